Source: an optimization exercise on an open RTL-to-GDS flow (aim: small area and a short achievable clock period). Production flows keep margins and buffers that such runs may drop. The RTL was checked by simulation tests, not by an equivalence proof against the original design. Order is by start time. A run may have started before the one above it ended, and the first run may already hold edits. Some runs may be left out. An edit can pass the tests and still lose a function that they never use.

$ cat flow/design.v
module weighted_mean #(
         parameter  N_INPUT =4,
         parameter SIZE =32  
			)  
		  (
		input  clk, reset,enable,reset_s,
		input  [N_INPUT*SIZE-1 :0] in,
		input  [N_INPUT*SIZE-1 :0] weight,
		output  reg [31:0]  mean
			);
integer i;			
reg [31:0]sum[0:3];
reg [31:0]weighted_sum[0:3]; 
reg [31:0] sum_all;
reg [31:0] weighted_sum_all;
reg [31:0]weight_in_prod[0:3];
reg [31:0] weight_sum;
reg [31:0] sum_weight_in_prod;
 always @(posedge clk)  begin
 if(reset)
 begin 
  sum_weight_in_prod <=0;
  weighted_sum_all <= 0;
 end else begin
 sum_weight_in_prod <= weight_in_prod[0]+weight_in_prod[1]+weight_in_prod[2]+weight_in_prod[3];
 weighted_sum_all<=weighted_sum[0]+weighted_sum[1]+weighted_sum[2]+weighted_sum[3];
 end 
 end
 always @(*)
 begin
 			if(reset) begin
	   weight_in_prod[0]=0;
		weight_in_prod[1]=0;
	   weight_in_prod[2]=0;
		weight_in_prod[3]=0;
		weighted_sum[0]=0;
		weighted_sum[1]=0;
		weighted_sum[2]=0;
		weighted_sum[3]=0;
		sum[0]=0;
		sum[1]=0;
		sum[2]=0;
		sum[3]=0;
		     sum_all = 0;
			  mean    = 0;
			  weight_sum = 0;
		 			end
         else 
			begin  
			 for( i=0; i < N_INPUT; i=i+1) 
				begin
				weight_in_prod[i] = (in[i*SIZE +: SIZE]*weight[i*SIZE +: SIZE]);
				sum_all = sum_weight_in_prod; 
				weighted_sum[i] =	weight[i*SIZE +: SIZE];
				end
				mean = (weighted_sum_all == 32'd0) ? 32'hFFFFFFFF : sum_all/weighted_sum_all;
			end
	end
endmodule 
$ cat flow/run.sh
#!/bin/bash
# synth_recipe.tcl (not shown) runs the flow's synth.tcl, then flattens the netlist and writes it again
# the make line also repeats each setting of config.mk as NAME=value (left out here)
make -C /OpenROAD-flow-scripts/flow DESIGN_CONFIG=/design/flow/config.mk WORK_HOME=/design/flow/orfs CLKGATE_MAP_FILE= SYNTH_SCRIPT=/design/flow/synth_recipe.tcl finish
$ cat flow/config.mk
export PLATFORM = sky130hd
export DESIGN_NAME = weighted_mean
export DESIGN_NICKNAME = weighted_mean
export VERILOG_FILES = /design/flow/design.v
export SDC_FILE = /design/flow/constraint.sdc
export NUM_CORES = 4
export LEC_CHECK = 0
export CAP_MARGIN = 20
export CORE_MARGIN = 2
export CORE_UTILIZATION = 40
export SLEW_MARGIN = 20
$ cat flow/constraint.sdc
create_clock -name core_clock -period 92.0 [get_ports {clk}]
set_input_delay 18.4000 -clock core_clock [delete_from_list [all_inputs] [get_ports {clk}]]
set_output_delay 18.4000 -clock core_clock [all_outputs]
set_load 0.01 [all_outputs]
==> implementation parameters, run 1 <==
Parameter                              Value

Outcome
  Outcome    complete, no violations

Yosys
  Share of the synthesized netlist area taken by xor and xnor gates    6.11%
  Share of cell area taken by muxes after synthesis    1.06%
  Part of the Yosys area used for sequential elements    1.29%
  Cell with the most instances after synthesis    sky130_fd_sc_hd__inv_1
  Post-synthesis async set-or-reset flop share    0%
  Fraction of synthesized cell area taken by the top area cell type    35.4%
  Post-synthesis share of cell area spent on full adders, half adders and majority gates    49.1%
  Simple logic cell fraction of the synthesized area    20.1%
  Cell variety after synth    roughly 110
  Mean instance size in the synthesized netlist    7.90 sq um
  Seq cells post-synth    64
  EDFF count, synth    0
  Synth Instances    about 13000
  Cells taking the most area after synthesis    sky130_fd_sc_hd__fa_1 (35%), sky130_fd_sc_hd__ha_1 (14%), sky130_fd_sc_hd__inv_1 (8.4%)
  Synth Area in Compound Gates    11.8%
  Leading register cell type out of synthesis    sky130_fd_sc_hd__dfxtp_1
  Main combinational cell family by area after synthesis    adder cells
  Largest area contributor in the synthesized netlist    sky130_fd_sc_hd__fa_1
  Post-Syn Area    99200 sq um
  Net Count, Synth    15655
  Yosys synthesis warning count    4
  Top cell types by occurrence after synthesis    sky130_fd_sc_hd__inv_1 (2223), sky130_fd_sc_hd__nand2_1 (2157), sky130_fd_sc_hd__fa_1 (1756), sky130_fd_sc_hd__ha_1 (1083), sky130_fd_sc_hd__nor2_1 (598)

Floorplan
  Placeable core region    approximately 250000 sq um
  Starting Density    40.3%
  Die Width    502 um
  Number of standard-cell rows in the floorplan    182
  Die Y-Extent    502 um
  Die ar.    252000 sq um
  Top-Level Pins    292

Setup path
  Critical path launch point type    flip-flop
  Data arrival time of the critical path    approximately 70 ns
  WP data required    ~74 ns
  Dominant cell type by count on the critical path    sky130_fd_sc_hd__buf_4
  Master of the slowest instance on the critical path    sky130_fd_sc_hd__or4_4
  Worst Setup Path Type    flip-flop to output port
  Type of destination of the critical path    output port
  Slowest stage delay, CP    0.58 ns
  Largest driver fanout on the critical path    16

Detailed routing
  Routed wire length    approximately 350000 um
  Vias per Instance    approximately 5.3
  DRT antenna net count    0
  Total via count in the routed design    91430
  Drt first pass iters    6
  Remaining routing DRC violations    0
  WL/cell    20.0 um
  Violation count after the first detailed-route iteration    6067

Job
  Maximum capacitance violations    0

Placement
  DP HPWL    276000 um
  Final Wtd Congestion    0.945
  IO buf count    289

Final layout
  Total of fill cells in the finished design    24416
  Growth of design area from synthesis to finish    19.0%
  Net count of the finished layout    17101
  Multi-input gate area    slightly below 90000 sq um
  Sequential cell area    1280 sq um
  Layout cell share with drive strength beyond 1    14.8%

Global route
  Maximum number of pins on one net before global-route repair    121
  Global route overflow    0
  Via count of the first global-routing pass    93144
  GRT Util Overall    roughly 28%
  Antenna violations before repair    19
  Global-route wire length before repair    about 540000 um

Timing
  Final number of hold-violating endpoints    0
  Final-report max-slew violation count    0
  Min Hold Slack    18.61 ns
  Final period util    between 90% and 100%
  Worst slew margin    between 10% and 20%
  Slew at the pin closest to its max-slew limit    about 1.2 ns
  Fmax    11.3 MHz
  Setup TNS    0 ns
  Minimum clock period after layout    between 80 and 90 ns
  Final setup vio count    0

Clock tree
  CTS buffer count    9
  Clock net sink count    64
  Clock-pin transition on the worst setup and hold timing paths    ~0.06 ns
  Level count of the clock H-tree    3
  Hold_buf cts    0
  Maximum count of clock buffers along a single path    2
  Clock tree from TritonCTS    built
  Clock root buffer    sky130_fd_sc_hd__clkbuf_16

Worst hold path
  Worst min path class    input pin to flip-flop
## kinds of logic (layout without fill, tap and decap cells)
group	after synthesis	after routing
xor+xnor	689	689
compound gates	1759	1759
buf+inv	2793	4244
fa+ha+maj	2839	2839
simple gates	4315	4315
flops	64	64
other cells	0	7
mux	97	97
## repair_timing
item                       CTS  global route
resized for setup            3           143
setup endpoints to repair    1             2
pin swaps                    1            30
buffers inserted             4            16
## layout make-up
type	instances	area share [%]
multi-input cells	9699	74.6
clock buffers	10	0.203
flip-flops and latches	64	1.09
diodes	7	0.0148
repair buffers	2004	13.4
clock inverters	6	0.0361
inverters	2224	7.08
well taps	3312	3.51
## metrics by stage
stage,utilization [%],setup slack [ns],instance area [sq um],instances
after floorplan,-,3.33,99200,12556
after global placement,47.5,0.508,117000,17283
after detailed placement,47.5,0.151,117000,17283
after CTS,47.6,0.0974,117000,17303
after global routing,47.9,-0.212,118000,17325
final,47.9,3.51,118000,17326
## per-layer routing
metal	up-vias	part of all wire [%]	global-route usage (%)
met5	-	0.039	0.251
met4	8	4.7	10.9
met3	682	7.1	3.59
met2	3193	46	45.2
met1	45134	42	36.7
li1	42413	-	-
## state kept, by name, summed over array words and instances (netlist names)
register / flops
sum_weight_in_prod: 32
weighted_sum_all: 32
## cell usage in the layout, fill, tap and decap left out, drive strengths merged, types with 277 or more instances in the layout
cell type      Yosys  final
buf               50   1727
xnor2            460    460
a21oi            490    490
fa              1756   1756
o21ai            326    326
ha              1083   1083
clkdlybuf4s50      0    277
and2             486    486
nor2             599    599
inv             2224   2224
nand2           2159   2159
## worst max-delay path: cells and delay by family, from the launching register on
kind / cells / cell delay, ns
compound gates: 166 / 33.98
simple gates: 80 / 15.82
fa+ha+maj: 31 / 8.82
buf+inv: 50 / 8.53
mux: 6 / 2.08
flops: 1 / 0.40
## worst paths after layout
| path | start | endpoint | slack, ns | depth (start not counted) |
|---|---|---|---|---|
| max | weighted_sum_all[29] | mean[0] | 3.51 | 333 |
| min | reset | weighted_sum_all[1] | 18.61 | 2 |
Power of run 1 is not shown: default switching activity piles up to over one toggle a cycle in this logic, so the estimate is an artifact.
## Run 2: large edit since run 1, in outline
flow/design.v: 59 -> 9421 lines; modules unchanged: 0
  weighted_mean: edited, 59 -> 9421 lines, shown in part
==> module weighted_mean, changes in run 2, first 69 of 9480 lines <==
@@ -1,59 +1,9421 @@
 module weighted_mean #(
-         parameter  N_INPUT =4,
-         parameter SIZE =32  
-			)  
-		  (
-		input  clk, reset,enable,reset_s,
-		input  [N_INPUT*SIZE-1 :0] in,
-		input  [N_INPUT*SIZE-1 :0] weight,
-		output  reg [31:0]  mean
-			);
-integer i;			
-reg [31:0]sum[0:3];
-reg [31:0]weighted_sum[0:3]; 
-reg [31:0] sum_all;
-reg [31:0] weighted_sum_all;
-reg [31:0]weight_in_prod[0:3];
-reg [31:0] weight_sum;
-reg [31:0] sum_weight_in_prod;
- always @(posedge clk)  begin
- if(reset)
- begin 
-  sum_weight_in_prod <=0;
-  weighted_sum_all <= 0;
- end else begin
- sum_weight_in_prod <= weight_in_prod[0]+weight_in_prod[1]+weight_in_prod[2]+weight_in_prod[3];
- weighted_sum_all<=weighted_sum[0]+weighted_sum[1]+weighted_sum[2]+weighted_sum[3];
- end 
- end
- always @(*)
- begin
- 			if(reset) begin
-	   weight_in_prod[0]=0;
-		weight_in_prod[1]=0;
-	   weight_in_prod[2]=0;
-		weight_in_prod[3]=0;
-		weighted_sum[0]=0;
-		weighted_sum[1]=0;
-		weighted_sum[2]=0;
-		weighted_sum[3]=0;
-		sum[0]=0;
-		sum[1]=0;
-		sum[2]=0;
-		sum[3]=0;
-		     sum_all = 0;
-			  mean    = 0;
-			  weight_sum = 0;
-		 			end
-         else 
-			begin  
-			 for( i=0; i < N_INPUT; i=i+1) 
-				begin
-				weight_in_prod[i] = (in[i*SIZE +: SIZE]*weight[i*SIZE +: SIZE]);
-				sum_all = sum_weight_in_prod; 
-				weighted_sum[i] =	weight[i*SIZE +: SIZE];
-				end
-				mean = (weighted_sum_all == 32'd0) ? 32'hFFFFFFFF : sum_all/weighted_sum_all;
-			end
-	end
-endmodule 
+    parameter N_INPUT = 4,
+    parameter SIZE = 32
+) (
+    input clk, reset, enable, reset_s,
+    input [N_INPUT*SIZE-1:0] in,
+    input [N_INPUT*SIZE-1:0] weight,
+    output [31:0] mean
+);
+  wire one1, two2, neg3, pp4, pp5, pp6, pp7, pp8, pp9, pp10, pp11, pp12, pp13, pp14, pp15, pp16;
==> run 2 against run 1 <==
Design area is 18% lower. Critical endpoint unchanged. Cell count is 22% lower. Global-route usage is 9.8 points higher. Maximum frequency is 60% higher. Worst setup slack better by 33 ns. Sequential cell count is 49 higher. Count of clock-buffer cells in the layout is 7 higher. Critical path type unchanged. Die area is 10% lower. Still clean on timing, DRC and antenna. Non-clock buffer count is 1405 lower. Synthesized area is 10% lower.
==> implementation parameters, run 2 <==
Parameter                              Value

Yosys
  Largest area contributor in the synthesized netlist    sky130_fd_sc_hd__fa_1
  Part of the Yosys area used for sequential elements    2.54% (+1.2 points)
  Net Count, Synth    12966 (-17%)
  Synth Instances    10573 (-16%)
  Seq cells post-synth    113 (+77%)
  Cells taking the most area after synthesis    sky130_fd_sc_hd__fa_1 (27%), sky130_fd_sc_hd__ha_1 (13%), sky130_fd_sc_hd__xor2_1 (9.5%)
  Top cell types by occurrence after synthesis    sky130_fd_sc_hd__inv_1 (1316), sky130_fd_sc_hd__fa_1 (1191), sky130_fd_sc_hd__xor2_1 (968), sky130_fd_sc_hd__ha_1 (942), sky130_fd_sc_hd__a22oi_1 (941)
  Leading register cell type out of synthesis    sky130_fd_sc_hd__dfxtp_1
  Post-synthesis async set-or-reset flop share    0% (unchanged)
  Mean instance size in the synthesized netlist    8.43 sq um (+6.8%)
  Cell variety after synth    121 (+6.1%)
  Fraction of synthesized cell area taken by the top area cell type    26.7% (-8.7 points)
  Cell with the most instances after synthesis    sky130_fd_sc_hd__inv_1
  Yosys synthesis warning count    1 (-3)
  Post-Syn Area    89200 sq um (-10%)
  EDFF count, synth    0 (unchanged)

Detailed routing
  Remaining routing DRC violations    0 (unchanged)
  Vias per Instance    6.24 (+18%)
  Total via count in the routed design    84673 (-7.4%)
  DRT antenna net count    0 (unchanged)
  Drt first pass iters    7 (+1)
  Violation count after the first detailed-route iteration    9822 (+62%)
  WL/cell    32.1 um (+61%)
  Routed wire length    436000 um (+26%)

Outcome
  Outcome    complete, no violations

Floorplan
  Die Y-Extent    476 um (-5.1%)
  Placeable core region    222000 sq um (-9.9%)
  Die ar.    227000 sq um (-10%)
  Top-Level Pins    292 (unchanged)
  Die Width    476 um (-5.1%)
  Number of standard-cell rows in the floorplan    173 (-4.9%)
  Starting Density    40.2% (-0.10 points)

Clock tree
  Clock-pin transition on the worst setup and hold timing paths    0.06 ns (about the same)
  Clock root buffer    sky130_fd_sc_hd__clkbuf_16
  Clock tree from TritonCTS    built
  Level count of the clock H-tree    4 (+1)
  Clock net sink count    113 (+77%)
  Maximum count of clock buffers along a single path    2 (unchanged)
  CTS-repair resized insts    0 (-3)
  CTS buffer count    17 (+8)
  Hold_buf cts    0 (unchanged)
  Post-CTS Setup Repair Bufs    0 (-4)

Final layout
  Layout cell share with drive strength beyond 1    5.08% (-9.7 points)
  Total of fill cells in the finished design    22106 (-9.5%)
  Net count of the finished layout    12960 (-24%)
  Commonest non-fill, non-tap cells in the layout    sky130_fd_sc_hd__inv_1 (1316), sky130_fd_sc_hd__fa_1 (1191), sky130_fd_sc_hd__xor2_1 (966)
  Largest registers    mq3: 34 flops, r_q: 32 flops, w_q: 31 flops
  Flip-flop count of the largest register, all copies and words added    34
  Growth of design area from synthesis to finish    8.41%
  Leading cell type in the layout, fill and taps excluded    sky130_fd_sc_hd__inv_1
  Post-layout utilization of the core    43.6% (-4.4 points)
  Top reg by flops    mq3

Timing
  Worst slew margin    11.5% (-8.3 points)
  Setup TNS    0 ns (unchanged)
  Final-report max-slew violation count    0 (unchanged)
  Final number of hold-violating endpoints    0 (unchanged)
  Slew at the pin closest to its max-slew limit    1.32 ns (+0.119 ns)
  Final setup vio count    0 (unchanged)
  Minimum clock period after layout    55.38 ns (-33.11 ns)
  Final period util    60.2% (-36 points)
  Unrepaired setup endpoints after global routing    no
  Fmax    18.1 MHz (+60%)

Worst hold path
  Worst min path class    input pin to flip-flop
  Hold Path Depth    2 (unchanged)
  Worst Hold Launch    reset
  Worst-case hold path end point    r_q[6]

Global route
  Global route overflow    0 (unchanged)
  Global-route wire length before repair    616000 um (+15%)
  GRT Util Overall    37.4% (+9.8 points)
  Maximum number of pins on one net before global-route repair    83 (-31%)
  Via count of the first global-routing pass    85325 (-8.4%)
  Antenna violations before repair    16 (-3)

Setup path
  Type of destination of the critical path    output port
  Master of the slowest instance on the critical path    sky130_fd_sc_hd__nor4b_2
  Critical path launch point type    flip-flop
  Worst Setup Path Type    flip-flop to output port
  Largest driver fanout on the critical path    24 (+8)
  Dominant cell type by count on the critical path    sky130_fd_sc_hd__a21o_1
  WP data required    73.60 ns (about the same)
  Data arrival time of the critical path    36.98 ns (-33.11 ns)
  Slowest stage delay, CP    0.76 ns (+0.18 ns)

Job
  Maximum capacitance violations    0 (unchanged)

Placement
  Final Wtd Congestion    1.10 (+17%)
  IO buf count    289 (unchanged)
  DP HPWL    338000 um (+23%)
run 2: critical path: cells and delay by family, from the launching register on:
kind            cells  cell delay [ns]
compound gates     82            21.33
simple gates       38             9.48
buf+inv            10             2.76
flops               1             0.37
fa+ha+maj           7             2.46
run 2: worst max-delay path by stage:
stage / start / to / slack [ns] / cells after the start
2_1_floorplan: weight[45] / r_q[24] / 45.49 / 139
3_3_place_gp: w_q[31] / mean[0] / 38.16 / 136
3_5_place_dp: w_q[31] / mean[0] / 37.79 / 136
4_1_cts: w_q[31] / mean[0] / 37.20 / 136
5_1_grt: w_q[31] / mean[0] / 34.90 / 136
6_report: w_q[31] / mean[0] / 36.62 / 137
run 2: per-stage QoR:
stage	setup slack (ns)	cells	hold slack (ns)	area [sq um]
2_1_floorplan	45.49	10573	18.72	89200
3_3_place_gp	38.16	13522	18.91	96000
3_5_place_dp	37.79	13522	18.91	96100
4_1_cts	37.20	13554	18.45	96600
5_1_grt	34.90	13562	18.48	96600
6_report	36.62	13569	18.47	96700
run 2: logic make-up after synthesis:
logic type	Yosys count	synth area share, %
adder cells (fa/ha/maj)	2134	40.0
AO/OA/AOI/OAI	2782	21.8
XOR/XNOR	1671	16.5
buffers and inverters	1948	8.25
multiplexers	52	0.591
AND/OR/NAND/NOR	1873	10.4
flip-flops	113	2.54
run 2: cell type report:
type                       count  area [sq um]  share of cell area, %
timing repair buffer         599          5170                   5.35
multi-input combinational   8512         79900                   82.7
tap                         2975          3720                   3.85
sequential                   113          2260                   2.34
clock inverter                15           128                  0.132
inverter                    1324          4980                   5.15
antenna                       14          35.0                 0.0362
clock buffer                  17           425                  0.440
run 2: per-layer routing:
metal  GRT usage (%)  wire length (um)  part of all wire (%)  up-vias
met3            9.84             43600                    10     1640
met4            38.7             55800                    13       12
li1                -                 -                     -    36223
met1            41.4            149000                    34    41588
met5           0.399               161                 0.037        -
met2            56.7            187000                    43     5210
Power of run 2 is left out for the same reason.
==> inputs of run 3 (changes only) <==
==> flow/flow/run.sh (new file) <==
#!/bin/bash
# Standard ORFS layout with two changes:
#  1. after the standard synthesis, inverters between full-adder cells are pushed
#     through the (self-dual) adders and mostly removed (flow/fapol.py);
#  2. repair_timing is asked to leave extra setup slack (SETUP_SLACK_MARGIN), so the
#     resizer keeps working on the paths that set the achieved period.
set -euo pipefail
R=orfs/results/sky130hd/weighted_mean/base
bash standard.sh synth > make_synth.log 2>&1
cp $R/1_2_yosys.v $R/1_2_yosys_std.v
python3 flow/fapol.py $R/1_2_yosys_std.v $R/1_2_yosys.v > fapol.log 2>&1 || cp $R/1_2_yosys_std.v $R/1_2_yosys.v
touch $R/1_2_yosys.v
bash standard.sh finish SETUP_SLACK_MARGIN=50 > make.log 2>&1
==> flow/flow/fapol.py (new file) <==
#!/usr/bin/env python3
"""Push inverters through full-adder cells in a Yosys gate netlist.

A full adder is self-dual: FA(~a,~b,~c) = (~sum, ~cout). Each fa cell may be
'flipped' (fed with inverted inputs, producing inverted outputs). This picks
flips that reduce the number of inverters, removes the inverters and inserts one
inverter per signal that some pin still needs inverted.
usage: fapol.py in.v out.v
"""
import re, sys, collections

src = open(sys.argv[1]).read()
m = re.search(r'\bmodule\b.*?\bendmodule\b', src, re.S)
body = m.group(0)
inst_re = re.compile(r'^(\s*)(sky130_fd_sc_hd__\w+)\s+(\S+)\s*\((.*?)\);\s*$', re.S | re.M)
pin_re = re.compile(r'\.(\w+)\(\s*([^()]*?)\s*\)')
OUTP = {'X', 'Y', 'Q', 'Q_N', 'SUM', 'COUT', 'HI', 'LO'}

cells = []
for mm in inst_re.finditer(body):
    typ, name, pins = mm.group(2), mm.group(3), mm.group(4)
    cells.append({'type': typ, 'name': name, 'pins': dict(pin_re.findall(pins)), 'span': mm.span()})

def is_inv(c):
    return re.match(r'sky130_fd_sc_hd__(inv|clkinv)_\d+$', c['type']) is not None
def is_fa(c):
    return re.match(r'sky130_fd_sc_hd__fa_\d+$', c['type']) is not None

inv_of = {}        # inverter output net -> input net
for c in cells:
    if is_inv(c):
        inv_of[c['pins']['Y']] = c['pins']['A']

def root(n):
    """strip inverter chain: returns (root net, parity)"""
    par = 0
    seen = 0
    while n in inv_of and seen < 100:
        n = inv_of[n]; par ^= 1; seen += 1
    return n, par

# consumers: every input pin of a non-inverter cell, plus output ports
ports_out = set()
for mm in re.finditer(r'^\s*output\s+(\[[^\]]*\]\s*)?([^;]+);', body, re.M):
    rng, names = mm.group(1), mm.group(2)
    for nm in names.split(','):
        nm = nm.strip()
        if rng:
            hi, lo = [int(x) for x in rng.strip()[1:-1].split(':')]
            for i in range(min(hi, lo), max(hi, lo) + 1):
                ports_out.add(f'{nm}[{i}]')
        else:
            ports_out.add(nm)
# assigns that read nets (e.g. assign out = net;)
assign_reads = []
for mm in re.finditer(r'^\s*assign\s+(.+?)\s*=\s*(.+?)\s*;', body, re.M):
    assign_reads.append((mm.group(1), mm.group(2)))

fas = [c for c in cells if is_fa(c)]
fa_idx = {c['name']: i for i, c in enumerate(fas)}
drv_fa = {}
for i, c in enumerate(fas):
    drv_fa[c['pins']['SUM']] = i
    drv_fa[c['pins']['COUT']] = i

# consumers per root: list of (cell name or None, parity needed)
uses = collections.defaultdict(list)   # root -> list of (fa index or -1, parity)
for c in cells:
    if is_inv(c):
        continue
    for p, n in c['pins'].items():
        if p in OUTP or n == '':
            continue
        r, par = root(n)
        uses[r].append((fa_idx.get(c['name'], -1) if is_fa(c) else -1, par))
# nets read by assigns or output ports keep their polarity; inverter outputs feeding
# ports/assigns: treat as consumers
for lhs, rhs in assign_reads:
    for tok in re.findall(r'[\\\w$\.\[\]]+', rhs):
        if tok in inv_of or tok in drv_fa:
            r, par = root(tok)
            uses[r].append((-1, par))
for n in ports_out:
    if n in inv_of or n in drv_fa:
        r, par = root(n)
        uses[r].append((-1, par))

flip = [0] * len(fas)
def src_flip(r):
    i = drv_fa.get(r)
    return flip[i] if i is not None else 0
def needs_inv(r):
    sf = src_flip(r)
    return any((par ^ (flip[ci] if ci >= 0 else 0) ^ sf) for ci, par in uses[r])
# roots touched by fa i
touch = collections.defaultdict(set)
for r, lst in uses.items():
    for ci, _ in lst:
        if ci >= 0:
            touch[ci].add(r)
for i, c in enumerate(fas):
    touch[i].add(c['pins']['SUM']); touch[i].add(c['pins']['COUT'])
def count(rs):
    return sum(1 for r in rs if needs_inv(r))
before = sum(1 for r in list(uses) if needs_inv(r))
for it in range(6):
    changed = 0
    for i in range(len(fas)):
        rs = touch[i]
        a = count(rs)
        flip[i] ^= 1
        b = count(rs)
        if b < a:
            changed += 1
        else:
            flip[i] ^= 1
    if not changed:
        break
after = sum(1 for r in list(uses) if needs_inv(r))
ninv = sum(1 for c in cells if is_inv(c))
print(f'inverters {ninv}; needed before {before}, after {after}; flipped {sum(flip)} of {len(fas)} fa', file=sys.stderr)

# rebuild: physical net for (root, parity): parity 0 -> root if source not flipped
# For a flipped fa, its outputs drive new nets root+'_n' (=~root). Signals:
#   phys(root, want) : net carrying root ^ want
newinv = []
cnt = [0]
phys_cache = {}
def fresh(base):
    cnt[0] += 1
    return f'_fapol{cnt[0]}_'
flip_out = {}
for i, c in enumerate(fas):
    if flip[i]:
        for p in ('SUM', 'COUT'):
            flip_out[c['pins'][p]] = fresh('o')
def phys(r, want):
    key = (r, want)
    if key in phys_cache:
        return phys_cache[key]
    sf = src_flip(r)
    if want == sf:
        net = flip_out[r] if sf else r
    else:
        # need an inverter from the available polarity
        srcn = flip_out[r] if sf else r
        if not sf:
            # root net carries the true value; produce its complement
            net = fresh('i')
        else:
            # flipped source carries ~r on flip_out; the true value goes on r itself
            net = r
        newinv.append((srcn, net))
    phys_cache[key] = net
    return net

out_cells = []
for c in cells:
    if is_inv(c):
        continue
    pins = dict(c['pins'])
    ci = fa_idx.get(c['name']) if is_fa(c) else None
    cf = flip[ci] if ci is not None else 0
    for p, n in list(pins.items()):
        if p in OUTP:
            if ci is not None and cf:
                pins[p] = flip_out[n]
            continue
        if n == '':
            continue
        r, par = root(n)
        pins[p] = phys(r, par ^ cf)
    out_cells.append((c['type'], c['name'], pins))
# ports / assigns: the original net name must carry its original value
fix = []
def keep_name(n):
    r, par = root(n)
    p = phys(r, par)
    if p != n:
        fix.append((n, p))
for n in ports_out:
    if n in inv_of or n in drv_fa:
        keep_name(n)
for lhs, rhs in assign_reads:
    for tok in re.findall(r'[\\\w$\.\[\]]+', rhs):
        if tok in inv_of or tok in drv_fa:
            keep_name(tok)
print(f'new inverters {len(newinv)}', file=sys.stderr)

# emit
def esc(n):
    return n + ' ' if n.startswith('\\') else n
lines = []
decl_new = set()
for a, b in newinv:
    for n in (a, b):
        if n.startswith('_fapol'):
            decl_new.add(n)
for n in flip_out.values():
    decl_new.add(n)
head_end = body.index(';') + 1   # end of module header
# keep all non-instance text (declarations, assigns) except instances
text = []
pos = 0
for mm in inst_re.finditer(body):
    text.append(body[pos:mm.start()])
    pos = mm.end()
text.append(body[pos:])
rest = ''.join(text)
rest = rest.rstrip()
assert rest.endswith('endmodule')
rest = rest[:-len('endmodule')]
o = [rest]
for n in sorted(decl_new):
    o.append(f'  wire {n};\n')
k = 0
for typ, name, pins in out_cells:
    o.append(f'  {typ} {name} (\n' + ',\n'.join(f'    .{p}({esc(n)})' for p, n in pins.items()) + '\n  );\n')
for a, b in newinv:
    k += 1
    o.append(f'  sky130_fd_sc_hd__inv_1 _fapolinv{k}_ (\n    .A({esc(a)}),\n    .Y({esc(b)})\n  );\n')
for n, p in fix:
    o.append(f'  assign {esc(n)} = {esc(p)};\n')
o.append('endmodule\n')
res = src[:m.start()] + ''.join(o) + src[m.end():]
open(sys.argv[2], 'w').write(res)
==> flow/standard.sh (new file) <==
#!/bin/bash
# synth_recipe.tcl (not shown) runs the flow's synth.tcl, then flattens the netlist and writes it again
# the make line also repeats each setting of config.mk as NAME=value (left out here)
make -C /OpenROAD-flow-scripts/flow DESIGN_CONFIG=/design/flow/config.mk WORK_HOME=/design/flow/orfs CLKGATE_MAP_FILE= SYNTH_SCRIPT=/design/flow/synth_recipe.tcl "${@:-finish}"
--- a/flow/config.mk
+++ b/flow/config.mk
@@ -7,5 +7,6 @@
 export LEC_CHECK = 0
 export CAP_MARGIN = 20
 export CORE_MARGIN = 2
-export CORE_UTILIZATION = 40
+export CORE_UTILIZATION = 70
+export PLACE_DENSITY = 0.8
 export SLEW_MARGIN = 20
removed: flow/run.sh
==> run 3 against run 2 <==
The run now fails in global routing. Synthesized cell count fell by 6.3%. Synthesized area is 2.8% lower.
==> implementation parameters, run 3 <==
Parameter                              Value

Clock tree
  Clock root buffer    sky130_fd_sc_hd__clkbuf_16
  Level count of the clock H-tree    4 (unchanged)
  CTS buffer count    17 (unchanged)
  Maximum count of clock buffers along a single path    2 (unchanged)

Floorplan
  Die Y-Extent    356 um (-25%)
  Die Width    356 um (-25%)
  Top-Level Pins    292 (unchanged)
  Number of standard-cell rows in the floorplan    129 (-25%)
  Starting Density    70.3% (+30 points)

Yosys
  Mean instance size in the synthesized netlist    8.75 sq um (+3.7%)
  Yosys synthesis warning count    1 (unchanged)
  Net Count, Synth    12301 (-5.1%)
  Synth Instances    9908 (-6.3%)
  Post-Syn Area    86600 sq um (-2.8%)

Global route
  Maximum number of pins on one net before global-route repair    92

Outcome
  Tool Error    [ERROR GRT-0116] Global routing finished with congestion. Check the congestion regions in the DRC Viewer.
  Outcome    stopped before the end
  Halt Stage    global routing

Placement
  Pre-CTS setup slack    40.15 ns (+2.37 ns)
  DP HPWL    307000 um (-9.3%)
  IO buf count    289 (unchanged)
  Final Wtd Congestion    1.14 (+3.8%)
run 3: how the worst max path moves through the flow:
stage | from | end | cells past startpoint
CTS | w_q[2] | mean[0] | 138
floorplan | weight[11] | r_q[24] | 137
global placement | w_q[31] | mean[0] | 124
detailed placement | w_q[31] | mean[0] | 125
run 3: timing repair:
action,in CTS
resized for setup,1641
pin swaps,494
gates cloned,44
buffers inserted,657
hold buffers,0
endpoints found under the setup margin,26
run 3: metrics by stage:
stage               instances  utilization (%)  cell area [sq um]
CTS                     12192             84.7             104000
detailed placement      11459             75.4              93000
global placement        11459             75.4              93000
floorplan                9908                -              89600
==> inputs of run 4 (changes only) <==
--- a/flow/config.mk
+++ b/flow/config.mk
@@ -5,6 +5,7 @@
 export SDC_FILE = /design/flow/constraint.sdc
 export NUM_CORES = 4
 export LEC_CHECK = 0
+export ABC_AREA = 1
 export CAP_MARGIN = 20
 export CORE_MARGIN = 2
 export CORE_UTILIZATION = 70
==> run 4 against run 3 <==
The flow again stops in global routing. Synthesized area fell by 2.8%. Synthesized cell count rose by 9.4%.
==> implementation parameters, run 4 <==
Parameter                              Value

Placement
  Pre-CTS setup slack    37.51 ns (-2.65 ns)
  IO buf count    289 (unchanged)
  DP HPWL    294000 um (-4.3%)
  Final Wtd Congestion    1.16 (+1.6%)
  Placed cell area    88600 sq um (-4.7%)

Yosys
  Post-Syn Area    84200 sq um (-2.8%)
  Mean instance size in the synthesized netlist    7.77 sq um (-11%)
  Net Count, Synth    13228 (+7.5%)
  Yosys synthesis warning count    1 (unchanged)
  Synth Instances    10835 (+9.4%)

Floorplan
  Die Width    351 um (-1.4%)
  Starting Density    70.4% (+0.10 points)
  Die Y-Extent    351 um (-1.4%)
  Number of standard-cell rows in the floorplan    127 (-1.6%)
  Top-Level Pins    292 (unchanged)

Clock tree
  Maximum count of clock buffers along a single path    2 (unchanged)
  Level count of the clock H-tree    4 (unchanged)
  CTS buffer count    17 (unchanged)
  Clock root buffer    sky130_fd_sc_hd__clkbuf_16

Global route
  Maximum number of pins on one net before global-route repair    just over 70

Outcome
  Halt Stage    global routing
  Outcome    stopped before the end
  Tool Error    [ERROR GRT-0116] Global routing finished with congestion. Check the congestion regions in the DRC Viewer.
run 4: timing repair:
action	in CTS
setup buffers	1053
gates resized for setup	1178
endpoints found under the setup margin	28
hold buffers	0
cloned	54
pin swaps	321
run 4: worst min path at each step:
stage	start	end	slack, ns	cells past startpoint
floorplan	qh_q[16]	mean[16]	18.76	2
global placement	reset	w_q[1]	18.98	2
detailed placement	reset	w_q[1]	18.98	2
CTS	reset	w_q[1]	18.54	2
run 4: per-stage QoR:
| step | cells | hold slack, ns |
|---|---|---|
| global placement | 12434 | 18.98 |
| floorplan | 10835 | 18.76 |
| CTS | 13572 | 18.54 |
| detailed placement | 12434 | 18.98 |
==> inputs of run 5 (changes only) <==
--- a/flow/flow/run.sh
+++ b/flow/flow/run.sh
@@ -10,4 +10,4 @@
 cp $R/1_2_yosys.v $R/1_2_yosys_std.v
 python3 flow/fapol.py $R/1_2_yosys_std.v $R/1_2_yosys.v > fapol.log 2>&1 || cp $R/1_2_yosys_std.v $R/1_2_yosys.v
 touch $R/1_2_yosys.v
-bash standard.sh finish SETUP_SLACK_MARGIN=50 > make.log 2>&1
+bash standard.sh finish SETUP_SLACK_MARGIN=46 > make.log 2>&1
--- a/flow/config.mk
+++ b/flow/config.mk
@@ -8,6 +8,6 @@
 export ABC_AREA = 1
 export CAP_MARGIN = 20
 export CORE_MARGIN = 2
-export CORE_UTILIZATION = 70
-export PLACE_DENSITY = 0.8
+export CORE_UTILIZATION = 50
+export PLACE_DENSITY = 0.62
 export SLEW_MARGIN = 20
==> run 5 against run 4 <==
Now clean on timing, DRC and antenna. Synthesized cell count stayed put. Synthesized area stayed put.
==> implementation parameters, run 5 <==
Parameter                              Value

Outcome
  Outcome    complete, no violations

Final layout
  Total of fill cells in the finished design    15437
  Commonest non-fill, non-tap cells in the layout    sky130_fd_sc_hd__inv_1 (1436), sky130_fd_sc_hd__nand2_1 (1382), sky130_fd_sc_hd__xor2_1 (1194)
  Growth of design area from synthesis to finish    15.8%
  Layout cell share with drive strength beyond 1    14.9%
  Net count of the finished layout    13693
  Leading cell type in the layout, fill and taps excluded    sky130_fd_sc_hd__inv_1
  Flip-flop count of the largest register, all copies and words added    34
  Largest registers    mq3: 34 flops, r_q: 32 flops, w_q: 31 flops
  Top reg by flops    mq3
  Post-layout utilization of the core    58.3%

Detailed routing
  Routed wire length    418000 um
  Remaining routing DRC violations    0
  Violation count after the first detailed-route iteration    10148
  WL/cell    30.9 um
  Total via count in the routed design    ~86000
  DRT antenna net count    0
  Vias per Instance    roughly 6.4
  Drt first pass iters    7

Timing
  Slew at the pin closest to its max-slew limit    1.25 ns
  Minimum clock period after layout    45.27 ns
  Final period util    49.2%
  Worst slew margin    15.8%
  Final number of hold-violating endpoints    0
  Final setup vio count    0
  Final-report max-slew violation count    0
  Unrepaired setup endpoints after global routing    yes
  Fmax    22.1 MHz
  Final worst-path setup slack    46.73 ns
  Setup TNS    0 ns

Setup path
  Dominant cell type by count on the critical path    sky130_fd_sc_hd__nand2_2
  Bufs and invs on worst path    26
  Critical path launch point type    flip-flop
  Data arrival time of the critical path    roughly 27 ns
  Slowest stage delay, CP    roughly 0.4 ns
  Master of the slowest instance on the critical path    sky130_fd_sc_hd__fa_2
  Worst Setup Path Type    flip-flop to output port
  WP data required    73.60 ns
  Type of destination of the critical path    output port
  Largest delay contributor family on the critical path    simple AND/OR/NAND/NOR gates
  Largest driver fanout on the critical path    9

Yosys
  Mean instance size in the synthesized netlist    7.77 sq um (unchanged)
  Yosys synthesis warning count    1 (unchanged)
  Net Count, Synth    13228 (unchanged)
  Post-Syn Area    84200 sq um (unchanged)
  Synth Instances    10835 (unchanged)

Clock tree
  Clock net sink count    around 110
  Clock tree from TritonCTS    built
  Level count of the clock H-tree    4 (unchanged)
  Maximum count of clock buffers along a single path    2 (unchanged)
  CTS buffer count    17 (unchanged)
  Hold_buf cts    0 (unchanged)
  Clock root buffer    sky130_fd_sc_hd__clkbuf_16
  Clock-pin transition on the worst setup and hold timing paths    0.06 ns

Placement
  IO buf count    289 (unchanged)
  DP HPWL    320000 um (+8.8%)
  Final Wtd Congestion    1.08 (-6.7%)
  Pre-CTS setup slack    36.95 ns (-0.561 ns)

Global route
  Maximum number of pins on one net before global-route repair    74
  Global route overflow    0
  Antenna violations before repair    21
  Via count of the first global-routing pass    between 80000 and 90000
  Global-route track usage on met1    52.1%
  Global-route wire length before repair    592000 um
  GR Util met3    15.2%
  GR peak layer    met2
  GRT Util Overall    between 40% and 50%
  Global-route track usage on met2    around 70%

Floorplan
  Placeable core region    167000 sq um
  Die Y-Extent    414 um (+18%)
  Die ar.    172000 sq um
  Top-Level Pins    292 (unchanged)
  Number of standard-cell rows in the floorplan    150 (+18%)
  Starting Density    50.4% (-20 points)
  Die Width    414 um (+18%)

Worst hold path
  Worst min path class    input pin to flip-flop

Job
  Maximum capacitance violations    0
## run 5: layout make-up
cell class                 instances  area (sq um)  share of cell area [%]
timing repair buffer             888          7920                    8.12
timing repair inverter             7          47.5                  0.0487
antenna                           12          30.0                  0.0308
multi-input combinational       8737         77800                    79.8
tap                             2204          2760                    2.83
clock buffer                      18           439                   0.450
inverter                        1536          6030                    6.18
clock inverter                    14           180                   0.185
sequential                       113          2280                    2.34
## run 5: path summary, 6_finish.rpt
kind    start      end  slack (ns)  cells past startpoint
max   r_q[14]  mean[0]       46.73                    236
min     reset   w_q[9]       18.57                      2
## run 5: routing by layer
metal / vias to the layer above / routed length, um / part of all wire (%)
li1: 36784 / - / -
met1: 41481 / 138000 / 33
met2: 5730 / 179000 / 43
met3: 1953 / 45900 / 11
met4: 14 / 55400 / 13
met5: - / 94 / 0.022
## run 5: through the flow
step	cells	instance area [sq um]	hold WS, ns
2_1_floorplan	10835	84200	18.76
3_3_place_gp	13077	89600	19.01
3_5_place_dp	13077	89600	19.00
4_1_cts	13283	93200	18.52
5_1_grt	13520	97500	18.57
6_report	13529	97500	18.57
## run 5: what timing repair did
item	in CTS	in global routing
pin swaps	107	347
endpoints found under the setup margin	24	22
cloned	10	3
gates resized for setup	407	646
buffers inserted	164	228
Power of run 5 is left out for the same reason.
==> inputs of run 6 (changes only) <==
--- a/flow/design.v
+++ b/flow/design.v
@@ -5385,57 +5385,42 @@
   assign r4619 = (~cm4389 & r4305) | (sel4602 & d4403) | (sel4603 & d4501) | (cm4585 & d4599);
   assign r4620 = (~cm4389 & r4306) | (sel4602 & d4404) | (sel4603 & d4502) | (cm4585 & d4600);
   assign r4621 = (~cm4389 & r4307) | (sel4602 & d4405) | (sel4603 & d4503) | (cm4585 & d4601);
-  reg [31:0] r_q;
-  reg [31:16] qh_q;
-  always @(posedge clk) begin
-    if (reset) begin
-      r_q <= 32'd0;
-      w_q <= 32'd0;
-      qh_q <= {16{1'b1}};
-      mq3 <= 0;
-    end else begin
-      r_q <= {r4621, r4620, r4619, r4618, r4617, r4616, r4615, r4614, r4613, r4612, r4611, r4610, r4609, r4608, r4607, r4606, p[15], p[14], p[13], p[12], p[11], p[10], p[9], p[8], p[7], p[6], p[5], p[4], p[3], p[2], p[1], p[0]};
-      w_q <= wsum;
-      qh_q <= {qd3369, qd3368, qd3429, qd3428, qd3521, qd3520, qd3657, qd3656, qd3825, qd3824, qd4037, qd4036, qd4293, qd4292, qd4605, qd4604};
-      mq3 <= m3_a;
-    end
-  end
-  assign x4622 = r_q[14] ^ ~m1_b[0];
-  assign g4623 = r_q[14] | ~m1_b[0];
-  assign x4624 = r_q[15] ^ ~m1_b[1];
-  assign g4625 = r_q[15] & ~m1_b[1];
-  assign x4626 = r_q[16] ^ ~m1_b[2];
-  assign g4627 = r_q[16] & ~m1_b[2];
-  assign x4628 = r_q[17] ^ ~m1_b[3];
-  assign g4629 = r_q[17] & ~m1_b[3];
-  assign x4630 = r_q[18] ^ ~m1_b[4];
-  assign g4631 = r_q[18] & ~m1_b[4];
-  assign x4632 = r_q[19] ^ ~m1_b[5];
-  assign g4633 = r_q[19] & ~m1_b[5];
-  assign x4634 = r_q[20] ^ ~m1_b[6];
-  assign g4635 = r_q[20] & ~m1_b[6];
-  assign x4636 = r_q[21] ^ ~m1_b[7];
-  assign g4637 = r_q[21] & ~m1_b[7];
-  assign x4638 = r_q[22] ^ ~m1_b[8];
-  assign g4639 = r_q[22] & ~m1_b[8];
-  assign x4640 = r_q[23] ^ ~m1_b[9];
-  assign g4641 = r_q[23] & ~m1_b[9];
-  assign x4642 = r_q[24] ^ ~m1_b[10];
-  assign g4643 = r_q[24] & ~m1_b[10];
-  assign x4644 = r_q[25] ^ ~m1_b[11];
-  assign g4645 = r_q[25] & ~m1_b[11];
-  assign x4646 = r_q[26] ^ ~m1_b[12];
-  assign g4647 = r_q[26] & ~m1_b[12];
-  assign x4648 = r_q[27] ^ ~m1_b[13];
-  assign g4649 = r_q[27] & ~m1_b[13];
-  assign x4650 = r_q[28] ^ ~m1_b[14];
-  assign g4651 = r_q[28] & ~m1_b[14];
-  assign x4652 = r_q[29] ^ ~m1_b[15];
-  assign g4653 = r_q[29] & ~m1_b[15];
-  assign x4654 = r_q[30] ^ ~m1_b[16];
-  assign g4655 = r_q[30] & ~m1_b[16];
-  assign x4656 = r_q[31] ^ ~m1_b[17];
-  assign g4657 = r_q[31] & ~m1_b[17];
+  assign x4622 = p[14] ^ ~m1_a[0];
+  assign g4623 = p[14] | ~m1_a[0];
+  assign x4624 = p[15] ^ ~m1_a[1];
+  assign g4625 = p[15] & ~m1_a[1];
+  assign x4626 = r4606 ^ ~m1_a[2];
+  assign g4627 = r4606 & ~m1_a[2];
+  assign x4628 = r4607 ^ ~m1_a[3];
+  assign g4629 = r4607 & ~m1_a[3];
+  assign x4630 = r4608 ^ ~m1_a[4];
+  assign g4631 = r4608 & ~m1_a[4];
+  assign x4632 = r4609 ^ ~m1_a[5];
+  assign g4633 = r4609 & ~m1_a[5];
+  assign x4634 = r4610 ^ ~m1_a[6];
+  assign g4635 = r4610 & ~m1_a[6];
+  assign x4636 = r4611 ^ ~m1_a[7];
+  assign g4637 = r4611 & ~m1_a[7];
+  assign x4638 = r4612 ^ ~m1_a[8];
+  assign g4639 = r4612 & ~m1_a[8];
+  assign x4640 = r4613 ^ ~m1_a[9];
+  assign g4641 = r4613 & ~m1_a[9];
+  assign x4642 = r4614 ^ ~m1_a[10];
+  assign g4643 = r4614 & ~m1_a[10];
+  assign x4644 = r4615 ^ ~m1_a[11];
+  assign g4645 = r4615 & ~m1_a[11];
+  assign x4646 = r4616 ^ ~m1_a[12];
+  assign g4647 = r4616 & ~m1_a[12];
+  assign x4648 = r4617 ^ ~m1_a[13];
+  assign g4649 = r4617 & ~m1_a[13];
+  assign x4650 = r4618 ^ ~m1_a[14];
+  assign g4651 = r4618 & ~m1_a[14];
+  assign x4652 = r4619 ^ ~m1_a[15];
+  assign g4653 = r4619 & ~m1_a[15];
+  assign x4654 = r4620 ^ ~m1_a[16];
+  assign g4655 = r4620 & ~m1_a[16];
+  assign x4656 = r4621 ^ ~m1_a[17];
+  assign g4657 = r4621 & ~m1_a[17];
   assign g4658 = g4625 | (x4624 & g4623);
   assign g4659 = g4629 | (x4628 & g4627);
   assign pr4660 = x4628 & x4626;
@@ -5489,7 +5474,7 @@
   assign g4708 = g4699 | (pr4700 & g4692);
   assign g4709 = g4655 | (x4654 & g4708);
   assign g4710 = g4673 | (pr4674 & g4708);
-  assign cm4711 = g4710 & hz1_b[18];
+  assign cm4711 = g4710 & hz1_a[18];
   assign d4712 = ~x4622;
   assign d4713 = x4624 ^ g4623;
   assign d4714 = x4626 ^ g4658;
@@ -5508,42 +5493,42 @@
   assign d4727 = x4652 ^ g4707;
   assign d4728 = x4654 ^ g4708;
   assign d4729 = x4656 ^ g4709;
-  assign x4730 = r_q[14] ^ ~m2_b[0];
-  assign g4731 = r_q[14] | ~m2_b[0];
-  assign x4732 = r_q[15] ^ ~m2_b[1];
-  assign g4733 = r_q[15] & ~m2_b[1];
-  assign x4734 = r_q[16] ^ ~m2_b[2];
-  assign g4735 = r_q[16] & ~m2_b[2];
-  assign x4736 = r_q[17] ^ ~m2_b[3];
-  assign g4737 = r_q[17] & ~m2_b[3];
-  assign x4738 = r_q[18] ^ ~m2_b[4];
-  assign g4739 = r_q[18] & ~m2_b[4];
-  assign x4740 = r_q[19] ^ ~m2_b[5];
-  assign g4741 = r_q[19] & ~m2_b[5];
-  assign x4742 = r_q[20] ^ ~m2_b[6];
-  assign g4743 = r_q[20] & ~m2_b[6];
-  assign x4744 = r_q[21] ^ ~m2_b[7];
-  assign g4745 = r_q[21] & ~m2_b[7];
-  assign x4746 = r_q[22] ^ ~m2_b[8];
-  assign g4747 = r_q[22] & ~m2_b[8];
-  assign x4748 = r_q[23] ^ ~m2_b[9];
-  assign g4749 = r_q[23] & ~m2_b[9];
-  assign x4750 = r_q[24] ^ ~m2_b[10];
-  assign g4751 = r_q[24] & ~m2_b[10];
-  assign x4752 = r_q[25] ^ ~m2_b[11];
-  assign g4753 = r_q[25] & ~m2_b[11];
-  assign x4754 = r_q[26] ^ ~m2_b[12];
-  assign g4755 = r_q[26] & ~m2_b[12];
-  assign x4756 = r_q[27] ^ ~m2_b[13];
-  assign g4757 = r_q[27] & ~m2_b[13];
-  assign x4758 = r_q[28] ^ ~m2_b[14];
-  assign g4759 = r_q[28] & ~m2_b[14];
-  assign x4760 = r_q[29] ^ ~m2_b[15];
-  assign g4761 = r_q[29] & ~m2_b[15];
-  assign x4762 = r_q[30] ^ ~m2_b[16];
-  assign g4763 = r_q[30] & ~m2_b[16];
-  assign x4764 = r_q[31] ^ ~m2_b[17];
-  assign g4765 = r_q[31] & ~m2_b[17];
+  assign x4730 = p[14] ^ ~m2_a[0];
+  assign g4731 = p[14] | ~m2_a[0];
+  assign x4732 = p[15] ^ ~m2_a[1];
+  assign g4733 = p[15] & ~m2_a[1];
+  assign x4734 = r4606 ^ ~m2_a[2];
+  assign g4735 = r4606 & ~m2_a[2];
+  assign x4736 = r4607 ^ ~m2_a[3];
+  assign g4737 = r4607 & ~m2_a[3];
+  assign x4738 = r4608 ^ ~m2_a[4];
+  assign g4739 = r4608 & ~m2_a[4];
+  assign x4740 = r4609 ^ ~m2_a[5];
+  assign g4741 = r4609 & ~m2_a[5];
+  assign x4742 = r4610 ^ ~m2_a[6];
+  assign g4743 = r4610 & ~m2_a[6];
+  assign x4744 = r4611 ^ ~m2_a[7];
+  assign g4745 = r4611 & ~m2_a[7];
+  assign x4746 = r4612 ^ ~m2_a[8];
+  assign g4747 = r4612 & ~m2_a[8];
+  assign x4748 = r4613 ^ ~m2_a[9];
+  assign g4749 = r4613 & ~m2_a[9];
+  assign x4750 = r4614 ^ ~m2_a[10];
+  assign g4751 = r4614 & ~m2_a[10];
+  assign x4752 = r4615 ^ ~m2_a[11];
+  assign g4753 = r4615 & ~m2_a[11];
+  assign x4754 = r4616 ^ ~m2_a[12];
+  assign g4755 = r4616 & ~m2_a[12];
+  assign x4756 = r4617 ^ ~m2_a[13];
+  assign g4757 = r4617 & ~m2_a[13];
+  assign x4758 = r4618 ^ ~m2_a[14];
+  assign g4759 = r4618 & ~m2_a[14];
+  assign x4760 = r4619 ^ ~m2_a[15];
+  assign g4761 = r4619 & ~m2_a[15];
+  assign x4762 = r4620 ^ ~m2_a[16];
+  assign g4763 = r4620 & ~m2_a[16];
+  assign x4764 = r4621 ^ ~m2_a[17];
+  assign g4765 = r4621 & ~m2_a[17];
   assign g4766 = g4733 | (x4732 & g4731);
   assign g4767 = g4737 | (x4736 & g4735);
   assign pr4768 = x4736 & x4734;
@@ -5597,7 +5582,7 @@
   assign g4816 = g4807 | (pr4808 & g4800);
   assign g4817 = g4763 | (x4762 & g4816);
   assign g4818 = g4781 | (pr4782 & g4816);
-  assign cm4819 = g4818 & hz2_b[18];
+  assign cm4819 = g4818 & hz2_a[18];
   assign d4820 = ~x4730;
   assign d4821 = x4732 ^ g4731;
   assign d4822 = x4734 ^ g4766;
@@ -5616,42 +5601,42 @@
   assign d4835 = x4760 ^ g4815;
   assign d4836 = x4762 ^ g4816;
   assign d4837 = x4764 ^ g4817;
-  assign x4838 = r_q[14] ^ ~m3_b[0];
-  assign g4839 = r_q[14] | ~m3_b[0];
-  assign x4840 = r_q[15] ^ ~m3_b[1];
-  assign g4841 = r_q[15] & ~m3_b[1];
-  assign x4842 = r_q[16] ^ ~m3_b[2];
-  assign g4843 = r_q[16] & ~m3_b[2];
-  assign x4844 = r_q[17] ^ ~m3_b[3];
-  assign g4845 = r_q[17] & ~m3_b[3];
-  assign x4846 = r_q[18] ^ ~m3_b[4];
-  assign g4847 = r_q[18] & ~m3_b[4];
-  assign x4848 = r_q[19] ^ ~m3_b[5];
-  assign g4849 = r_q[19] & ~m3_b[5];
-  assign x4850 = r_q[20] ^ ~m3_b[6];
-  assign g4851 = r_q[20] & ~m3_b[6];
-  assign x4852 = r_q[21] ^ ~m3_b[7];
-  assign g4853 = r_q[21] & ~m3_b[7];
-  assign x4854 = r_q[22] ^ ~m3_b[8];
-  assign g4855 = r_q[22] & ~m3_b[8];
-  assign x4856 = r_q[23] ^ ~m3_b[9];
-  assign g4857 = r_q[23] & ~m3_b[9];
-  assign x4858 = r_q[24] ^ ~m3_b[10];
-  assign g4859 = r_q[24] & ~m3_b[10];
-  assign x4860 = r_q[25] ^ ~m3_b[11];
-  assign g4861 = r_q[25] & ~m3_b[11];
-  assign x4862 = r_q[26] ^ ~m3_b[12];
-  assign g4863 = r_q[26] & ~m3_b[12];
-  assign x4864 = r_q[27] ^ ~m3_b[13];
-  assign g4865 = r_q[27] & ~m3_b[13];
-  assign x4866 = r_q[28] ^ ~m3_b[14];
-  assign g4867 = r_q[28] & ~m3_b[14];
-  assign x4868 = r_q[29] ^ ~m3_b[15];
-  assign g4869 = r_q[29] & ~m3_b[15];
-  assign x4870 = r_q[30] ^ ~m3_b[16];
-  assign g4871 = r_q[30] & ~m3_b[16];
-  assign x4872 = r_q[31] ^ ~m3_b[17];
-  assign g4873 = r_q[31] & ~m3_b[17];
+  assign x4838 = p[14] ^ ~m3_a[0];
+  assign g4839 = p[14] | ~m3_a[0];
+  assign x4840 = p[15] ^ ~m3_a[1];
+  assign g4841 = p[15] & ~m3_a[1];
+  assign x4842 = r4606 ^ ~m3_a[2];
+  assign g4843 = r4606 & ~m3_a[2];
+  assign x4844 = r4607 ^ ~m3_a[3];
+  assign g4845 = r4607 & ~m3_a[3];
+  assign x4846 = r4608 ^ ~m3_a[4];
+  assign g4847 = r4608 & ~m3_a[4];
+  assign x4848 = r4609 ^ ~m3_a[5];
+  assign g4849 = r4609 & ~m3_a[5];
+  assign x4850 = r4610 ^ ~m3_a[6];
+  assign g4851 = r4610 & ~m3_a[6];
+  assign x4852 = r4611 ^ ~m3_a[7];
+  assign g4853 = r4611 & ~m3_a[7];
+  assign x4854 = r4612 ^ ~m3_a[8];
+  assign g4855 = r4612 & ~m3_a[8];
+  assign x4856 = r4613 ^ ~m3_a[9];
+  assign g4857 = r4613 & ~m3_a[9];
+  assign x4858 = r4614 ^ ~m3_a[10];
+  assign g4859 = r4614 & ~m3_a[10];
+  assign x4860 = r4615 ^ ~m3_a[11];
+  assign g4861 = r4615 & ~m3_a[11];
+  assign x4862 = r4616 ^ ~m3_a[12];
+  assign g4863 = r4616 & ~m3_a[12];
+  assign x4864 = r4617 ^ ~m3_a[13];
+  assign g4865 = r4617 & ~m3_a[13];
+  assign x4866 = r4618 ^ ~m3_a[14];
+  assign g4867 = r4618 & ~m3_a[14];
+  assign x4868 = r4619 ^ ~m3_a[15];
+  assign g4869 = r4619 & ~m3_a[15];
+  assign x4870 = r4620 ^ ~m3_a[16];
+  assign g4871 = r4620 & ~m3_a[16];
+  assign x4872 = r4621 ^ ~m3_a[17];
+  assign g4873 = r4621 & ~m3_a[17];
   assign g4874 = g4841 | (x4840 & g4839);
   assign g4875 = g4845 | (x4844 & g4843);
   assign pr4876 = x4844 & x4842;
@@ -5705,7 +5690,7 @@
   assign g4924 = g4915 | (pr4916 & g4908);
   assign g4925 = g4871 | (x4870 & g4924);
   assign g4926 = g4889 | (pr4890 & g4924);
-  assign cm4927 = g4926 & hz3_b[18];
+  assign cm4927 = g4926 & hz3_a[18];
   assign d4928 = ~x4838;
   assign d4929 = x4840 ^ g4839;
   assign d4930 = x4842 ^ g4874;
@@ -5728,64 +5713,79 @@
   assign sel4947 = cm4819 & ~cm4927;
   assign qd4948 = sel4946 | cm4927;
   assign qd4949 = sel4947 | cm4927;
-  assign r4950 = (~cm4711 & r_q[14]) | (sel4946 & d4712) | (sel4947 & d4820) | (cm4927 & d4928);
-  assign r4951 = (~cm4711 & r_q[15]) | (sel4946 & d4713) | (sel4947 & d4821) | (cm4927 & d4929);
-  assign r4952 = (~cm4711 & r_q[16]) | (sel4946 & d4714) | (sel4947 & d4822) | (cm4927 & d4930);
-  assign r4953 = (~cm4711 & r_q[17]) | (sel4946 & d4715) | (sel4947 & d4823) | (cm4927 & d4931);
-  assign r4954 = (~cm4711 & r_q[18]) | (sel4946 & d4716) | (sel4947 & d4824) | (cm4927 & d4932);
-  assign r4955 = (~cm4711 & r_q[19]) | (sel4946 & d4717) | (sel4947 & d4825) | (cm4927 & d4933);
-  assign r4956 = (~cm4711 & r_q[20]) | (sel4946 & d4718) | (sel4947 & d4826) | (cm4927 & d4934);
-  assign r4957 = (~cm4711 & r_q[21]) | (sel4946 & d4719) | (sel4947 & d4827) | (cm4927 & d4935);
-  assign r4958 = (~cm4711 & r_q[22]) | (sel4946 & d4720) | (sel4947 & d4828) | (cm4927 & d4936);
-  assign r4959 = (~cm4711 & r_q[23]) | (sel4946 & d4721) | (sel4947 & d4829) | (cm4927 & d4937);
-  assign r4960 = (~cm4711 & r_q[24]) | (sel4946 & d4722) | (sel4947 & d4830) | (cm4927 & d4938);
-  assign r4961 = (~cm4711 & r_q[25]) | (sel4946 & d4723) | (sel4947 & d4831) | (cm4927 & d4939);
-  assign r4962 = (~cm4711 & r_q[26]) | (sel4946 & d4724) | (sel4947 & d4832) | (cm4927 & d4940);
-  assign r4963 = (~cm4711 & r_q[27]) | (sel4946 & d4725) | (sel4947 & d4833) | (cm4927 & d4941);
-  assign r4964 = (~cm4711 & r_q[28]) | (sel4946 & d4726) | (sel4947 & d4834) | (cm4927 & d4942);
-  assign r4965 = (~cm4711 & r_q[29]) | (sel4946 & d4727) | (sel4947 & d4835) | (cm4927 & d4943);
-  assign r4966 = (~cm4711 & r_q[30]) | (sel4946 & d4728) | (sel4947 & d4836) | (cm4927 & d4944);
-  assign r4967 = (~cm4711 & r_q[31]) | (sel4946 & d4729) | (sel4947 & d4837) | (cm4927 & d4945);
+  assign r4950 = (~cm4711 & p[14]) | (sel4946 & d4712) | (sel4947 & d4820) | (cm4927 & d4928);
+  assign r4951 = (~cm4711 & p[15]) | (sel4946 & d4713) | (sel4947 & d4821) | (cm4927 & d4929);
+  assign r4952 = (~cm4711 & r4606) | (sel4946 & d4714) | (sel4947 & d4822) | (cm4927 & d4930);
+  assign r4953 = (~cm4711 & r4607) | (sel4946 & d4715) | (sel4947 & d4823) | (cm4927 & d4931);
+  assign r4954 = (~cm4711 & r4608) | (sel4946 & d4716) | (sel4947 & d4824) | (cm4927 & d4932);
+  assign r4955 = (~cm4711 & r4609) | (sel4946 & d4717) | (sel4947 & d4825) | (cm4927 & d4933);
+  assign r4956 = (~cm4711 & r4610) | (sel4946 & d4718) | (sel4947 & d4826) | (cm4927 & d4934);
+  assign r4957 = (~cm4711 & r4611) | (sel4946 & d4719) | (sel4947 & d4827) | (cm4927 & d4935);
+  assign r4958 = (~cm4711 & r4612) | (sel4946 & d4720) | (sel4947 & d4828) | (cm4927 & d4936);
+  assign r4959 = (~cm4711 & r4613) | (sel4946 & d4721) | (sel4947 & d4829) | (cm4927 & d4937);
+  assign r4960 = (~cm4711 & r4614) | (sel4946 & d4722) | (sel4947 & d4830) | (cm4927 & d4938);
+  assign r4961 = (~cm4711 & r4615) | (sel4946 & d4723) | (sel4947 & d4831) | (cm4927 & d4939);
+  assign r4962 = (~cm4711 & r4616) | (sel4946 & d4724) | (sel4947 & d4832) | (cm4927 & d4940);
+  assign r4963 = (~cm4711 & r4617) | (sel4946 & d4725) | (sel4947 & d4833) | (cm4927 & d4941);
+  assign r4964 = (~cm4711 & r4618) | (sel4946 & d4726) | (sel4947 & d4834) | (cm4927 & d4942);
+  assign r4965 = (~cm4711 & r4619) | (sel4946 & d4727) | (sel4947 & d4835) | (cm4927 & d4943);
+  assign r4966 = (~cm4711 & r4620) | (sel4946 & d4728) | (sel4947 & d4836) | (cm4927 & d4944);
+  assign r4967 = (~cm4711 & r4621) | (sel4946 & d4729) | (sel4947 & d4837) | (cm4927 & d4945);
+  reg [31:0] r_q;
+  reg [31:14] qh_q;
+  always @(posedge clk) begin
+    if (reset) begin
+      r_q <= 32'd0;
+      w_q <= 32'd0;
+      qh_q <= {18{1'b1}};
+      mq3 <= 0;
+    end else begin
+      r_q <= {r4967, r4966, r4965, r4964, r4963, r4962, r4961, r4960, r4959, r4958, r4957, r4956, r4955, r4954, r4953, r4952, r4951, r4950, p[13], p[12], p[11], p[10], p[9], p[8], p[7], p[6], p[5], p[4], p[3], p[2], p[1], p[0]};
+      w_q <= wsum;
+      qh_q <= {qd3369, qd3368, qd3429, qd3428, qd3521, qd3520, qd3657, qd3656, qd3825, qd3824, qd4037, qd4036, qd4293, qd4292, qd4605, qd4604, qd4949, qd4948};
+      mq3 <= m3_a;
+    end
+  end
   assign x4968 = r_q[12] ^ ~m1_b[0];
   assign g4969 = r_q[12] | ~m1_b[0];
   assign x4970 = r_q[13] ^ ~m1_b[1];
   assign g4971 = r_q[13] & ~m1_b[1];
-  assign x4972 = r4950 ^ ~m1_b[2];
-  assign g4973 = r4950 & ~m1_b[2];
-  assign x4974 = r4951 ^ ~m1_b[3];
-  assign g4975 = r4951 & ~m1_b[3];
-  assign x4976 = r4952 ^ ~m1_b[4];
-  assign g4977 = r4952 & ~m1_b[4];
-  assign x4978 = r4953 ^ ~m1_b[5];
-  assign g4979 = r4953 & ~m1_b[5];
-  assign x4980 = r4954 ^ ~m1_b[6];
-  assign g4981 = r4954 & ~m1_b[6];
-  assign x4982 = r4955 ^ ~m1_b[7];
-  assign g4983 = r4955 & ~m1_b[7];
-  assign x4984 = r4956 ^ ~m1_b[8];
-  assign g4985 = r4956 & ~m1_b[8];
-  assign x4986 = r4957 ^ ~m1_b[9];
-  assign g4987 = r4957 & ~m1_b[9];
-  assign x4988 = r4958 ^ ~m1_b[10];
-  assign g4989 = r4958 & ~m1_b[10];
-  assign x4990 = r4959 ^ ~m1_b[11];
-  assign g4991 = r4959 & ~m1_b[11];
-  assign x4992 = r4960 ^ ~m1_b[12];
-  assign g4993 = r4960 & ~m1_b[12];
-  assign x4994 = r4961 ^ ~m1_b[13];
-  assign g4995 = r4961 & ~m1_b[13];
-  assign x4996 = r4962 ^ ~m1_b[14];
-  assign g4997 = r4962 & ~m1_b[14];
-  assign x4998 = r4963 ^ ~m1_b[15];
-  assign g4999 = r4963 & ~m1_b[15];
-  assign x5000 = r4964 ^ ~m1_b[16];
-  assign g5001 = r4964 & ~m1_b[16];
-  assign x5002 = r4965 ^ ~m1_b[17];
-  assign g5003 = r4965 & ~m1_b[17];
-  assign x5004 = r4966 ^ ~m1_b[18];
-  assign g5005 = r4966 & ~m1_b[18];
-  assign x5006 = r4967 ^ ~m1_b[19];
-  assign g5007 = r4967 & ~m1_b[19];
+  assign x4972 = r_q[14] ^ ~m1_b[2];
+  assign g4973 = r_q[14] & ~m1_b[2];
+  assign x4974 = r_q[15] ^ ~m1_b[3];
+  assign g4975 = r_q[15] & ~m1_b[3];
+  assign x4976 = r_q[16] ^ ~m1_b[4];
+  assign g4977 = r_q[16] & ~m1_b[4];
+  assign x4978 = r_q[17] ^ ~m1_b[5];
+  assign g4979 = r_q[17] & ~m1_b[5];
+  assign x4980 = r_q[18] ^ ~m1_b[6];
+  assign g4981 = r_q[18] & ~m1_b[6];
+  assign x4982 = r_q[19] ^ ~m1_b[7];
+  assign g4983 = r_q[19] & ~m1_b[7];
+  assign x4984 = r_q[20] ^ ~m1_b[8];
+  assign g4985 = r_q[20] & ~m1_b[8];
+  assign x4986 = r_q[21] ^ ~m1_b[9];
+  assign g4987 = r_q[21] & ~m1_b[9];
+  assign x4988 = r_q[22] ^ ~m1_b[10];
+  assign g4989 = r_q[22] & ~m1_b[10];
+  assign x4990 = r_q[23] ^ ~m1_b[11];
+  assign g4991 = r_q[23] & ~m1_b[11];
+  assign x4992 = r_q[24] ^ ~m1_b[12];
+  assign g4993 = r_q[24] & ~m1_b[12];
+  assign x4994 = r_q[25] ^ ~m1_b[13];
+  assign g4995 = r_q[25] & ~m1_b[13];
+  assign x4996 = r_q[26] ^ ~m1_b[14];
+  assign g4997 = r_q[26] & ~m1_b[14];
+  assign x4998 = r_q[27] ^ ~m1_b[15];
+  assign g4999 = r_q[27] & ~m1_b[15];
+  assign x5000 = r_q[28] ^ ~m1_b[16];
+  assign g5001 = r_q[28] & ~m1_b[16];
+  assign x5002 = r_q[29] ^ ~m1_b[17];
+  assign g5003 = r_q[29] & ~m1_b[17];
+  assign x5004 = r_q[30] ^ ~m1_b[18];
+  assign g5005 = r_q[30] & ~m1_b[18];
+  assign x5006 = r_q[31] ^ ~m1_b[19];
+  assign g5007 = r_q[31] & ~m1_b[19];
   assign g5008 = g4971 | (x4970 & g4969);
   assign g5009 = g4975 | (x4974 & g4973);
   assign pr5010 = x4974 & x4972;
@@ -5872,42 +5872,42 @@
   assign g5091 = r_q[12] | ~m2_b[0];
   assign x5092 = r_q[13] ^ ~m2_b[1];
   assign g5093 = r_q[13] & ~m2_b[1];
-  assign x5094 = r4950 ^ ~m2_b[2];
-  assign g5095 = r4950 & ~m2_b[2];
-  assign x5096 = r4951 ^ ~m2_b[3];
-  assign g5097 = r4951 & ~m2_b[3];
-  assign x5098 = r4952 ^ ~m2_b[4];
-  assign g5099 = r4952 & ~m2_b[4];
-  assign x5100 = r4953 ^ ~m2_b[5];
-  assign g5101 = r4953 & ~m2_b[5];
-  assign x5102 = r4954 ^ ~m2_b[6];
-  assign g5103 = r4954 & ~m2_b[6];
-  assign x5104 = r4955 ^ ~m2_b[7];
-  assign g5105 = r4955 & ~m2_b[7];
-  assign x5106 = r4956 ^ ~m2_b[8];
-  assign g5107 = r4956 & ~m2_b[8];
-  assign x5108 = r4957 ^ ~m2_b[9];
-  assign g5109 = r4957 & ~m2_b[9];
-  assign x5110 = r4958 ^ ~m2_b[10];
-  assign g5111 = r4958 & ~m2_b[10];
-  assign x5112 = r4959 ^ ~m2_b[11];
-  assign g5113 = r4959 & ~m2_b[11];
-  assign x5114 = r4960 ^ ~m2_b[12];
-  assign g5115 = r4960 & ~m2_b[12];
-  assign x5116 = r4961 ^ ~m2_b[13];
-  assign g5117 = r4961 & ~m2_b[13];
-  assign x5118 = r4962 ^ ~m2_b[14];
-  assign g5119 = r4962 & ~m2_b[14];
-  assign x5120 = r4963 ^ ~m2_b[15];
-  assign g5121 = r4963 & ~m2_b[15];
-  assign x5122 = r4964 ^ ~m2_b[16];
-  assign g5123 = r4964 & ~m2_b[16];
-  assign x5124 = r4965 ^ ~m2_b[17];
-  assign g5125 = r4965 & ~m2_b[17];
-  assign x5126 = r4966 ^ ~m2_b[18];
-  assign g5127 = r4966 & ~m2_b[18];
-  assign x5128 = r4967 ^ ~m2_b[19];
-  assign g5129 = r4967 & ~m2_b[19];
+  assign x5094 = r_q[14] ^ ~m2_b[2];
+  assign g5095 = r_q[14] & ~m2_b[2];
+  assign x5096 = r_q[15] ^ ~m2_b[3];
+  assign g5097 = r_q[15] & ~m2_b[3];
+  assign x5098 = r_q[16] ^ ~m2_b[4];
+  assign g5099 = r_q[16] & ~m2_b[4];
+  assign x5100 = r_q[17] ^ ~m2_b[5];
+  assign g5101 = r_q[17] & ~m2_b[5];
+  assign x5102 = r_q[18] ^ ~m2_b[6];
+  assign g5103 = r_q[18] & ~m2_b[6];
+  assign x5104 = r_q[19] ^ ~m2_b[7];
+  assign g5105 = r_q[19] & ~m2_b[7];
+  assign x5106 = r_q[20] ^ ~m2_b[8];
+  assign g5107 = r_q[20] & ~m2_b[8];
+  assign x5108 = r_q[21] ^ ~m2_b[9];
+  assign g5109 = r_q[21] & ~m2_b[9];
+  assign x5110 = r_q[22] ^ ~m2_b[10];
+  assign g5111 = r_q[22] & ~m2_b[10];
+  assign x5112 = r_q[23] ^ ~m2_b[11];
+  assign g5113 = r_q[23] & ~m2_b[11];
+  assign x5114 = r_q[24] ^ ~m2_b[12];
+  assign g5115 = r_q[24] & ~m2_b[12];
+  assign x5116 = r_q[25] ^ ~m2_b[13];
+  assign g5117 = r_q[25] & ~m2_b[13];
+  assign x5118 = r_q[26] ^ ~m2_b[14];
+  assign g5119 = r_q[26] & ~m2_b[14];
+  assign x5120 = r_q[27] ^ ~m2_b[15];
+  assign g5121 = r_q[27] & ~m2_b[15];
+  assign x5122 = r_q[28] ^ ~m2_b[16];
+  assign g5123 = r_q[28] & ~m2_b[16];
+  assign x5124 = r_q[29] ^ ~m2_b[17];
+  assign g5125 = r_q[29] & ~m2_b[17];
+  assign x5126 = r_q[30] ^ ~m2_b[18];
+  assign g5127 = r_q[30] & ~m2_b[18];
+  assign x5128 = r_q[31] ^ ~m2_b[19];
+  assign g5129 = r_q[31] & ~m2_b[19];
   assign g5130 = g5093 | (x5092 & g5091);
   assign g5131 = g5097 | (x5096 & g5095);
   assign pr5132 = x5096 & x5094;
@@ -5994,42 +5994,42 @@
   assign g5213 = r_q[12] | ~m3_b[0];
   assign x5214 = r_q[13] ^ ~m3_b[1];
   assign g5215 = r_q[13] & ~m3_b[1];
-  assign x5216 = r4950 ^ ~m3_b[2];
-  assign g5217 = r4950 & ~m3_b[2];
-  assign x5218 = r4951 ^ ~m3_b[3];
-  assign g5219 = r4951 & ~m3_b[3];
-  assign x5220 = r4952 ^ ~m3_b[4];
-  assign g5221 = r4952 & ~m3_b[4];
-  assign x5222 = r4953 ^ ~m3_b[5];
-  assign g5223 = r4953 & ~m3_b[5];
-  assign x5224 = r4954 ^ ~m3_b[6];
-  assign g5225 = r4954 & ~m3_b[6];
-  assign x5226 = r4955 ^ ~m3_b[7];
-  assign g5227 = r4955 & ~m3_b[7];
-  assign x5228 = r4956 ^ ~m3_b[8];
-  assign g5229 = r4956 & ~m3_b[8];
-  assign x5230 = r4957 ^ ~m3_b[9];
-  assign g5231 = r4957 & ~m3_b[9];
-  assign x5232 = r4958 ^ ~m3_b[10];
-  assign g5233 = r4958 & ~m3_b[10];
-  assign x5234 = r4959 ^ ~m3_b[11];
-  assign g5235 = r4959 & ~m3_b[11];
-  assign x5236 = r4960 ^ ~m3_b[12];
-  assign g5237 = r4960 & ~m3_b[12];
-  assign x5238 = r4961 ^ ~m3_b[13];
-  assign g5239 = r4961 & ~m3_b[13];
-  assign x5240 = r4962 ^ ~m3_b[14];
-  assign g5241 = r4962 & ~m3_b[14];
-  assign x5242 = r4963 ^ ~m3_b[15];
-  assign g5243 = r4963 & ~m3_b[15];
-  assign x5244 = r4964 ^ ~m3_b[16];
-  assign g5245 = r4964 & ~m3_b[16];
-  assign x5246 = r4965 ^ ~m3_b[17];
-  assign g5247 = r4965 & ~m3_b[17];
-  assign x5248 = r4966 ^ ~m3_b[18];
-  assign g5249 = r4966 & ~m3_b[18];
-  assign x5250 = r4967 ^ ~m3_b[19];
-  assign g5251 = r4967 & ~m3_b[19];
+  assign x5216 = r_q[14] ^ ~m3_b[2];
+  assign g5217 = r_q[14] & ~m3_b[2];
+  assign x5218 = r_q[15] ^ ~m3_b[3];
+  assign g5219 = r_q[15] & ~m3_b[3];
+  assign x5220 = r_q[16] ^ ~m3_b[4];
+  assign g5221 = r_q[16] & ~m3_b[4];
+  assign x5222 = r_q[17] ^ ~m3_b[5];
+  assign g5223 = r_q[17] & ~m3_b[5];
+  assign x5224 = r_q[18] ^ ~m3_b[6];
+  assign g5225 = r_q[18] & ~m3_b[6];
+  assign x5226 = r_q[19] ^ ~m3_b[7];
+  assign g5227 = r_q[19] & ~m3_b[7];
+  assign x5228 = r_q[20] ^ ~m3_b[8];
+  assign g5229 = r_q[20] & ~m3_b[8];
+  assign x5230 = r_q[21] ^ ~m3_b[9];
+  assign g5231 = r_q[21] & ~m3_b[9];
+  assign x5232 = r_q[22] ^ ~m3_b[10];
+  assign g5233 = r_q[22] & ~m3_b[10];
+  assign x5234 = r_q[23] ^ ~m3_b[11];
+  assign g5235 = r_q[23] & ~m3_b[11];
+  assign x5236 = r_q[24] ^ ~m3_b[12];
+  assign g5237 = r_q[24] & ~m3_b[12];
+  assign x5238 = r_q[25] ^ ~m3_b[13];
+  assign g5239 = r_q[25] & ~m3_b[13];
+  assign x5240 = r_q[26] ^ ~m3_b[14];
+  assign g5241 = r_q[26] & ~m3_b[14];
+  assign x5242 = r_q[27] ^ ~m3_b[15];
+  assign g5243 = r_q[27] & ~m3_b[15];
+  assign x5244 = r_q[28] ^ ~m3_b[16];
+  assign g5245 = r_q[28] & ~m3_b[16];
+  assign x5246 = r_q[29] ^ ~m3_b[17];
+  assign g5247 = r_q[29] & ~m3_b[17];
+  assign x5248 = r_q[30] ^ ~m3_b[18];
+  assign g5249 = r_q[30] & ~m3_b[18];
+  assign x5250 = r_q[31] ^ ~m3_b[19];
+  assign g5251 = r_q[31] & ~m3_b[19];
   assign g5252 = g5215 | (x5214 & g5213);
   assign g5253 = g5219 | (x5218 & g5217);
   assign pr5254 = x5218 & x5216;
@@ -6118,24 +6118,24 @@
   assign qd5337 = sel5335 | cm5313;
   assign r5338 = (~cm5069 & r_q[12]) | (sel5334 & d5070) | (sel5335 & d5192) | (cm5313 & d5314);
   assign r5339 = (~cm5069 & r_q[13]) | (sel5334 & d5071) | (sel5335 & d5193) | (cm5313 & d5315);
-  assign r5340 = (~cm5069 & r4950) | (sel5334 & d5072) | (sel5335 & d5194) | (cm5313 & d5316);
-  assign r5341 = (~cm5069 & r4951) | (sel5334 & d5073) | (sel5335 & d5195) | (cm5313 & d5317);
-  assign r5342 = (~cm5069 & r4952) | (sel5334 & d5074) | (sel5335 & d5196) | (cm5313 & d5318);
-  assign r5343 = (~cm5069 & r4953) | (sel5334 & d5075) | (sel5335 & d5197) | (cm5313 & d5319);
-  assign r5344 = (~cm5069 & r4954) | (sel5334 & d5076) | (sel5335 & d5198) | (cm5313 & d5320);
-  assign r5345 = (~cm5069 & r4955) | (sel5334 & d5077) | (sel5335 & d5199) | (cm5313 & d5321);
-  assign r5346 = (~cm5069 & r4956) | (sel5334 & d5078) | (sel5335 & d5200) | (cm5313 & d5322);
-  assign r5347 = (~cm5069 & r4957) | (sel5334 & d5079) | (sel5335 & d5201) | (cm5313 & d5323);
-  assign r5348 = (~cm5069 & r4958) | (sel5334 & d5080) | (sel5335 & d5202) | (cm5313 & d5324);
-  assign r5349 = (~cm5069 & r4959) | (sel5334 & d5081) | (sel5335 & d5203) | (cm5313 & d5325);
-  assign r5350 = (~cm5069 & r4960) | (sel5334 & d5082) | (sel5335 & d5204) | (cm5313 & d5326);
-  assign r5351 = (~cm5069 & r4961) | (sel5334 & d5083) | (sel5335 & d5205) | (cm5313 & d5327);
-  assign r5352 = (~cm5069 & r4962) | (sel5334 & d5084) | (sel5335 & d5206) | (cm5313 & d5328);
-  assign r5353 = (~cm5069 & r4963) | (sel5334 & d5085) | (sel5335 & d5207) | (cm5313 & d5329);
-  assign r5354 = (~cm5069 & r4964) | (sel5334 & d5086) | (sel5335 & d5208) | (cm5313 & d5330);
-  assign r5355 = (~cm5069 & r4965) | (sel5334 & d5087) | (sel5335 & d5209) | (cm5313 & d5331);
-  assign r5356 = (~cm5069 & r4966) | (sel5334 & d5088) | (sel5335 & d5210) | (cm5313 & d5332);
-  assign r5357 = (~cm5069 & r4967) | (sel5334 & d5089) | (sel5335 & d5211) | (cm5313 & d5333);
+  assign r5340 = (~cm5069 & r_q[14]) | (sel5334 & d5072) | (sel5335 & d5194) | (cm5313 & d5316);
+  assign r5341 = (~cm5069 & r_q[15]) | (sel5334 & d5073) | (sel5335 & d5195) | (cm5313 & d5317);
+  assign r5342 = (~cm5069 & r_q[16]) | (sel5334 & d5074) | (sel5335 & d5196) | (cm5313 & d5318);
+  assign r5343 = (~cm5069 & r_q[17]) | (sel5334 & d5075) | (sel5335 & d5197) | (cm5313 & d5319);
+  assign r5344 = (~cm5069 & r_q[18]) | (sel5334 & d5076) | (sel5335 & d5198) | (cm5313 & d5320);
+  assign r5345 = (~cm5069 & r_q[19]) | (sel5334 & d5077) | (sel5335 & d5199) | (cm5313 & d5321);
+  assign r5346 = (~cm5069 & r_q[20]) | (sel5334 & d5078) | (sel5335 & d5200) | (cm5313 & d5322);
+  assign r5347 = (~cm5069 & r_q[21]) | (sel5334 & d5079) | (sel5335 & d5201) | (cm5313 & d5323);
+  assign r5348 = (~cm5069 & r_q[22]) | (sel5334 & d5080) | (sel5335 & d5202) | (cm5313 & d5324);
+  assign r5349 = (~cm5069 & r_q[23]) | (sel5334 & d5081) | (sel5335 & d5203) | (cm5313 & d5325);
+  assign r5350 = (~cm5069 & r_q[24]) | (sel5334 & d5082) | (sel5335 & d5204) | (cm5313 & d5326);
+  assign r5351 = (~cm5069 & r_q[25]) | (sel5334 & d5083) | (sel5335 & d5205) | (cm5313 & d5327);
+  assign r5352 = (~cm5069 & r_q[26]) | (sel5334 & d5084) | (sel5335 & d5206) | (cm5313 & d5328);
+  assign r5353 = (~cm5069 & r_q[27]) | (sel5334 & d5085) | (sel5335 & d5207) | (cm5313 & d5329);
+  assign r5354 = (~cm5069 & r_q[28]) | (sel5334 & d5086) | (sel5335 & d5208) | (cm5313 & d5330);
+  assign r5355 = (~cm5069 & r_q[29]) | (sel5334 & d5087) | (sel5335 & d5209) | (cm5313 & d5331);
+  assign r5356 = (~cm5069 & r_q[30]) | (sel5334 & d5088) | (sel5335 & d5210) | (cm5313 & d5332);
+  assign r5357 = (~cm5069 & r_q[31]) | (sel5334 & d5089) | (sel5335 & d5211) | (cm5313 & d5333);
   assign x5358 = r_q[10] ^ ~m1_b[0];
   assign g5359 = r_q[10] | ~m1_b[0];
   assign x5360 = r_q[11] ^ ~m1_b[1];
@@ -9416,6 +9416,6 @@
   assign sel8635 = cm8439 & ~cm8633;
   assign qd8636 = sel8634 | cm8633;
   assign qd8637 = sel8635 | cm8633;
-  wire [31:0] quo = {qh_q, qd4949, qd4948, qd5337, qd5336, qd5769, qd5768, qd6257, qd6256, qd6789, qd6788, qd7377, qd7376, qd8021, qd8020, qd8637, qd8636};
+  wire [31:0] quo = {qh_q, qd5337, qd5336, qd5769, qd5768, qd6257, qd6256, qd6789, qd6788, qd7377, qd7376, qd8021, qd8020, qd8637, qd8636};
   assign mean = reset ? 32'd0 : quo;
 endmodule
==> run 6 against run 5 <==
Still clean on timing, DRC and antenna. Synthesized cell count shrank 1.0%. Global-route usage grew 0.94 points. Routed wire length grew 3.4%. Hold slack lost 0.18 ns. First-iteration DRC count grew 0.89%. Synthesized area shrank 0.38%. Design area grew 4.7%. Critical path type is now input pin to flip-flop. Critical endpoint is now r_q[30].
==> implementation parameters, run 6 <==
Parameter                              Value

Outcome
  Outcome    complete, no violations

Yosys
  Mean instance size in the synthesized netlist    7.82 sq um (+0.64%)
  Yosys synthesis warning count    1 (unchanged)
  Synth Instances    10725 (-1.0%)
  Post-Syn Area    83900 sq um (-0.38%)
  Net Count, Synth    13118 (-0.83%)

Global route
  Antenna violations before repair    13 (-38%)
  Maximum number of pins on one net before global-route repair    62 (-16%)
  Via count of the first global-routing pass    82472 (-1.1%)
  GRT Util Overall    48.5% (+0.94 points)
  Global-route wire length before repair    591000 um (-0.28%)
  Global route overflow    0 (unchanged)

Placement
  DP HPWL    326000 um (+2.0%)
  IO buf count    289 (unchanged)
  Final Wtd Congestion    1.05 (-3.1%)
  Count of placed standard cells including taps    12978 (-0.76%)

Timing
  Final number of hold-violating endpoints    0 (unchanged)
  Final-report max-slew violation count    0 (unchanged)
  Setup TNS    0 ns (unchanged)
  Fmax    22.0 MHz (-0.49%)
  Unrepaired setup endpoints after global routing    yes
  Final period util    49.5% (+0.24 points)
  Minimum clock period after layout    45.50 ns (+0.224 ns)
  Final setup vio count    0 (unchanged)
  Worst slew margin    16.0% (+0.14 points)
  Slew at the pin closest to its max-slew limit    1.25 ns (-0.00202 ns)

Detailed routing
  DRT antenna net count    0 (unchanged)
  Total via count in the routed design    86955 (+1.2%)
  Remaining routing DRC violations    0 (unchanged)
  Routed wire length    433000 um (+3.4%)
  Vias per Instance    6.35 (-0.11%)
  Violation count after the first detailed-route iteration    10238 (+0.89%)
  Drt first pass iters    7 (unchanged)
  WL/cell    31.6 um (+2.1%)

Final layout
  Total of fill cells in the finished design    14878 (-3.6%)
  Leading cell type in the layout, fill and taps excluded    sky130_fd_sc_hd__nand2_1
  Growth of design area from synthesis to finish    21.8%
  Net count of the finished layout    13869 (+1.3%)
  Number of cells in the finished layout apart from fillers    13701 (+1.3%)
  Layout cell share with drive strength beyond 1    19.6% (+4.7 points)
  Commonest non-fill, non-tap cells in the layout    sky130_fd_sc_hd__nand2_1 (1347), sky130_fd_sc_hd__inv_1 (1334), sky130_fd_sc_hd__xor2_1 (1159)
  Post-layout utilization of the core    61.2% (+2.9 points)
  Top reg by flops    mq3
  Largest registers    mq3: 34 flops, r_q: 32 flops, w_q: 31 flops
  Flip-flop count of the largest register, all copies and words added    34 (unchanged)

Setup path
  Largest driver fanout on the critical path    18 (+9)
  WP data required    92.34 ns (+18.74 ns)
  Dominant cell type by count on the critical path    sky130_fd_sc_hd__nand2_1
  Worst Setup Path Type    input pin to flip-flop
  Slowest stage delay, CP    0.77 ns (+0.36 ns)
  Type of destination of the critical path    flip-flop
  Master of the slowest instance on the critical path    sky130_fd_sc_hd__fa_2
  Critical path launch point type    input pin
  Data arrival time of the critical path    45.83 ns (+18.96 ns)

Floorplan
  Top-Level Pins    292 (unchanged)
  Die Width    414 um (-0.19%)
  Placeable core region    167000 sq um (-0.22%)
  Die Y-Extent    414 um (-0.19%)
  Starting Density    50.3% (-0.078 points)
  Die ar.    171000 sq um (-0.38%)
  Number of standard-cell rows in the floorplan    150 (unchanged)

Clock tree
  Clock root buffer    sky130_fd_sc_hd__clkbuf_16
  Hold_buf cts    0 (unchanged)
  CTS buffer count    17 (unchanged)
  Clock tree from TritonCTS    built
  Level count of the clock H-tree    4 (unchanged)
  Clock net sink count    115 (+1.8%)
  Maximum count of clock buffers along a single path    2 (unchanged)
  Clock-pin transition on the worst setup and hold timing paths    0.06 ns (about the same)

Worst hold path
  Hold Path Depth    2 (unchanged)
  Worst-case hold path end point    w_q[2]
  Worst min path class    input pin to flip-flop
  Worst Hold Launch    reset

Job
  Maximum capacitance violations    0 (unchanged)
-- run 6: cell type report --
type,instances,area [sq um],share of cell area (%)
clock inverters,15,216,0.212
repair inverters,14,97.6,0.0956
repair buffers,1165,10900,10.7
flip-flops and latches,115,2320,2.27
well taps,2204,2760,2.70
diodes,8,20.0,0.0196
multi-input cells,8673,79300,77.7
clock buffers,17,425,0.417
inverters,1490,6010,5.89
-- run 6: critical path, delay by kind of cell --
family	cells	cell delay [ns]
AO/OA/AOI/OAI	56	9.36
adder cells (fa/ha/maj)	19	7.97
AND/OR/NAND/NOR	64	6.02
buffers and inverters	22	3.30
XOR/XNOR	1	0.66
-- run 6: per-stage QoR --
stage	setup WS [ns]	area [sq um]	hold slack (ns)
after floorplan	47.42	83900	18.76
after global placement	37.30	89400	18.85
after detailed placement	36.88	89400	18.85
after CTS	45.98	94600	18.37
after global routing	45.42	102000	18.39
final	46.50	102000	18.39
-- run 6: how the worst max path moves through the flow --
stage / start / endpoint / cells after the start / slack (ns)
finish: in[32] / r_q[30] / 162 / 46.50
global route: w_q[1] / mean[0] / 241 / 45.42
CTS: w_q[1] / mean[0] / 236 / 45.98
detailed placement: weight[107] / r_q[14] / 154 / 36.88
global placement: weight[105] / r_q[14] / 154 / 37.30
floorplan: weight[7] / r_q[30] / 155 / 47.42
-- run 6: what timing repair did --
| action | CTS | global route |
|---|---|---|
| gates resized for setup | 639 | 996 |
| pin swaps | 131 | 444 |
| buffers inserted | 256 | 384 |
| endpoints found under the setup margin | 27 | 24 |
| gates cloned | 13 | 29 |
-- run 6: metal layers --
metal,GRT usage (%),part of all wire [%],vias to the layer above
met1,52.4,32,42009
li1,-,-,36990
met4,49.5,14,6
met3,14.5,11,1979
met2,73.9,43,5971
met5,0,0.0088,-
Power of run 6 is left out for the same reason.
==> inputs of run 7 (changes only) <==
==> flow/design.v: back to that of run 2 <==
--- a/flow/flow/run.sh
+++ b/flow/flow/run.sh
@@ -1,10 +1,13 @@
 #!/bin/bash
-# Standard ORFS layout with two changes:
+# Standard ORFS layout with three changes:
 #  1. after the standard synthesis, inverters between full-adder cells are pushed
 #     through the (self-dual) adders and mostly removed (flow/fapol.py);
 #  2. repair_timing is asked to leave extra setup slack (SETUP_SLACK_MARGIN), so the
-#     resizer keeps working on the paths that set the achieved period.
+#     resizer keeps working on the paths that set the achieved period;
+#  3. the input and output ports are buffered with buf_2 cells instead of the
+#     default delay buffer.
 set -euo pipefail
+export BUFFER_PORTS_ARGS="-buffer_cell sky130_fd_sc_hd__buf_2"
 R=orfs/results/sky130hd/weighted_mean/base
 bash standard.sh synth > make_synth.log 2>&1
 cp $R/1_2_yosys.v $R/1_2_yosys_std.v
==> run 7 against run 6 <==
First-iteration DRC count decreased by 4.9%. Core utilization shrank 3.5 points. Via count fell by 1.7%. Still clean. Synthesized cell count rose by 1.0%. Routed wire length shrank 3.9%. Hold slack improved by 0.21 ns. Sequential share of layout area rose by 0.099 points.
==> implementation parameters, run 7 <==
Parameter                              Value

Setup path
  Largest delay contributor family on the critical path    simple AND/OR/NAND/NOR gates
  Endpoint of the most critical setup path    mean[1]
  Master of the slowest instance on the critical path    sky130_fd_sc_hd__fa_2
  Crit path depth    248 (+53%)
  Slowest stage delay, CP    0.39 ns (-0.38 ns)
  Type of destination of the critical path    output port
  WP data required    73.60 ns (-18.74 ns)
  Launching instance or port of the critical path    r_q[14]
  Worst Setup Path Type    flip-flop to output port
  Data arrival time of the critical path    26.87 ns (-18.96 ns)
  Bufs and invs on worst path    22 (unchanged)
  Largest driver fanout on the critical path    6 (-12)
  Dominant cell type by count on the critical path    sky130_fd_sc_hd__nand2_2
  Critical path launch point type    flip-flop

Timing
  Final period util    49.2% (-0.24 points)
  Unrepaired setup endpoints after global routing    yes
  Final setup vio count    0 (unchanged)
  Setup TNS    0 ns (unchanged)
  Final-report max-slew violation count    0 (unchanged)
  Fmax    22.1 MHz (+0.49%)
  Final number of hold-violating endpoints    0 (unchanged)
  Worst slew margin    20.1% (+4.1 points)
  Minimum clock period after layout    45.27 ns (-0.221 ns)
  Slew at the pin closest to its max-slew limit    1.20 ns (-0.0531 ns)

Clock tree
  Level count of the clock H-tree    4 (unchanged)
  Maximum count of clock buffers along a single path    2 (unchanged)
  Hold_buf cts    0 (unchanged)
  Clock root buffer    sky130_fd_sc_hd__clkbuf_16
  Clock-pin transition on the worst setup and hold timing paths    0.06 ns (about the same)
  Clock tree from TritonCTS    built
  Clock net sink count    113 (-1.7%)
  CTS buffer count    17 (unchanged)

Yosys
  Net Count, Synth    13228 (+0.84%)
  Synth Instances    10835 (+1.0%)
  Post-Syn Area    84200 sq um (+0.38%)
  Yosys synthesis warning count    1 (unchanged)
  Mean instance size in the synthesized netlist    7.77 sq um (-0.64%)

Final layout
  Flip-flop count of the largest register, all copies and words added    34 (unchanged)
  Total of fill cells in the finished design    15486 (+4.1%)
  Multi-input gate area    78000 sq um (-1.6%)
  Sequential cell area    2280 sq um (-1.5%)
  Top reg by flops    mq3
  Largest registers    mq3: 34 flops, r_q: 32 flops, w_q: 31 flops
  Net count of the finished layout    13703 (-1.2%)
  Commonest non-fill, non-tap cells in the layout    sky130_fd_sc_hd__inv_1 (1443), sky130_fd_sc_hd__nand2_1 (1346), sky130_fd_sc_hd__xor2_1 (1188)
  Leading cell type in the layout, fill and taps excluded    sky130_fd_sc_hd__inv_1
  Growth of design area from synthesis to finish    14.5%
  Layout cell share with drive strength beyond 1    17.7% (-1.9 points)

Detailed routing
  Total via count in the routed design    85492 (-1.7%)
  WL/cell    30.7 um (-2.9%)
  DRT antenna net count    0 (unchanged)
  Violation count after the first detailed-route iteration    9737 (-4.9%)
  Routed wire length    415000 um (-3.9%)
  Remaining routing DRC violations    0 (unchanged)
  Drt first pass iters    7 (unchanged)
  Vias per Instance    6.31 (-0.59%)

Floorplan
  Starting Density    50.4% (+0.078 points)
  Die ar.    172000 sq um (+0.38%)
  Die Width    414 um (+0.19%)
  Number of standard-cell rows in the floorplan    150 (unchanged)
  Die Y-Extent    414 um (+0.19%)
  Top-Level Pins    292 (unchanged)
  Placeable core region    167000 sq um (+0.22%)

Worst hold path
  Worst min path class    input pin to flip-flop

Placement
  DP HPWL    318000 um (-2.5%)
  IO buf count    289 (unchanged)
  Final Wtd Congestion    1.10 (+4.3%)

Global route
  Global-route wire length before repair    588000 um (-0.39%)
  Maximum number of pins on one net before global-route repair    64 (+3.2%)
  Via count of the first global-routing pass    83015 (+0.66%)
  Antenna violations before repair    30 (+17)
  Global route overflow    0 (unchanged)
  GRT Util Overall    47.3% (-1.2 points)

Outcome
  Outcome    complete, no violations

Job
  Maximum capacitance violations    0 (unchanged)
[run 7: per-layer routing]
metal	track usage, %	vias to the layer above	share of wire (%)
met4	48.1	16	13
met3	15.8	1875	11
met2	69.8	5532	42
li1	-	36831	-
met5	0.556	-	0.033
met1	52.2	41238	34
[run 7: worst min-delay path by stage]
stage | from | depth (start not counted) | slack (ns) | end
2_1_floorplan | qh_q[16] | 2 | 18.76 | mean[16]
3_5_place_dp | qh_q[25] | 3 | 18.87 | mean[25]
6_report | reset | 2 | 18.60 | w_q[10]
3_3_place_gp | qh_q[27] | 3 | 18.86 | mean[27]
5_1_grt | reset | 2 | 18.60 | mq3[9]
4_1_cts | reset | 2 | 18.55 | mq3[14]
[run 7: layout make-up]
cell class / count / area share, %
diodes: 24 / 0.0623
clock buffers: 19 / 0.470
clock inverters: 13 / 0.202
inverters: 1536 / 6.22
multi-input cells: 8737 / 80.9
flip-flops and latches: 113 / 2.37
well taps: 2204 / 2.86
repair buffers: 901 / 6.87
repair inverters: 4 / 0.0234
[run 7: stage by stage]
step	setup WS, ns	cells	util [%]	hold WS (ns)	cell area [sq um]
after global placement	38.02	13086	52.8	18.86	88200
after floorplan	48.89	10835	-	18.76	84200
after detailed placement	37.36	13086	52.8	18.87	88200
after CTS	45.97	13288	54.9	18.55	91700
final	46.73	13551	57.7	18.60	96400
after global routing	45.18	13537	57.7	18.60	96400
[run 7: timing repair]
action                                  CTS  global route
gates cloned                              8             3
resized for setup                       359           710
buffers inserted                        162           231
endpoints found under the setup margin   24            22
pin swaps                                90           375
Power of run 7 is left out for the same reason.
==> inputs of run 8 (changes only) <==
--- a/flow/flow/run.sh
+++ b/flow/flow/run.sh
@@ -13,4 +13,4 @@
 cp $R/1_2_yosys.v $R/1_2_yosys_std.v
 python3 flow/fapol.py $R/1_2_yosys_std.v $R/1_2_yosys.v > fapol.log 2>&1 || cp $R/1_2_yosys_std.v $R/1_2_yosys.v
 touch $R/1_2_yosys.v
-bash standard.sh finish SETUP_SLACK_MARGIN=46 > make.log 2>&1
+bash standard.sh finish SETUP_SLACK_MARGIN=44 > make.log 2>&1
==> run 8 against run 7 <==
Hold slack lost 0.021 ns. Synthesized cell count is the same. Count of clock-buffer cells in the layout is the same. Critical path depth is 4 lower. Sequential cell count unchanged. Cell count decreased by 1.2%. Design area is 3.3% lower. Maximum frequency is 2.3% lower. Critical endpoint is now mean[0]. Largest cell class unchanged.
==> implementation parameters, run 8 <==
Parameter                              Value

Outcome
  Outcome    complete, no violations

Clock tree
  Clock net sink count    113 (unchanged)
  Level count of the clock H-tree    4 (unchanged)
  Clock-pin transition on the worst setup and hold timing paths    0.06 ns (about the same)
  Clock root buffer    sky130_fd_sc_hd__clkbuf_16
  CTS buffer count    17 (unchanged)
  Clock tree from TritonCTS    built
  Maximum count of clock buffers along a single path    2 (unchanged)

Setup path
  Worst Setup Path Type    flip-flop to output port
  Launching instance or port of the critical path    w_q[30]
  Master of the slowest instance on the critical path    sky130_fd_sc_hd__o211ai_1
  Dominant cell type by count on the critical path    sky130_fd_sc_hd__nand2_1
  Largest driver fanout on the critical path    21 (+15)
  WP data required    73.60 ns (about the same)
  Critical path launch point type    flip-flop
  Endpoint of the most critical setup path    mean[0]
  Type of destination of the critical path    output port
  Slowest stage delay, CP    0.38 ns (about the same)
  Data arrival time of the critical path    27.93 ns (+1.06 ns)

Final layout
  Leading cell type in the layout, fill and taps excluded    sky130_fd_sc_hd__nand2_1
  Flip-flop count of the largest register, all copies and words added    34 (unchanged)
  Net count of the finished layout    13544 (-1.2%)
  Growth of design area from synthesis to finish    10.8%
  Total of fill cells in the finished design    15857 (+2.4%)
  Final design area excluding fillers    93300 sq um (-3.3%)
  Commonest non-fill, non-tap cells in the layout    sky130_fd_sc_hd__nand2_1 (1573), sky130_fd_sc_hd__inv_1 (1471), sky130_fd_sc_hd__xor2_1 (1191)
  Layout cell share with drive strength beyond 1    13.3% (-4.5 points)
  Top reg by flops    mq3
  Largest registers    mq3: 34 flops, r_q: 32 flops, w_q: 31 flops

Yosys
  Synth Instances    10835 (unchanged)
  Post-Syn Area    84200 sq um (unchanged)
  Yosys synthesis warning count    1 (unchanged)
  Mean instance size in the synthesized netlist    7.77 sq um (unchanged)
  Net Count, Synth    13228 (unchanged)

Global route
  Global route overflow    0 (unchanged)
  Maximum number of pins on one net before global-route repair    64 (unchanged)
  Global-route wire length before repair    581000 um (-1.2%)
  GRT Util Overall    46.7% (-0.54 points)
  Antenna violations before repair    26 (-13%)
  Via count of the first global-routing pass    81814 (-1.4%)

Timing
  Setup TNS    0 ns (unchanged)
  Final setup vio count    0 (unchanged)
  Minimum clock period after layout    46.33 ns (+1.05 ns)
  Worst slew margin    7.03% (-13 points)
  Final-report max-slew violation count    0 (unchanged)
  Fmax    21.6 MHz (-2.3%)
  Unrepaired setup endpoints after global routing    yes
  Final number of hold-violating endpoints    0 (unchanged)
  Min Hold Slack    18.58 ns (-0.0208 ns)
  Final period util    50.4% (+1.1 points)
  Slew at the pin closest to its max-slew limit    1.38 ns (+0.186 ns)

Detailed routing
  Drt first pass iters    9 (+2)
  Routed wire length    409000 um (-1.6%)
  Vias per Instance    6.28 (-0.52%)
  Total via count in the routed design    84008 (-1.7%)
  WL/cell    30.5 um (-0.41%)
  Remaining routing DRC violations    0 (unchanged)
  DRT antenna net count    0 (unchanged)
  Violation count after the first detailed-route iteration    9507 (-2.4%)

Floorplan
  Starting Density    50.4% (unchanged)
  Die Width    414 um (unchanged)
  Die Y-Extent    414 um (unchanged)
  Die ar.    172000 sq um (unchanged)
  Top-Level Pins    292 (unchanged)
  Placeable core region    167000 sq um (unchanged)
  Number of standard-cell rows in the floorplan    150 (unchanged)

Placement
  IO buf count    289 (unchanged)
  Final Wtd Congestion    1.10 (unchanged)
  Placed cell area    88200 sq um (unchanged)
  DP HPWL    318000 um (unchanged)

Worst hold path
  Worst min path class    input pin to flip-flop

Job
  Maximum capacitance violations    0 (unchanged)
==> run 8: what timing repair did <==
item	4_1_cts	5_1_grt
resized for setup	143	431
pin swaps	18	144
setup buffers	64	173
setup endpoints to repair	22	22
hold buffers	0	0
cloned	3	5
==> run 8: metrics by stage <==
step,cells,setup slack (ns),util (%)
after floorplan,10835,48.89,-
after global placement,13086,38.02,52.8
final,13385,45.67,55.8
after global routing,13377,43.54,55.8
after CTS,13185,43.90,53.8
after detailed placement,13086,37.36,52.8
==> run 8: worst min-delay path by stage <==
stage / start / end / slack (ns) / cells past startpoint
2_1_floorplan: qh_q[16] / mean[16] / 18.76 / 2
3_3_place_gp: qh_q[27] / mean[27] / 18.86 / 3
3_5_place_dp: qh_q[25] / mean[25] / 18.87 / 3
4_1_cts: reset / mq3[14] / 18.55 / 2
5_1_grt: reset / mq3[9] / 18.58 / 2
6_report: reset / w_q[10] / 18.58 / 2
==> run 8: critical path: cells and delay by family (launching register included) <==
| family | cells | cell delay (ns) |
|---|---|---|
| flip-flops | 1 | 0.31 |
| AO/OA/AOI/OAI | 40 | 7.44 |
| AND/OR/NAND/NOR | 169 | 14.14 |
| buffers and inverters | 28 | 3.33 |
| adder cells (fa/ha/maj) | 7 | 2.18 |
==> run 8: layout make-up <==
type	count	area, sq um	area share (%)
Antenna cell	17	42.5	0.0456
Clock buffer	19	453	0.486
Clock inverter	13	195	0.209
Inverter	1536	5950	6.38
Multi-Input combinational cell	8737	76400	81.9
Sequential cell	113	2280	2.45
Tap cell	2204	2760	2.96
Timing Repair Buffer	743	5210	5.58
Timing Repair inverter	3	15.0	0.0161
==> run 8: per-layer routing <==
layer	vias to the layer above	part of all wire, %	global-route usage, %
li1	36488	-	-
met2	5265	42	69.0
met5	-	0.034	0.222
met1	40538	34	51.7
met3	1703	11	15.3
met4	14	13	47.8
Power of run 8 is left out for the same reason.
==> inputs of run 9 (changes only) <==
--- a/flow/flow/run.sh
+++ b/flow/flow/run.sh
@@ -13,4 +13,4 @@
 cp $R/1_2_yosys.v $R/1_2_yosys_std.v
 python3 flow/fapol.py $R/1_2_yosys_std.v $R/1_2_yosys.v > fapol.log 2>&1 || cp $R/1_2_yosys_std.v $R/1_2_yosys.v
 touch $R/1_2_yosys.v
-bash standard.sh finish SETUP_SLACK_MARGIN=44 > make.log 2>&1
+bash standard.sh finish SETUP_SLACK_MARGIN=42 > make.log 2>&1
==> run 9 against run 8 <==
Count of clock-buffer cells in the layout did not move. Global-route usage hardly changed. Synthesized cell count is the same. Core utilization shrank 1.1 points. Die area unchanged. Still clean on timing, DRC and antenna. Critical path type unchanged.
==> implementation parameters, run 9 <==
Parameter                              Value

Final layout
  Layout cell share with drive strength beyond 1    10.4% (-2.9 points)
  Total of fill cells in the finished design    16041 (+1.2%)
  Post-layout utilization of the core    54.6% (-1.1 points)
  Leading cell type in the layout, fill and taps excluded    sky130_fd_sc_hd__nand2_1
  Largest registers    mq3: 34 flops, r_q: 32 flops, w_q: 31 flops
  Sequential cell area    2280 sq um (about the same)
  Top reg by flops    mq3
  Flip-flop count of the largest register, all copies and words added    34 (unchanged)
  Multi-input gate area    75400 sq um (-1.2%)
  Commonest non-fill, non-tap cells in the layout    sky130_fd_sc_hd__nand2_1 (1687), sky130_fd_sc_hd__inv_1 (1499), sky130_fd_sc_hd__xor2_1 (1193)
  Number of cells in the finished layout apart from fillers    13284 (-0.75%)
  Growth of design area from synthesis to finish    8.50%
  Net count of the finished layout    13435 (-0.80%)

Floorplan
  Number of standard-cell rows in the floorplan    150 (unchanged)
  Placeable core region    167000 sq um (unchanged)
  Die Width    414 um (unchanged)
  Die ar.    172000 sq um (unchanged)
  Die Y-Extent    414 um (unchanged)
  Top-Level Pins    292 (unchanged)
  Starting Density    50.4% (unchanged)

Outcome
  Outcome    complete, no violations

Global route
  GRT Util Overall    46.7% (about the same)
  Antenna violations before repair    34 (+31%)
  Maximum number of pins on one net before global-route repair    64 (unchanged)
  Via count of the first global-routing pass    81450 (-0.44%)
  Global-route wire length before repair    580000 um (-0.15%)
  Global route overflow    0 (unchanged)

Yosys
  Post-Syn Area    84200 sq um (unchanged)
  Mean instance size in the synthesized netlist    7.77 sq um (unchanged)
  Synth Instances    10835 (unchanged)
  Net Count, Synth    13228 (unchanged)
  Yosys synthesis warning count    1 (unchanged)

Timing
  Setup TNS    0 ns (unchanged)
  Final number of hold-violating endpoints    0 (unchanged)
  Final-report max-slew violation count    0 (unchanged)
  Slew at the pin closest to its max-slew limit    1.20 ns (-0.180 ns)
  Fmax    20.9 MHz (-3.0%)
  Unrepaired setup endpoints after global routing    no
  Final period util    51.9% (+1.6 points)
  Minimum clock period after layout    47.77 ns (+1.44 ns)
  Worst slew margin    19.7% (+13 points)
  Final setup vio count    0 (unchanged)

Setup path
  Dominant cell type by count on the critical path    sky130_fd_sc_hd__nand2_1
  Launching instance or port of the critical path    w_q[29]
  Slowest stage delay, CP    0.40 ns (+0.02 ns)
  Largest driver fanout on the critical path    21 (unchanged)
  WP data required    73.60 ns (about the same)
  Critical path launch point type    flip-flop
  Worst Setup Path Type    flip-flop to output port
  Crit path depth    244 (unchanged)
  Largest delay contributor family on the critical path    simple AND/OR/NAND/NOR gates
  Data arrival time of the critical path    29.37 ns (+1.44 ns)
  Master of the slowest instance on the critical path    sky130_fd_sc_hd__dfxtp_4
  Type of destination of the critical path    output port
  Bufs and invs on worst path    33 (+18%)
  Endpoint of the most critical setup path    mean[0]

Clock tree
  Hold_buf cts    0 (unchanged)
  Maximum count of clock buffers along a single path    2 (unchanged)
  Clock net sink count    113 (unchanged)
  Level count of the clock H-tree    4 (unchanged)
  Clock root buffer    sky130_fd_sc_hd__clkbuf_16
  Clock tree from TritonCTS    built
  Clock-pin transition on the worst setup and hold timing paths    0.06 ns (about the same)
  CTS buffer count    17 (unchanged)

Placement
  Final Wtd Congestion    1.10 (unchanged)
  IO buf count    289 (unchanged)
  Count of placed standard cells including taps    13086 (unchanged)
  DP HPWL    318000 um (unchanged)

Detailed routing
  DRT antenna net count    0 (unchanged)
  Vias per Instance    6.28 (about the same)
  Violation count after the first detailed-route iteration    8899 (-6.4%)
  Routed wire length    407000 um (-0.49%)
  Drt first pass iters    8 (-1)
  WL/cell    30.6 um (+0.27%)
  Total via count in the routed design    83375 (-0.75%)
  Remaining routing DRC violations    0 (unchanged)

Worst hold path
  Hold Path Depth    2 (unchanged)
  Worst min path class    input pin to flip-flop

Job
  Maximum capacitance violations    0 (unchanged)
-- run 9: cell count changes in the layout (fill, tap and decap cells not counted), sizes merged --
cell / change
buf: -105
inv: +18
diode: +8
clkinvlp: -18
nand2: -1
clkbuf: -3
-- run 9: area by class of cell --
| cell class | count | area share [%] |
|---|---|---|
| diodes | 25 | 0.0685 |
| clock buffers | 19 | 0.496 |
| clock inverters | 13 | 0.214 |
| inverters | 1536 | 6.44 |
| multi-input cells | 8736 | 82.6 |
| flip-flops and latches | 113 | 2.50 |
| well taps | 2204 | 3.02 |
| repair buffers | 635 | 4.67 |
| repair inverters | 3 | 0.0164 |
-- run 9: timing repair --
item	4_1_cts	5_1_grt
gates resized for setup	72	212
buffers inserted	31	98
pin swaps	5	58
cloned	3	3
setup endpoints to repair	4	22
-- run 9: worst min path at each step --
stage,endpoint,from
floorplan,mean[16],qh_q[16]
global placement,mean[27],qh_q[27]
detailed placement,mean[25],qh_q[25]
CTS,mq3[14],reset
global route,mq3[9],reset
finish,w_q[10],reset
-- run 9: metrics by stage --
stage / worst slack [ns] / area (sq um) / hold WS, ns
after floorplan: 48.89 / 84200 / 18.76
after global placement: 38.02 / 88200 / 18.86
after detailed placement: 37.36 / 88200 / 18.87
after CTS: 42.01 / 89400 / 18.55
after global routing: 41.82 / 91300 / 18.58
final: 44.23 / 91400 / 18.57
-- run 9: routing by layer --
layer / global-route usage, % / vias to the layer above / wire length [um]
met5: 0 / - / 128
li1: - / 36269 / -
met2: 68.9 / 5137 / 171000
met4: 47.3 / 20 / 53000
met1: 51.6 / 40260 / 138000
met3: 15.8 / 1689 / 44700
Power of run 9 is left out for the same reason.
==> inputs of run 10 (changes only) <==
--- a/flow/flow/run.sh
+++ b/flow/flow/run.sh
@@ -13,4 +13,4 @@
 cp $R/1_2_yosys.v $R/1_2_yosys_std.v
 python3 flow/fapol.py $R/1_2_yosys_std.v $R/1_2_yosys.v > fapol.log 2>&1 || cp $R/1_2_yosys_std.v $R/1_2_yosys.v
 touch $R/1_2_yosys.v
-bash standard.sh finish SETUP_SLACK_MARGIN=42 > make.log 2>&1
+bash standard.sh finish SETUP_SLACK_MARGIN=40 > make.log 2>&1
==> run 10 against run 9 <==
Sequential cell count unchanged. Sequential share of layout area about the same. Design area fell by 1.3%. Count of clock-buffer cells in the layout unchanged. Synthesized area stayed put. Largest cell class unchanged.
==> implementation parameters, run 10 <==
Parameter                              Value

Global route
  Global-route wire length before repair    579000 um (-0.20%)
  Via count of the first global-routing pass    81478 (+0.034%)
  GRT Util Overall    46.6% (-0.16 points)
  Global route overflow    0 (unchanged)
  Maximum number of pins on one net before global-route repair    64 (unchanged)
  Antenna violations before repair    34 (unchanged)

Floorplan
  Die Width    414 um (unchanged)
  Number of standard-cell rows in the floorplan    150 (unchanged)
  Starting Density    50.4% (unchanged)
  Die Y-Extent    414 um (unchanged)
  Die ar.    172000 sq um (unchanged)
  Top-Level Pins    292 (unchanged)
  Placeable core region    167000 sq um (unchanged)

Placement
  Placed cell area    88200 sq um (unchanged)
  IO buf count    289 (unchanged)
  Pre-CTS setup slack    37.36 ns (unchanged)
  Final Wtd Congestion    1.10 (unchanged)
  DP HPWL    318000 um (unchanged)

Final layout
  Top reg by flops    mq3
  Multi-input gate area    74900 sq um (-0.75%)
  Total of fill cells in the finished design    16144 (+0.64%)
  Net count of the finished layout    13375 (-0.45%)
  Growth of design area from synthesis to finish    7.08%
  Commonest non-fill, non-tap cells in the layout    sky130_fd_sc_hd__nand2_1 (1711), sky130_fd_sc_hd__inv_1 (1514), sky130_fd_sc_hd__xor2_1 (1196)
  Layout cell share with drive strength beyond 1    8.95% (-1.4 points)
  Post-layout utilization of the core    53.9% (-0.72 points)
  Sequential cell area    2280 sq um (-0.22%)
  Largest registers    mq3: 34 flops, r_q: 32 flops, w_q: 31 flops
  Flip-flop count of the largest register, all copies and words added    34 (unchanged)
  Leading cell type in the layout, fill and taps excluded    sky130_fd_sc_hd__nand2_1
  Final design area excluding fillers    90200 sq um (-1.3%)

Detailed routing
  Drt first pass iters    10 (+2)
  Vias per Instance    6.28 (about the same)
  WL/cell    30.6 um (-0.12%)
  Uppermost signal routing layer after detailed routing    met5
  Routed wire length    404000 um (-0.61%)
  Total via count in the routed design    83034 (-0.41%)
  Remaining routing DRC violations    0 (unchanged)
  Met1 WL    138000 um (-0.14%)
  DRT antenna net count    0 (unchanged)
  Violation count after the first detailed-route iteration    9691 (+8.9%)
  Amount of wire on met3 after detailed routing    43400 um (-2.9%)
  Met2 wire length    170000 um (-0.53%)

Clock tree
  Clock net sink count    113 (unchanged)
  CTS buffer count    17 (unchanged)
  Clock-pin transition on the worst setup and hold timing paths    0.06 ns (about the same)
  Clock tree from TritonCTS    built
  Maximum count of clock buffers along a single path    2 (unchanged)
  Level count of the clock H-tree    4 (unchanged)
  Clock root buffer    sky130_fd_sc_hd__clkbuf_16
  Hold_buf cts    0 (unchanged)

Timing
  Final worst-path setup slack    42.18 ns (-2.05 ns)
  Fmax    20.1 MHz (-4.1%)
  Final setup vio count    0 (unchanged)
  Setup TNS    0 ns (unchanged)
  Final number of hold-violating endpoints    0 (unchanged)
  Final period util    54.2% (+2.2 points)
  Final-report max-slew violation count    0 (unchanged)
  Worst slew margin    11.1% (-8.6 points)
  Unrepaired setup endpoints after global routing    no
  Slew at the pin closest to its max-slew limit    1.32 ns (+0.120 ns)
  Minimum clock period after layout    49.82 ns (+2.05 ns)

Job
  Maximum capacitance violations    0 (unchanged)

Setup path
  WP data required    92.37 ns (+18.77 ns)
  Endpoint of the most critical setup path    r_q[21]
  Dominant cell type by count on the critical path    sky130_fd_sc_hd__nand2_1
  Worst Setup Path Type    input pin to flip-flop
  Largest driver fanout on the critical path    18 (-14%)
  Type of destination of the critical path    flip-flop
  Master of the slowest instance on the critical path    sky130_fd_sc_hd__xnor2_1
  Critical path launch point type    input pin
  Launching instance or port of the critical path    weight[13]
  Slowest stage delay, CP    1.04 ns (+0.64 ns)
  Data arrival time of the critical path    50.20 ns (+20.83 ns)

Outcome
  Outcome    complete, no violations

Worst hold path
  Hold Path Depth    2 (unchanged)
  Worst min path class    input pin to flip-flop

Yosys
  Synth Instances    10835 (unchanged)
  Yosys synthesis warning count    1 (unchanged)
  Net Count, Synth    13228 (unchanged)
  Post-Syn Area    84200 sq um (unchanged)
  Mean instance size in the synthesized netlist    7.77 sq um (unchanged)
==> run 10: changes by cell type in the layout (fill, tap and decap cells not counted), moves of 10 or more <==
| cell | change |
|---|---|
| sky130_fd_sc_hd__buf_4 | -47 |
| sky130_fd_sc_hd__nand2_1 | +24 |
| sky130_fd_sc_hd__nand2_2 | -19 |
| sky130_fd_sc_hd__inv_1 | +15 |
| sky130_fd_sc_hd__o21ai_2 | -14 |
| sky130_fd_sc_hd__a21oi_1 | +12 |
| sky130_fd_sc_hd__ha_1 | +11 |
| sky130_fd_sc_hd__ha_4 | -11 |
| sky130_fd_sc_hd__nor2_1 | +10 |
==> run 10: what timing repair did <==
item                                    CTS  global route
endpoints found under the setup margin    3             4
endpoints found under the hold margin     0             0
buffers inserted                         18            52
cloned                                    2             2
pin swaps                                 1            14
gates resized for setup                  36            92
==> run 10: critical path: cells and delay by family <==
kind	cells	cell delay [ns]
adder cells (fa/ha/maj)	16	7.24
XOR/XNOR	7	2.35
AND/OR/NAND/NOR	59	8.89
AO/OA/AOI/OAI	40	9.71
buffers and inverters	13	3.51
==> run 10: worst min path at each step <==
stage / from / endpoint / slack [ns]
after global placement: qh_q[27] / mean[27] / 18.86
after detailed placement: qh_q[25] / mean[25] / 18.87
final: reset / w_q[10] / 18.57
after floorplan: qh_q[16] / mean[16] / 18.76
after global routing: reset / mq3[9] / 18.57
after CTS: reset / mq3[14] / 18.55
==> run 10: stage by stage <==
step                      hold slack, ns  instances
after floorplan                    18.76      10835
after global placement             18.86      13086
after detailed placement           18.87      13086
after CTS                          18.55      13138
after global routing               18.57      13208
final                              18.57      13219
==> run 10: cell type report <==
| type | count | area share, % |
|---|---|---|
| Antenna cell | 20 | 0.0555 |
| Clock buffer | 19 | 0.502 |
| Clock inverter | 13 | 0.216 |
| Inverter | 1536 | 6.48 |
| Multi-Input combinational cell | 8735 | 83.0 |
| Sequential cell | 113 | 2.53 |
| Tap cell | 2204 | 3.06 |
| Timing Repair Buffer | 575 | 4.09 |
| Timing Repair inverter | 4 | 0.0222 |
==> run 10: metal layers <==
metal,up-vias,global-route usage [%]
li1,36150,-
met1,39843,51.8
met2,5276,68.9
met3,1741,14.8
met4,24,47.3
met5,-,0.111
Power of run 10 is left out for the same reason.

-- port drivers added, routing unchanged --
The results above use ideal ports. As a check the final layouts listed here were re-extracted and re-timed, cells and wires unchanged. Step 1 (the two cells are an assumption about what drives the block):
set clk [get_ports {clk}]
set_driving_cell -lib_cell sky130_fd_sc_hd__clkbuf_16 $clk
set_driving_cell -lib_cell sky130_fd_sc_hd__buf_2 [delete_from_list [all_inputs] $clk]
Step 2, shift: input delay + t, output delay - t, t = (earliest + latest rising clock arrival at the registers) / 2. This alone moves slack from input paths to output paths. a / b / c = ideal / step 1 / step 2; a / b = the first two.
run | t (ns) | setup slack, ns | cell pins on the clock port's net
run 1 | 0.409 | 3.507 / 3.438 / 3.847 | 1
run 2 | 0.494 | 36.619 / 36.562 / 37.057 | 1
run 5 | 0.538 | 46.729 / 46.660 / 46.619 | 1
run 6 | 0.546 | 46.505 / 46.539 / 45.993 | 1
run 7 | 0.542 | 46.726 / 46.663 / 47.129 | 1
run 8 | 0.544 | 45.672 / 45.598 / 45.401 | 1
run 9 | 0.548 | 44.229 / 44.159 / 43.866 | 1
run 10 | 0.544 | 42.175 / 42.225 / 41.681 | 1
After both steps every run listed still meets setup and hold. For run 6, which loses most, drivers alone change the setup slack by +0.034 ns; drivers and shift together by -0.512 ns.
